From an optimization exercise on the open Yosys and OpenROAD flow, aimed at small area; shortcuts taken in it are not production practice. RTL that was checked went through simulation tests only; none was proved equivalent to the original. Order is by start time. A run may have started before the one above it ended, and the first run may already hold edits. The series may have gaps, and a smaller design here may also do less where the tests do not look. The RTL of runs 2 and 3 was laid out without a check of its function. Power figures rest on the tool's default switching activity, not on a simulated workload.

<file path="flow/design.v">
`timescale 1ns/1ps
module mac_mult (
	input logic act,
	input logic [15:0] a,
	input logic [23:0] bn,
	input logic [39:0] acc,
	output logic [39:0] p
);
	wire one0 = ~(a[0] ^ 1'b0);
	wire two0 = ~((a[1] & ~a[0] & ~1'b0) | (~a[1] & a[0] & 1'b0));
	wire neg0 = a[1];
	wire pp0_0;
	booth_sel0 u_pp0_0 (one0, neg0, bn[0], pp0_0);
	wire pp0_1;
	booth_sel u_pp0_1 (one0, two0, neg0, bn[1], bn[0], pp0_1);
	wire pp0_2;
	booth_sel u_pp0_2 (one0, two0, neg0, bn[2], bn[1], pp0_2);
	wire pp0_3;
	booth_sel u_pp0_3 (one0, two0, neg0, bn[3], bn[2], pp0_3);
	wire pp0_4;
	booth_sel u_pp0_4 (one0, two0, neg0, bn[4], bn[3], pp0_4);
	wire pp0_5;
	booth_sel u_pp0_5 (one0, two0, neg0, bn[5], bn[4], pp0_5);
	wire pp0_6;
	booth_sel u_pp0_6 (one0, two0, neg0, bn[6], bn[5], pp0_6);
	wire pp0_7;
	booth_sel u_pp0_7 (one0, two0, neg0, bn[7], bn[6], pp0_7);
	wire pp0_8;
	booth_sel u_pp0_8 (one0, two0, neg0, bn[8], bn[7], pp0_8);
	wire pp0_9;
	booth_sel u_pp0_9 (one0, two0, neg0, bn[9], bn[8], pp0_9);
	wire pp0_10;
	booth_sel u_pp0_10 (one0, two0, neg0, bn[10], bn[9], pp0_10);
	wire pp0_11;
	booth_sel u_pp0_11 (one0, two0, neg0, bn[11], bn[10], pp0_11);
	wire pp0_12;
	booth_sel u_pp0_12 (one0, two0, neg0, bn[12], bn[11], pp0_12);
	wire pp0_13;
	booth_sel u_pp0_13 (one0, two0, neg0, bn[13], bn[12], pp0_13);
	wire pp0_14;
	booth_sel u_pp0_14 (one0, two0, neg0, bn[14], bn[13], pp0_14);
	wire pp0_15;
	booth_sel u_pp0_15 (one0, two0, neg0, bn[15], bn[14], pp0_15);
	wire pp0_16;
	booth_sel u_pp0_16 (one0, two0, neg0, bn[16], bn[15], pp0_16);
	wire pp0_17;
	booth_sel u_pp0_17 (one0, two0, neg0, bn[17], bn[16], pp0_17);
	wire pp0_18;
	booth_sel u_pp0_18 (one0, two0, neg0, bn[18], bn[17], pp0_18);
	wire pp0_19;
	booth_sel u_pp0_19 (one0, two0, neg0, bn[19], bn[18], pp0_19);
	wire pp0_20;
	booth_sel u_pp0_20 (one0, two0, neg0, bn[20], bn[19], pp0_20);
	wire pp0_21;
	booth_sel u_pp0_21 (one0, two0, neg0, bn[21], bn[20], pp0_21);
	wire pp0_22;
	booth_sel u_pp0_22 (one0, two0, neg0, bn[22], bn[21], pp0_22);
	wire pp0_23;
	booth_sel u_pp0_23 (one0, two0, neg0, bn[23], bn[22], pp0_23);
	wire pp0_24;
	booth_sel_n u_pp0_24 (act, one0, two0, neg0, bn[23], bn[23], pp0_24);
	wire one1 = ~(a[2] ^ a[1]);
	wire two1 = ~((a[3] & ~a[2] & ~a[1]) | (~a[3] & a[2] & a[1]));
	wire neg1 = a[3];
	wire pp1_0;
	booth_sel0 u_pp1_0 (one1, neg1, bn[0], pp1_0);
	wire pp1_1;
	booth_sel u_pp1_1 (one1, two1, neg1, bn[1], bn[0], pp1_1);
	wire pp1_2;
	booth_sel u_pp1_2 (one1, two1, neg1, bn[2], bn[1], pp1_2);
	wire pp1_3;
	booth_sel u_pp1_3 (one1, two1, neg1, bn[3], bn[2], pp1_3);
	wire pp1_4;
	booth_sel u_pp1_4 (one1, two1, neg1, bn[4], bn[3], pp1_4);
	wire pp1_5;
	booth_sel u_pp1_5 (one1, two1, neg1, bn[5], bn[4], pp1_5);
	wire pp1_6;
	booth_sel u_pp1_6 (one1, two1, neg1, bn[6], bn[5], pp1_6);
	wire pp1_7;
	booth_sel u_pp1_7 (one1, two1, neg1, bn[7], bn[6], pp1_7);
	wire pp1_8;
	booth_sel u_pp1_8 (one1, two1, neg1, bn[8], bn[7], pp1_8);
	wire pp1_9;
	booth_sel u_pp1_9 (one1, two1, neg1, bn[9], bn[8], pp1_9);
	wire pp1_10;
	booth_sel u_pp1_10 (one1, two1, neg1, bn[10], bn[9], pp1_10);
	wire pp1_11;
	booth_sel u_pp1_11 (one1, two1, neg1, bn[11], bn[10], pp1_11);
	wire pp1_12;
	booth_sel u_pp1_12 (one1, two1, neg1, bn[12], bn[11], pp1_12);
	wire pp1_13;
	booth_sel u_pp1_13 (one1, two1, neg1, bn[13], bn[12], pp1_13);
	wire pp1_14;
	booth_sel u_pp1_14 (one1, two1, neg1, bn[14], bn[13], pp1_14);
	wire pp1_15;
	booth_sel u_pp1_15 (one1, two1, neg1, bn[15], bn[14], pp1_15);
	wire pp1_16;
	booth_sel u_pp1_16 (one1, two1, neg1, bn[16], bn[15], pp1_16);
	wire pp1_17;
	booth_sel u_pp1_17 (one1, two1, neg1, bn[17], bn[16], pp1_17);
	wire pp1_18;
	booth_sel u_pp1_18 (one1, two1, neg1, bn[18], bn[17], pp1_18);
	wire pp1_19;
	booth_sel u_pp1_19 (one1, two1, neg1, bn[19], bn[18], pp1_19);
	wire pp1_20;
	booth_sel u_pp1_20 (one1, two1, neg1, bn[20], bn[19], pp1_20);
	wire pp1_21;
	booth_sel u_pp1_21 (one1, two1, neg1, bn[21], bn[20], pp1_21);
	wire pp1_22;
	booth_sel u_pp1_22 (one1, two1, neg1, bn[22], bn[21], pp1_22);
	wire pp1_23;
	booth_sel u_pp1_23 (one1, two1, neg1, bn[23], bn[22], pp1_23);
	wire pp1_24;
	booth_sel_n u_pp1_24 (act, one1, two1, neg1, bn[23], bn[23], pp1_24);
	wire one2 = ~(a[4] ^ a[3]);
	wire two2 = ~((a[5] & ~a[4] & ~a[3]) | (~a[5] & a[4] & a[3]));
	wire neg2 = a[5];
	wire pp2_0;
	booth_sel0 u_pp2_0 (one2, neg2, bn[0], pp2_0);
	wire pp2_1;
	booth_sel u_pp2_1 (one2, two2, neg2, bn[1], bn[0], pp2_1);
	wire pp2_2;
	booth_sel u_pp2_2 (one2, two2, neg2, bn[2], bn[1], pp2_2);
	wire pp2_3;
	booth_sel u_pp2_3 (one2, two2, neg2, bn[3], bn[2], pp2_3);
	wire pp2_4;
	booth_sel u_pp2_4 (one2, two2, neg2, bn[4], bn[3], pp2_4);
	wire pp2_5;
	booth_sel u_pp2_5 (one2, two2, neg2, bn[5], bn[4], pp2_5);
	wire pp2_6;
	booth_sel u_pp2_6 (one2, two2, neg2, bn[6], bn[5], pp2_6);
	wire pp2_7;
	booth_sel u_pp2_7 (one2, two2, neg2, bn[7], bn[6], pp2_7);
	wire pp2_8;
	booth_sel u_pp2_8 (one2, two2, neg2, bn[8], bn[7], pp2_8);
	wire pp2_9;
	booth_sel u_pp2_9 (one2, two2, neg2, bn[9], bn[8], pp2_9);
	wire pp2_10;
	booth_sel u_pp2_10 (one2, two2, neg2, bn[10], bn[9], pp2_10);
	wire pp2_11;
	booth_sel u_pp2_11 (one2, two2, neg2, bn[11], bn[10], pp2_11);
	wire pp2_12;
	booth_sel u_pp2_12 (one2, two2, neg2, bn[12], bn[11], pp2_12);
	wire pp2_13;
	booth_sel u_pp2_13 (one2, two2, neg2, bn[13], bn[12], pp2_13);
	wire pp2_14;
	booth_sel u_pp2_14 (one2, two2, neg2, bn[14], bn[13], pp2_14);
	wire pp2_15;
	booth_sel u_pp2_15 (one2, two2, neg2, bn[15], bn[14], pp2_15);
	wire pp2_16;
	booth_sel u_pp2_16 (one2, two2, neg2, bn[16], bn[15], pp2_16);
	wire pp2_17;
	booth_sel u_pp2_17 (one2, two2, neg2, bn[17], bn[16], pp2_17);
	wire pp2_18;
	booth_sel u_pp2_18 (one2, two2, neg2, bn[18], bn[17], pp2_18);
	wire pp2_19;
	booth_sel u_pp2_19 (one2, two2, neg2, bn[19], bn[18], pp2_19);
	wire pp2_20;
	booth_sel u_pp2_20 (one2, two2, neg2, bn[20], bn[19], pp2_20);
	wire pp2_21;
	booth_sel u_pp2_21 (one2, two2, neg2, bn[21], bn[20], pp2_21);
	wire pp2_22;
	booth_sel u_pp2_22 (one2, two2, neg2, bn[22], bn[21], pp2_22);
	wire pp2_23;
	booth_sel u_pp2_23 (one2, two2, neg2, bn[23], bn[22], pp2_23);
	wire pp2_24;
	booth_sel_n u_pp2_24 (act, one2, two2, neg2, bn[23], bn[23], pp2_24);
	wire one3 = ~(a[6] ^ a[5]);
	wire two3 = ~((a[7] & ~a[6] & ~a[5]) | (~a[7] & a[6] & a[5]));
	wire neg3 = a[7];
	wire pp3_0;
	booth_sel0 u_pp3_0 (one3, neg3, bn[0], pp3_0);
	wire pp3_1;
	booth_sel u_pp3_1 (one3, two3, neg3, bn[1], bn[0], pp3_1);
	wire pp3_2;
	booth_sel u_pp3_2 (one3, two3, neg3, bn[2], bn[1], pp3_2);
	wire pp3_3;
	booth_sel u_pp3_3 (one3, two3, neg3, bn[3], bn[2], pp3_3);
	wire pp3_4;
	booth_sel u_pp3_4 (one3, two3, neg3, bn[4], bn[3], pp3_4);
	wire pp3_5;
	booth_sel u_pp3_5 (one3, two3, neg3, bn[5], bn[4], pp3_5);
	wire pp3_6;
	booth_sel u_pp3_6 (one3, two3, neg3, bn[6], bn[5], pp3_6);
	wire pp3_7;
	booth_sel u_pp3_7 (one3, two3, neg3, bn[7], bn[6], pp3_7);
	wire pp3_8;
	booth_sel u_pp3_8 (one3, two3, neg3, bn[8], bn[7], pp3_8);
	wire pp3_9;
	booth_sel u_pp3_9 (one3, two3, neg3, bn[9], bn[8], pp3_9);
	wire pp3_10;
	booth_sel u_pp3_10 (one3, two3, neg3, bn[10], bn[9], pp3_10);
	wire pp3_11;
	booth_sel u_pp3_11 (one3, two3, neg3, bn[11], bn[10], pp3_11);
	wire pp3_12;
	booth_sel u_pp3_12 (one3, two3, neg3, bn[12], bn[11], pp3_12);
	wire pp3_13;
	booth_sel u_pp3_13 (one3, two3, neg3, bn[13], bn[12], pp3_13);
	wire pp3_14;
	booth_sel u_pp3_14 (one3, two3, neg3, bn[14], bn[13], pp3_14);
	wire pp3_15;
	booth_sel u_pp3_15 (one3, two3, neg3, bn[15], bn[14], pp3_15);
	wire pp3_16;
	booth_sel u_pp3_16 (one3, two3, neg3, bn[16], bn[15], pp3_16);
	wire pp3_17;
	booth_sel u_pp3_17 (one3, two3, neg3, bn[17], bn[16], pp3_17);
	wire pp3_18;
	booth_sel u_pp3_18 (one3, two3, neg3, bn[18], bn[17], pp3_18);
	wire pp3_19;
	booth_sel u_pp3_19 (one3, two3, neg3, bn[19], bn[18], pp3_19);
	wire pp3_20;
	booth_sel u_pp3_20 (one3, two3, neg3, bn[20], bn[19], pp3_20);
	wire pp3_21;
	booth_sel u_pp3_21 (one3, two3, neg3, bn[21], bn[20], pp3_21);
	wire pp3_22;
	booth_sel u_pp3_22 (one3, two3, neg3, bn[22], bn[21], pp3_22);
	wire pp3_23;
	booth_sel u_pp3_23 (one3, two3, neg3, bn[23], bn[22], pp3_23);
	wire pp3_24;
	booth_sel_n u_pp3_24 (act, one3, two3, neg3, bn[23], bn[23], pp3_24);
	wire one4 = ~(a[8] ^ a[7]);
	wire two4 = ~((a[9] & ~a[8] & ~a[7]) | (~a[9] & a[8] & a[7]));
	wire neg4 = a[9];
	wire pp4_0;
	booth_sel0 u_pp4_0 (one4, neg4, bn[0], pp4_0);
	wire pp4_1;
	booth_sel u_pp4_1 (one4, two4, neg4, bn[1], bn[0], pp4_1);
	wire pp4_2;
	booth_sel u_pp4_2 (one4, two4, neg4, bn[2], bn[1], pp4_2);
	wire pp4_3;
	booth_sel u_pp4_3 (one4, two4, neg4, bn[3], bn[2], pp4_3);
	wire pp4_4;
	booth_sel u_pp4_4 (one4, two4, neg4, bn[4], bn[3], pp4_4);
	wire pp4_5;
	booth_sel u_pp4_5 (one4, two4, neg4, bn[5], bn[4], pp4_5);
	wire pp4_6;
	booth_sel u_pp4_6 (one4, two4, neg4, bn[6], bn[5], pp4_6);
	wire pp4_7;
	booth_sel u_pp4_7 (one4, two4, neg4, bn[7], bn[6], pp4_7);
	wire pp4_8;
	booth_sel u_pp4_8 (one4, two4, neg4, bn[8], bn[7], pp4_8);
	wire pp4_9;
	booth_sel u_pp4_9 (one4, two4, neg4, bn[9], bn[8], pp4_9);
	wire pp4_10;
	booth_sel u_pp4_10 (one4, two4, neg4, bn[10], bn[9], pp4_10);
	wire pp4_11;
	booth_sel u_pp4_11 (one4, two4, neg4, bn[11], bn[10], pp4_11);
	wire pp4_12;
	booth_sel u_pp4_12 (one4, two4, neg4, bn[12], bn[11], pp4_12);
	wire pp4_13;
	booth_sel u_pp4_13 (one4, two4, neg4, bn[13], bn[12], pp4_13);
	wire pp4_14;
	booth_sel u_pp4_14 (one4, two4, neg4, bn[14], bn[13], pp4_14);
	wire pp4_15;
	booth_sel u_pp4_15 (one4, two4, neg4, bn[15], bn[14], pp4_15);
	wire pp4_16;
	booth_sel u_pp4_16 (one4, two4, neg4, bn[16], bn[15], pp4_16);
	wire pp4_17;
	booth_sel u_pp4_17 (one4, two4, neg4, bn[17], bn[16], pp4_17);
	wire pp4_18;
	booth_sel u_pp4_18 (one4, two4, neg4, bn[18], bn[17], pp4_18);
	wire pp4_19;
	booth_sel u_pp4_19 (one4, two4, neg4, bn[19], bn[18], pp4_19);
	wire pp4_20;
	booth_sel u_pp4_20 (one4, two4, neg4, bn[20], bn[19], pp4_20);
	wire pp4_21;
	booth_sel u_pp4_21 (one4, two4, neg4, bn[21], bn[20], pp4_21);
	wire pp4_22;
	booth_sel u_pp4_22 (one4, two4, neg4, bn[22], bn[21], pp4_22);
	wire pp4_23;
	booth_sel u_pp4_23 (one4, two4, neg4, bn[23], bn[22], pp4_23);
	wire pp4_24;
	booth_sel_n u_pp4_24 (act, one4, two4, neg4, bn[23], bn[23], pp4_24);
	wire one5 = ~(a[10] ^ a[9]);
	wire two5 = ~((a[11] & ~a[10] & ~a[9]) | (~a[11] & a[10] & a[9]));
	wire neg5 = a[11];
	wire pp5_0;
	booth_sel0 u_pp5_0 (one5, neg5, bn[0], pp5_0);
	wire pp5_1;
	booth_sel u_pp5_1 (one5, two5, neg5, bn[1], bn[0], pp5_1);
	wire pp5_2;
	booth_sel u_pp5_2 (one5, two5, neg5, bn[2], bn[1], pp5_2);
	wire pp5_3;
	booth_sel u_pp5_3 (one5, two5, neg5, bn[3], bn[2], pp5_3);
	wire pp5_4;
	booth_sel u_pp5_4 (one5, two5, neg5, bn[4], bn[3], pp5_4);
	wire pp5_5;
	booth_sel u_pp5_5 (one5, two5, neg5, bn[5], bn[4], pp5_5);
	wire pp5_6;
	booth_sel u_pp5_6 (one5, two5, neg5, bn[6], bn[5], pp5_6);
	wire pp5_7;
	booth_sel u_pp5_7 (one5, two5, neg5, bn[7], bn[6], pp5_7);
	wire pp5_8;
	booth_sel u_pp5_8 (one5, two5, neg5, bn[8], bn[7], pp5_8);
	wire pp5_9;
	booth_sel u_pp5_9 (one5, two5, neg5, bn[9], bn[8], pp5_9);
	wire pp5_10;
	booth_sel u_pp5_10 (one5, two5, neg5, bn[10], bn[9], pp5_10);
	wire pp5_11;
	booth_sel u_pp5_11 (one5, two5, neg5, bn[11], bn[10], pp5_11);
	wire pp5_12;
	booth_sel u_pp5_12 (one5, two5, neg5, bn[12], bn[11], pp5_12);
	wire pp5_13;
	booth_sel u_pp5_13 (one5, two5, neg5, bn[13], bn[12], pp5_13);
	wire pp5_14;
	booth_sel u_pp5_14 (one5, two5, neg5, bn[14], bn[13], pp5_14);
	wire pp5_15;
	booth_sel u_pp5_15 (one5, two5, neg5, bn[15], bn[14], pp5_15);
	wire pp5_16;
	booth_sel u_pp5_16 (one5, two5, neg5, bn[16], bn[15], pp5_16);
	wire pp5_17;
	booth_sel u_pp5_17 (one5, two5, neg5, bn[17], bn[16], pp5_17);
	wire pp5_18;
	booth_sel u_pp5_18 (one5, two5, neg5, bn[18], bn[17], pp5_18);
	wire pp5_19;
	booth_sel u_pp5_19 (one5, two5, neg5, bn[19], bn[18], pp5_19);
	wire pp5_20;
	booth_sel u_pp5_20 (one5, two5, neg5, bn[20], bn[19], pp5_20);
	wire pp5_21;
	booth_sel u_pp5_21 (one5, two5, neg5, bn[21], bn[20], pp5_21);
	wire pp5_22;
	booth_sel u_pp5_22 (one5, two5, neg5, bn[22], bn[21], pp5_22);
	wire pp5_23;
	booth_sel u_pp5_23 (one5, two5, neg5, bn[23], bn[22], pp5_23);
	wire pp5_24;
	booth_sel_n u_pp5_24 (act, one5, two5, neg5, bn[23], bn[23], pp5_24);
	wire one6 = ~(a[12] ^ a[11]);
	wire two6 = ~((a[13] & ~a[12] & ~a[11]) | (~a[13] & a[12] & a[11]));
	wire neg6 = a[13];
	wire pp6_0;
	booth_sel0 u_pp6_0 (one6, neg6, bn[0], pp6_0);
	wire pp6_1;
	booth_sel u_pp6_1 (one6, two6, neg6, bn[1], bn[0], pp6_1);
	wire pp6_2;
	booth_sel u_pp6_2 (one6, two6, neg6, bn[2], bn[1], pp6_2);
	wire pp6_3;
	booth_sel u_pp6_3 (one6, two6, neg6, bn[3], bn[2], pp6_3);
	wire pp6_4;
	booth_sel u_pp6_4 (one6, two6, neg6, bn[4], bn[3], pp6_4);
	wire pp6_5;
	booth_sel u_pp6_5 (one6, two6, neg6, bn[5], bn[4], pp6_5);
	wire pp6_6;
	booth_sel u_pp6_6 (one6, two6, neg6, bn[6], bn[5], pp6_6);
	wire pp6_7;
	booth_sel u_pp6_7 (one6, two6, neg6, bn[7], bn[6], pp6_7);
	wire pp6_8;
	booth_sel u_pp6_8 (one6, two6, neg6, bn[8], bn[7], pp6_8);
	wire pp6_9;
	booth_sel u_pp6_9 (one6, two6, neg6, bn[9], bn[8], pp6_9);
	wire pp6_10;
	booth_sel u_pp6_10 (one6, two6, neg6, bn[10], bn[9], pp6_10);
	wire pp6_11;
	booth_sel u_pp6_11 (one6, two6, neg6, bn[11], bn[10], pp6_11);
	wire pp6_12;
	booth_sel u_pp6_12 (one6, two6, neg6, bn[12], bn[11], pp6_12);
	wire pp6_13;
	booth_sel u_pp6_13 (one6, two6, neg6, bn[13], bn[12], pp6_13);
	wire pp6_14;
	booth_sel u_pp6_14 (one6, two6, neg6, bn[14], bn[13], pp6_14);
	wire pp6_15;
	booth_sel u_pp6_15 (one6, two6, neg6, bn[15], bn[14], pp6_15);
	wire pp6_16;
	booth_sel u_pp6_16 (one6, two6, neg6, bn[16], bn[15], pp6_16);
	wire pp6_17;
	booth_sel u_pp6_17 (one6, two6, neg6, bn[17], bn[16], pp6_17);
	wire pp6_18;
	booth_sel u_pp6_18 (one6, two6, neg6, bn[18], bn[17], pp6_18);
	wire pp6_19;
	booth_sel u_pp6_19 (one6, two6, neg6, bn[19], bn[18], pp6_19);
	wire pp6_20;
	booth_sel u_pp6_20 (one6, two6, neg6, bn[20], bn[19], pp6_20);
	wire pp6_21;
	booth_sel u_pp6_21 (one6, two6, neg6, bn[21], bn[20], pp6_21);
	wire pp6_22;
	booth_sel u_pp6_22 (one6, two6, neg6, bn[22], bn[21], pp6_22);
	wire pp6_23;
	booth_sel u_pp6_23 (one6, two6, neg6, bn[23], bn[22], pp6_23);
	wire pp6_24;
	booth_sel_n u_pp6_24 (act, one6, two6, neg6, bn[23], bn[23], pp6_24);
	wire one7 = ~(a[14] ^ a[13]);
	wire two7 = ~((a[15] & ~a[14] & ~a[13]) | (~a[15] & a[14] & a[13]));
	wire neg7 = a[15];
	wire pp7_0;
	booth_sel0 u_pp7_0 (one7, neg7, bn[0], pp7_0);
	wire pp7_1;
	booth_sel u_pp7_1 (one7, two7, neg7, bn[1], bn[0], pp7_1);
	wire pp7_2;
	booth_sel u_pp7_2 (one7, two7, neg7, bn[2], bn[1], pp7_2);
	wire pp7_3;
	booth_sel u_pp7_3 (one7, two7, neg7, bn[3], bn[2], pp7_3);
	wire pp7_4;
	booth_sel u_pp7_4 (one7, two7, neg7, bn[4], bn[3], pp7_4);
	wire pp7_5;
	booth_sel u_pp7_5 (one7, two7, neg7, bn[5], bn[4], pp7_5);
	wire pp7_6;
	booth_sel u_pp7_6 (one7, two7, neg7, bn[6], bn[5], pp7_6);
	wire pp7_7;
	booth_sel u_pp7_7 (one7, two7, neg7, bn[7], bn[6], pp7_7);
	wire pp7_8;
	booth_sel u_pp7_8 (one7, two7, neg7, bn[8], bn[7], pp7_8);
	wire pp7_9;
	booth_sel u_pp7_9 (one7, two7, neg7, bn[9], bn[8], pp7_9);
	wire pp7_10;
	booth_sel u_pp7_10 (one7, two7, neg7, bn[10], bn[9], pp7_10);
	wire pp7_11;
	booth_sel u_pp7_11 (one7, two7, neg7, bn[11], bn[10], pp7_11);
	wire pp7_12;
	booth_sel u_pp7_12 (one7, two7, neg7, bn[12], bn[11], pp7_12);
	wire pp7_13;
	booth_sel u_pp7_13 (one7, two7, neg7, bn[13], bn[12], pp7_13);
	wire pp7_14;
	booth_sel u_pp7_14 (one7, two7, neg7, bn[14], bn[13], pp7_14);
	wire pp7_15;
	booth_sel u_pp7_15 (one7, two7, neg7, bn[15], bn[14], pp7_15);
	wire pp7_16;
	booth_sel u_pp7_16 (one7, two7, neg7, bn[16], bn[15], pp7_16);
	wire pp7_17;
	booth_sel u_pp7_17 (one7, two7, neg7, bn[17], bn[16], pp7_17);
	wire pp7_18;
	booth_sel u_pp7_18 (one7, two7, neg7, bn[18], bn[17], pp7_18);
	wire pp7_19;
	booth_sel u_pp7_19 (one7, two7, neg7, bn[19], bn[18], pp7_19);
	wire pp7_20;
	booth_sel u_pp7_20 (one7, two7, neg7, bn[20], bn[19], pp7_20);
	wire pp7_21;
	booth_sel u_pp7_21 (one7, two7, neg7, bn[21], bn[20], pp7_21);
	wire pp7_22;
	booth_sel u_pp7_22 (one7, two7, neg7, bn[22], bn[21], pp7_22);
	wire pp7_23;
	booth_sel u_pp7_23 (one7, two7, neg7, bn[23], bn[22], pp7_23);
	wire pp7_24;
	booth_sel_n u_pp7_24 (act, one7, two7, neg7, bn[23], bn[23], pp7_24);
	wire hs0, hc0;
	ha_cell u_hs0 (acc[14], neg7, hs0, hc0);
	wire hs1, hc1;
	ha_cell u_hs1 (acc[15], pp0_15, hs1, hc1);
	wire hs2, hc2;
	ha_cell u_hs2 (acc[16], pp0_16, hs2, hc2);
	wire hs3, hc3;
	ha_cell u_hs3 (acc[17], pp0_17, hs3, hc3);
	wire hs4, hc4;
	ha_cell u_hs4 (acc[18], pp0_18, hs4, hc4);
	wire hs5, hc5;
	ha_cell u_hs5 (acc[19], pp0_19, hs5, hc5);
	wire hs6, hc6;
	ha_cell u_hs6 (acc[20], pp0_20, hs6, hc6);
	wire hs7, hc7;
	ha_cell u_hs7 (acc[21], pp0_21, hs7, hc7);
	wire hs8, hc8;
	ha_cell u_hs8 (acc[22], pp0_22, hs8, hc8);
	wire hs9, hc9;
	ha_cell u_hs9 (acc[23], pp0_23, hs9, hc9);
	wire hs10, hc10;
	ha_cell u_hs10 (acc[24], pp0_24, hs10, hc10);
	wire hs11, hc11;
	ha_cell u_hs11 (acc[8], neg4, hs11, hc11);
	wire hs12, hc12;
	ha_cell u_hs12 (acc[9], pp0_9, hs12, hc12);
	wire s0, c0;
	fa_cell u_s0 (acc[10], neg5, pp0_10, s0, c0);
	wire hs13, hc13;
	ha_cell u_hs13 (pp1_8, pp2_6, hs13, hc13);
	wire s1, c1;
	fa_cell u_s1 (acc[11], pp0_11, pp1_9, s1, c1);
	wire hs14, hc14;
	ha_cell u_hs14 (pp2_7, pp3_5, hs14, hc14);
	wire s2, c2;
	fa_cell u_s2 (acc[12], neg6, pp0_12, s2, c2);
	wire s3, c3;
	fa_cell u_s3 (pp1_10, pp2_8, pp3_6, s3, c3);
	wire hs15, hc15;
	ha_cell u_hs15 (pp4_4, pp5_2, hs15, hc15);
	wire s4, c4;
	fa_cell u_s4 (acc[13], pp0_13, pp1_11, s4, c4);
	wire s5, c5;
	fa_cell u_s5 (pp2_9, pp3_7, pp4_5, s5, c5);
	wire hs16, hc16;
	ha_cell u_hs16 (pp5_3, pp6_1, hs16, hc16);
	wire s6, c6;
	fa_cell u_s6 (pp0_14, pp1_12, pp2_10, s6, c6);
	wire s7, c7;
	fa_cell u_s7 (pp3_8, pp4_6, pp5_4, s7, c7);
	wire s8, c8;
	fa_cell u_s8 (pp6_2, pp7_0, hs0, s8, c8);
	wire s9, c9;
	fa_cell u_s9 (pp1_13, pp2_11, pp3_9, s9, c9);
	wire s10, c10;
	fa_cell u_s10 (pp4_7, pp5_5, pp6_3, s10, c10);
	wire s11, c11;
	fa_cell u_s11 (pp7_1, hc0, hs1, s11, c11);
	wire s12, c12;
	fa_cell u_s12 (pp1_14, pp2_12, pp3_10, s12, c12);
	wire s13, c13;
	fa_cell u_s13 (pp4_8, pp5_6, pp6_4, s13, c13);
	wire s14, c14;
	fa_cell u_s14 (pp7_2, hc1, hs2, s14, c14);
	wire s15, c15;
	fa_cell u_s15 (pp1_15, pp2_13, pp3_11, s15, c15);
	wire s16, c16;
	fa_cell u_s16 (pp4_9, pp5_7, pp6_5, s16, c16);
	wire s17, c17;
	fa_cell u_s17 (pp7_3, hc2, hs3, s17, c17);
	wire s18, c18;
	fa_cell u_s18 (pp1_16, pp2_14, pp3_12, s18, c18);
	wire s19, c19;
	fa_cell u_s19 (pp4_10, pp5_8, pp6_6, s19, c19);
	wire s20, c20;
	fa_cell u_s20 (pp7_4, hc3, hs4, s20, c20);
	wire s21, c21;
	fa_cell u_s21 (pp1_17, pp2_15, pp3_13, s21, c21);
	wire s22, c22;
	fa_cell u_s22 (pp4_11, pp5_9, pp6_7, s22, c22);
	wire s23, c23;
	fa_cell u_s23 (pp7_5, hc4, hs5, s23, c23);
	wire s24, c24;
	fa_cell u_s24 (pp1_18, pp2_16, pp3_14, s24, c24);
	wire s25, c25;
	fa_cell u_s25 (pp4_12, pp5_10, pp6_8, s25, c25);
	wire s26, c26;
	fa_cell u_s26 (pp7_6, hc5, hs6, s26, c26);
	wire s27, c27;
	fa_cell u_s27 (pp1_19, pp2_17, pp3_15, s27, c27);
	wire s28, c28;
	fa_cell u_s28 (pp4_13, pp5_11, pp6_9, s28, c28);
	wire s29, c29;
	fa_cell u_s29 (pp7_7, hc6, hs7, s29, c29);
	wire s30, c30;
	fa_cell u_s30 (pp1_20, pp2_18, pp3_16, s30, c30);
	wire s31, c31;
	fa_cell u_s31 (pp4_14, pp5_12, pp6_10, s31, c31);
	wire s32, c32;
	fa_cell u_s32 (pp7_8, hc7, hs8, s32, c32);
	wire s33, c33;
	fa_cell u_s33 (pp1_21, pp2_19, pp3_17, s33, c33);
	wire s34, c34;
	fa_cell u_s34 (pp4_15, pp5_13, pp6_11, s34, c34);
	wire s35, c35;
	fa_cell u_s35 (pp7_9, hc8, hs9, s35, c35);
	wire s36, c36;
	fa_cell u_s36 (pp1_22, pp2_20, pp3_18, s36, c36);
	wire s37, c37;
	fa_cell u_s37 (pp4_16, pp5_14, pp6_12, s37, c37);
	wire s38, c38;
	fa_cell u_s38 (pp7_10, hc9, hs10, s38, c38);
	wire s39, c39;
	fa_cell u_s39 (acc[25], pp1_23, pp2_21, s39, c39);
	wire s40, c40;
	fa_cell u_s40 (pp3_19, pp4_17, pp5_15, s40, c40);
	wire s41, c41;
	fa_cell u_s41 (pp6_13, pp7_11, hc10, s41, c41);
	wire s42, c42;
	fa_cell u_s42 (acc[26], pp1_24, pp2_22, s42, c42);
	wire s43, c43;
	fa_cell u_s43 (pp3_20, pp4_18, pp5_16, s43, c43);
	wire hs17, hc17;
	ha_cell u_hs17 (pp6_14, pp7_12, hs17, hc17);
	wire s44, c44;
	fa_cell u_s44 (acc[27], pp2_23, pp3_21, s44, c44);
	wire s45, c45;
	fa_cell u_s45 (pp4_19, pp5_17, pp6_15, s45, c45);
	wire s46, c46;
	fa_cell u_s46 (acc[28], pp2_24, pp3_22, s46, c46);
	wire hs18, hc18;
	ha_cell u_hs18 (pp4_20, pp5_18, hs18, hc18);
	wire s47, c47;
	fa_cell u_s47 (acc[29], pp3_23, pp4_21, s47, c47);
	wire hs19, hc19;
	ha_cell u_hs19 (acc[30], pp3_24, hs19, hc19);
	wire hs20, hc20;
	ha_cell u_hs20 (acc[4], neg2, hs20, hc20);
	wire hs21, hc21;
	ha_cell u_hs21 (acc[5], pp0_5, hs21, hc21);
	wire s48, c48;
	fa_cell u_s48 (acc[6], neg3, pp0_6, s48, c48);
	wire hs22, hc22;
	ha_cell u_hs22 (pp1_4, pp2_2, hs22, hc22);
	wire s49, c49;
	fa_cell u_s49 (acc[7], pp0_7, pp1_5, s49, c49);
	wire hs23, hc23;
	ha_cell u_hs23 (pp2_3, pp3_1, hs23, hc23);
	wire s50, c50;
	fa_cell u_s50 (pp0_8, pp1_6, pp2_4, s50, c50);
	wire s51, c51;
	fa_cell u_s51 (pp3_2, pp4_0, hs11, s51, c51);
	wire s52, c52;
	fa_cell u_s52 (pp1_7, pp2_5, pp3_3, s52, c52);
	wire s53, c53;
	fa_cell u_s53 (pp4_1, hc11, hs12, s53, c53);
	wire s54, c54;
	fa_cell u_s54 (pp3_4, pp4_2, pp5_0, s54, c54);
	wire s55, c55;
	fa_cell u_s55 (hc12, hs13, s0, s55, c55);
	wire s56, c56;
	fa_cell u_s56 (pp4_3, pp5_1, hc13, s56, c56);
	wire s57, c57;
	fa_cell u_s57 (hs14, c0, s1, s57, c57);
	wire s58, c58;
	fa_cell u_s58 (pp6_0, hc14, hs15, s58, c58);
	wire s59, c59;
	fa_cell u_s59 (c1, s2, s3, s59, c59);
	wire s60, c60;
	fa_cell u_s60 (hc15, hs16, c2, s60, c60);
	wire s61, c61;
	fa_cell u_s61 (c3, s4, s5, s61, c61);
	wire s62, c62;
	fa_cell u_s62 (hc16, c4, c5, s62, c62);
	wire s63, c63;
	fa_cell u_s63 (s6, s7, s8, s63, c63);
	wire s64, c64;
	fa_cell u_s64 (c6, c7, c8, s64, c64);
	wire s65, c65;
	fa_cell u_s65 (s9, s10, s11, s65, c65);
	wire s66, c66;
	fa_cell u_s66 (c9, c10, s12, s66, c66);
	wire s67, c67;
	fa_cell u_s67 (s13, c11, s14, s67, c67);
	wire s68, c68;
	fa_cell u_s68 (c12, c13, s15, s68, c68);
	wire s69, c69;
	fa_cell u_s69 (s16, c14, s17, s69, c69);
	wire s70, c70;
	fa_cell u_s70 (c15, c16, s18, s70, c70);
	wire s71, c71;
	fa_cell u_s71 (s19, c17, s20, s71, c71);
	wire s72, c72;
	fa_cell u_s72 (c18, c19, s21, s72, c72);
	wire s73, c73;
	fa_cell u_s73 (s22, c20, s23, s73, c73);
	wire s74, c74;
	fa_cell u_s74 (c21, c22, s24, s74, c74);
	wire s75, c75;
	fa_cell u_s75 (s25, c23, s26, s75, c75);
	wire s76, c76;
	fa_cell u_s76 (c24, c25, s27, s76, c76);
	wire s77, c77;
	fa_cell u_s77 (s28, c26, s29, s77, c77);
	wire s78, c78;
	fa_cell u_s78 (c27, c28, s30, s78, c78);
	wire s79, c79;
	fa_cell u_s79 (s31, c29, s32, s79, c79);
	wire s80, c80;
	fa_cell u_s80 (c30, c31, s33, s80, c80);
	wire s81, c81;
	fa_cell u_s81 (s34, c32, s35, s81, c81);
	wire s82, c82;
	fa_cell u_s82 (c33, c34, s36, s82, c82);
	wire s83, c83;
	fa_cell u_s83 (s37, c35, s38, s83, c83);
	wire s84, c84;
	fa_cell u_s84 (c36, c37, s39, s84, c84);
	wire s85, c85;
	fa_cell u_s85 (s40, c38, s41, s85, c85);
	wire s86, c86;
	fa_cell u_s86 (hs17, c39, c40, s86, c86);
	wire s87, c87;
	fa_cell u_s87 (s42, s43, c41, s87, c87);
	wire s88, c88;
	fa_cell u_s88 (pp7_13, hc17, c42, s88, c88);
	wire s89, c89;
	fa_cell u_s89 (c43, s44, s45, s89, c89);
	wire s90, c90;
	fa_cell u_s90 (pp6_16, pp7_14, hs18, s90, c90);
	wire s91, c91;
	fa_cell u_s91 (c44, c45, s46, s91, c91);
	wire s92, c92;
	fa_cell u_s92 (pp5_19, pp6_17, pp7_15, s92, c92);
	wire s93, c93;
	fa_cell u_s93 (hc18, c46, s47, s93, c93);
	wire s94, c94;
	fa_cell u_s94 (pp4_22, pp5_20, pp6_18, s94, c94);
	wire s95, c95;
	fa_cell u_s95 (pp7_16, hs19, c47, s95, c95);
	wire s96, c96;
	fa_cell u_s96 (acc[31], pp4_23, pp5_21, s96, c96);
	wire s97, c97;
	fa_cell u_s97 (pp6_19, pp7_17, hc19, s97, c97);
	wire s98, c98;
	fa_cell u_s98 (acc[32], pp4_24, pp5_22, s98, c98);
	wire hs24, hc24;
	ha_cell u_hs24 (pp6_20, pp7_18, hs24, hc24);
	wire s99, c99;
	fa_cell u_s99 (acc[33], pp5_23, pp6_21, s99, c99);
	wire hs25, hc25;
	ha_cell u_hs25 (acc[34], pp5_24, hs25, hc25);
	wire hs26, hc26;
	ha_cell u_hs26 (acc[2], neg1, hs26, hc26);
	wire hs27, hc27;
	ha_cell u_hs27 (acc[3], pp0_3, hs27, hc27);
	wire s100, c100;
	fa_cell u_s100 (pp0_4, pp1_2, pp2_0, s100, c100);
	wire s101, c101;
	fa_cell u_s101 (pp1_3, pp2_1, hc20, s101, c101);
	wire s102, c102;
	fa_cell u_s102 (pp3_0, hc21, hs22, s102, c102);
	wire s103, c103;
	fa_cell u_s103 (hc22, hs23, c48, s103, c103);
	wire s104, c104;
	fa_cell u_s104 (hc23, c49, s50, s104, c104);
	wire s105, c105;
	fa_cell u_s105 (c50, c51, s52, s105, c105);
	wire s106, c106;
	fa_cell u_s106 (c52, s54, c53, s106, c106);
	wire s107, c107;
	fa_cell u_s107 (c54, s56, c55, s107, c107);
	wire s108, c108;
	fa_cell u_s108 (c56, s58, c57, s108, c108);
	wire s109, c109;
	fa_cell u_s109 (c58, c59, s60, s109, c109);
	wire s110, c110;
	fa_cell u_s110 (c60, c61, s62, s110, c110);
	wire s111, c111;
	fa_cell u_s111 (c62, c63, s64, s111, c111);
	wire s112, c112;
	fa_cell u_s112 (c64, s66, c65, s112, c112);
	wire s113, c113;
	fa_cell u_s113 (c66, s68, c67, s113, c113);
	wire s114, c114;
	fa_cell u_s114 (c68, s70, c69, s114, c114);
	wire s115, c115;
	fa_cell u_s115 (c70, s72, c71, s115, c115);
	wire s116, c116;
	fa_cell u_s116 (c72, s74, c73, s116, c116);
	wire s117, c117;
	fa_cell u_s117 (c74, s76, c75, s117, c117);
	wire s118, c118;
	fa_cell u_s118 (c76, s78, c77, s118, c118);
	wire s119, c119;
	fa_cell u_s119 (c78, s80, c79, s119, c119);
	wire s120, c120;
	fa_cell u_s120 (c80, s82, c81, s120, c120);
	wire s121, c121;
	fa_cell u_s121 (c82, s84, c83, s121, c121);
	wire s122, c122;
	fa_cell u_s122 (c84, s86, c85, s122, c122);
	wire s123, c123;
	fa_cell u_s123 (c86, s88, s89, s123, c123);
	wire s124, c124;
	fa_cell u_s124 (c88, s90, c89, s124, c124);
	wire s125, c125;
	fa_cell u_s125 (s92, c90, c91, s125, c125);
	wire s126, c126;
	fa_cell u_s126 (c92, s94, c93, s126, c126);
	wire s127, c127;
	fa_cell u_s127 (c94, s96, s97, s127, c127);
	wire s128, c128;
	fa_cell u_s128 (hs24, c96, s98, s128, c128);
	wire s129, c129;
	fa_cell u_s129 (pp7_19, hc24, c98, s129, c129);
	wire s130, c130;
	fa_cell u_s130 (pp6_22, pp7_20, hs25, s130, c130);
	wire s131, c131;
	fa_cell u_s131 (acc[35], pp6_23, pp7_21, s131, c131);
	wire hs28, hc28;
	ha_cell u_hs28 (acc[36], pp6_24, hs28, hc28);
	wire hs29, hc29;
	ha_cell u_hs29 (acc[0], neg0, hs29, hc29);
	wire hs30, hc30;
	ha_cell u_hs30 (acc[1], pp0_1, hs30, hc30);
	wire s132, c132;
	fa_cell u_s132 (pp0_2, pp1_0, hs26, s132, c132);
	wire s133, c133;
	fa_cell u_s133 (pp1_1, hc26, hs27, s133, c133);
	wire s134, c134;
	fa_cell u_s134 (hs20, hc27, s100, s134, c134);
	wire s135, c135;
	fa_cell u_s135 (hs21, c100, s101, s135, c135);
	wire s136, c136;
	fa_cell u_s136 (c101, s48, s102, s136, c136);
	wire s137, c137;
	fa_cell u_s137 (s49, c102, s103, s137, c137);
	wire s138, c138;
	fa_cell u_s138 (s51, c103, s104, s138, c138);
	wire s139, c139;
	fa_cell u_s139 (s53, c104, s105, s139, c139);
	wire s140, c140;
	fa_cell u_s140 (c105, s55, s106, s140, c140);
	wire s141, c141;
	fa_cell u_s141 (s57, c106, s107, s141, c141);
	wire s142, c142;
	fa_cell u_s142 (s59, c107, s108, s142, c142);
	wire s143, c143;
	fa_cell u_s143 (s61, c108, s109, s143, c143);
	wire s144, c144;
	fa_cell u_s144 (s63, c109, s110, s144, c144);
	wire s145, c145;
	fa_cell u_s145 (c110, s65, s111, s145, c145);
	wire s146, c146;
	fa_cell u_s146 (s67, c111, s112, s146, c146);
	wire s147, c147;
	fa_cell u_s147 (s69, c112, s113, s147, c147);
	wire s148, c148;
	fa_cell u_s148 (s71, c113, s114, s148, c148);
	wire s149, c149;
	fa_cell u_s149 (s73, c114, s115, s149, c149);
	wire s150, c150;
	fa_cell u_s150 (s75, c115, s116, s150, c150);
	wire s151, c151;
	fa_cell u_s151 (s77, c116, s117, s151, c151);
	wire s152, c152;
	fa_cell u_s152 (s79, c117, s118, s152, c152);
	wire s153, c153;
	fa_cell u_s153 (s81, c118, s119, s153, c153);
	wire s154, c154;
	fa_cell u_s154 (s83, c119, s120, s154, c154);
	wire s155, c155;
	fa_cell u_s155 (s85, c120, s121, s155, c155);
	wire s156, c156;
	fa_cell u_s156 (s87, c121, s122, s156, c156);
	wire s157, c157;
	fa_cell u_s157 (c87, s123, c122, s157, c157);
	wire s158, c158;
	fa_cell u_s158 (s91, s124, c123, s158, c158);
	wire s159, c159;
	fa_cell u_s159 (s93, c124, s125, s159, c159);
	wire s160, c160;
	fa_cell u_s160 (s95, c125, s126, s160, c160);
	wire s161, c161;
	fa_cell u_s161 (c95, s127, c126, s161, c161);
	wire s162, c162;
	fa_cell u_s162 (c97, s128, c127, s162, c162);
	wire s163, c163;
	fa_cell u_s163 (s99, c128, s129, s163, c163);
	wire s164, c164;
	fa_cell u_s164 (c99, c129, s130, s164, c164);
	wire s165, c165;
	fa_cell u_s165 (hc25, s131, c130, s165, c165);
	wire s166, c166;
	fa_cell u_s166 (pp7_22, hs28, c131, s166, c166);
	wire s167, c167;
	fa_cell u_s167 (acc[37], pp7_23, hc28, s167, c167);
	wire hs31, hc31;
	ha_cell u_hs31 (acc[38], pp7_24, hs31, hc31);
	wire hs32, hc32;
	ha_cell u_hs32 (pp0_0, hs29, hs32, hc32);
	assign p[0] = hs32;
	wire s168, c168;
	fa_cell u_s168 (hc29, hs30, hc32, s168, c168);
	assign p[1] = s168;
	wire s169, c169;
	fa_cell u_s169 (hc30, s132, c168, s169, c169);
	assign p[2] = s169;
	wire s170, c170;
	fa_cell u_s170 (c132, s133, c169, s170, c170);
	assign p[3] = s170;
	wire s171, c171;
	fa_cell u_s171 (c133, s134, c170, s171, c171);
	assign p[4] = s171;
	wire s172, c172;
	fa_cell u_s172 (c134, s135, c171, s172, c172);
	assign p[5] = s172;
	wire s173, c173;
	fa_cell u_s173 (c135, s136, c172, s173, c173);
	assign p[6] = s173;
	wire s174, c174;
	fa_cell u_s174 (c136, s137, c173, s174, c174);
	assign p[7] = s174;
	wire g8, p8;
	assign {g8, p8} = c137 + s138;
	wire g9, p9;
	assign {g9, p9} = c138 + s139;
	wire g10, p10;
	assign {g10, p10} = c139 + s140;
	wire g11, p11;
	assign {g11, p11} = c140 + s141;
	wire g12, p12;
	assign {g12, p12} = c141 + s142;
	wire g13, p13;
	assign {g13, p13} = c142 + s143;
	wire g14, p14;
	assign {g14, p14} = c143 + s144;
	wire g15, p15;
	assign {g15, p15} = c144 + s145;
	wire g16, p16;
	assign {g16, p16} = c145 + s146;
	wire g17, p17;
	assign {g17, p17} = c146 + s147;
	wire g18, p18;
	assign {g18, p18} = c147 + s148;
	wire g19, p19;
	assign {g19, p19} = c148 + s149;
	wire g20, p20;
	assign {g20, p20} = c149 + s150;
	wire g21, p21;
	assign {g21, p21} = c150 + s151;
	wire g22, p22;
	assign {g22, p22} = c151 + s152;
	wire g23, p23;
	assign {g23, p23} = c152 + s153;
	wire g24, p24;
	assign {g24, p24} = c153 + s154;
	wire g25, p25;
	assign {g25, p25} = c154 + s155;
	wire g26, p26;
	assign {g26, p26} = c155 + s156;
	wire g27, p27;
	assign {g27, p27} = s157 + c156;
	wire g28, p28;
	assign {g28, p28} = s158 + c157;
	wire g29, p29;
	assign {g29, p29} = c158 + s159;
	wire g30, p30;
	assign {g30, p30} = c159 + s160;
	wire g31, p31;
	assign {g31, p31} = c160 + s161;
	wire g32, p32;
	assign {g32, p32} = s162 + c161;
	wire g33, p33;
	assign {g33, p33} = s163 + c162;
	wire g34, p34;
	assign {g34, p34} = c163 + s164;
	wire g35, p35;
	assign {g35, p35} = c164 + s165;
	wire g36, p36;
	assign {g36, p36} = s166 + c165;
	wire g37, p37;
	assign {g37, p37} = s167 + c166;
	wire g38, p38;
	assign {g38, p38} = hs31 + c167;
	wire g39, p39;
	assign {g39, p39} = acc[39] + hc31;
	wire G0 = g8 | (p8 & c174);
	wire P0 = p8 & 1'b0;
	wire G1 = g10 | (p10 & g9);
	wire P1 = p10 & p9;
	wire G2 = g12 | (p12 & g11);
	wire P2 = p12 & p11;
	wire G3 = g14 | (p14 & g13);
	wire P3 = p14 & p13;
	wire G4 = g16 | (p16 & g15);
	wire P4 = p16 & p15;
	wire G5 = g18 | (p18 & g17);
	wire P5 = p18 & p17;
	wire G6 = g20 | (p20 & g19);
	wire P6 = p20 & p19;
	wire G7 = g22 | (p22 & g21);
	wire P7 = p22 & p21;
	wire G8 = g24 | (p24 & g23);
	wire P8 = p24 & p23;
	wire G9 = g26 | (p26 & g25);
	wire P9 = p26 & p25;
	wire G10 = g28 | (p28 & g27);
	wire P10 = p28 & p27;
	wire G11 = g30 | (p30 & g29);
	wire P11 = p30 & p29;
	wire G12 = g32 | (p32 & g31);
	wire P12 = p32 & p31;
	wire G13 = g34 | (p34 & g33);
	wire P13 = p34 & p33;
	wire G14 = g36 | (p36 & g35);
	wire P14 = p36 & p35;
	wire G15 = g38 | (p38 & g37);
	wire P15 = p38 & p37;
	wire G16 = G1 | (P1 & G0);
	wire P16 = P1 & P0;
	wire G17 = G3 | (P3 & G2);
	wire P17 = P3 & P2;
	wire G18 = G5 | (P5 & G4);
	wire P18 = P5 & P4;
	wire G19 = G7 | (P7 & G6);
	wire P19 = P7 & P6;
	wire G20 = G9 | (P9 & G8);
	wire P20 = P9 & P8;
	wire G21 = G11 | (P11 & G10);
	wire P21 = P11 & P10;
	wire G22 = G13 | (P13 & G12);
	wire P22 = P13 & P12;
	wire G23 = G15 | (P15 & G14);
	wire P23 = P15 & P14;
	wire G24 = G17 | (P17 & G16);
	wire P24 = P17 & P16;
	wire G25 = G19 | (P19 & G18);
	wire P25 = P19 & P18;
	wire G26 = G21 | (P21 & G20);
	wire P26 = P21 & P20;
	wire G27 = G23 | (P23 & G22);
	wire P27 = P23 & P22;
	wire G28 = G25 | (P25 & G24);
	wire P28 = P25 & P24;
	wire G29 = G27 | (P27 & G26);
	wire P29 = P27 & P26;
	wire G30 = G29 | (P29 & G28);
	wire P30 = P29 & P28;
	wire G31 = G26 | (P26 & G28);
	wire P31 = P26 & P28;
	wire G32 = G18 | (P18 & G24);
	wire P32 = P18 & P24;
	wire G33 = G20 | (P20 & G28);
	wire P33 = P20 & P28;
	wire G34 = G22 | (P22 & G31);
	wire P34 = P22 & P31;
	wire G35 = G2 | (P2 & G16);
	wire P35 = P2 & P16;
	wire G36 = G4 | (P4 & G24);
	wire P36 = P4 & P24;
	wire G37 = G6 | (P6 & G32);
	wire P37 = P6 & P32;
	wire G38 = G8 | (P8 & G28);
	wire P38 = P8 & P28;
	wire G39 = G10 | (P10 & G33);
	wire P39 = P10 & P33;
	wire G40 = G12 | (P12 & G31);
	wire P40 = P12 & P31;
	wire G41 = G14 | (P14 & G34);
	wire P41 = P14 & P34;
	wire G42 = g9 | (p9 & G0);
	wire P42 = p9 & P0;
	wire G43 = g11 | (p11 & G16);
	wire P43 = p11 & P16;
	wire G44 = g13 | (p13 & G35);
	wire P44 = p13 & P35;
	wire G45 = g15 | (p15 & G24);
	wire P45 = p15 & P24;
	wire G46 = g17 | (p17 & G36);
	wire P46 = p17 & P36;
	wire G47 = g19 | (p19 & G32);
	wire P47 = p19 & P32;
	wire G48 = g21 | (p21 & G37);
	wire P48 = p21 & P37;
	wire G49 = g23 | (p23 & G28);
	wire P49 = p23 & P28;
	wire G50 = g25 | (p25 & G38);
	wire P50 = p25 & P38;
	wire G51 = g27 | (p27 & G33);
	wire P51 = p27 & P33;
	wire G52 = g29 | (p29 & G39);
	wire P52 = p29 & P39;
	wire G53 = g31 | (p31 & G31);
	wire P53 = p31 & P31;
	wire G54 = g33 | (p33 & G40);
	wire P54 = p33 & P40;
	wire G55 = g35 | (p35 & G34);
	wire P55 = p35 & P34;
	wire G56 = g37 | (p37 & G41);
	wire P56 = p37 & P41;
	wire G57 = g39 | (p39 & G30);
	wire P57 = p39 & P30;
	assign p[8] = p8 ^ c174;
	assign p[9] = p9 ^ G0;
	assign p[10] = p10 ^ G42;
	assign p[11] = p11 ^ G16;
	assign p[12] = p12 ^ G43;
	assign p[13] = p13 ^ G35;
	assign p[14] = p14 ^ G44;
	assign p[15] = p15 ^ G24;
	assign p[16] = p16 ^ G45;
	assign p[17] = p17 ^ G36;
	assign p[18] = p18 ^ G46;
	assign p[19] = p19 ^ G32;
	assign p[20] = p20 ^ G47;
	assign p[21] = p21 ^ G37;
	assign p[22] = p22 ^ G48;
	assign p[23] = p23 ^ G28;
	assign p[24] = p24 ^ G49;
	assign p[25] = p25 ^ G38;
	assign p[26] = p26 ^ G50;
	assign p[27] = p27 ^ G33;
	assign p[28] = p28 ^ G51;
	assign p[29] = p29 ^ G39;
	assign p[30] = p30 ^ G52;
	assign p[31] = p31 ^ G31;
	assign p[32] = p32 ^ G53;
	assign p[33] = p33 ^ G40;
	assign p[34] = p34 ^ G54;
	assign p[35] = p35 ^ G34;
	assign p[36] = p36 ^ G55;
	assign p[37] = p37 ^ G41;
	assign p[38] = p38 ^ G56;
	assign p[39] = p39 ^ G30;
endmodule
`timescale 1ns/1ps
module fa_cell (
	input logic a,
	input logic b,
	input logic c,
	output logic s,
	output logic co
);
	assign {co, s} = a + b + c;
endmodule
module ha_cell (
	input logic a,
	input logic b,
	output logic s,
	output logic co
);
	assign {co, s} = a + b;
endmodule
module booth_sel (
	input logic one_n,
	input logic two_n,
	input logic neg,
	input logic b0_n,
	input logic b1_n,
	output logic p
);
	assign p = ((~one_n & ~b0_n) | (~two_n & ~b1_n)) ^ neg;
endmodule
module booth_sel_n (
	input logic act,
	input logic one_n,
	input logic two_n,
	input logic neg,
	input logic b0_n,
	input logic b1_n,
	output logic p
);
	assign p = act & ~(((~one_n & ~b0_n) | (~two_n & ~b1_n)) ^ neg);
endmodule
module booth_sel0 (
	input logic one_n,
	input logic neg,
	input logic b0_n,
	output logic p
);
	assign p = (~one_n & ~b0_n) ^ neg;
endmodule
module sel_or10 (
	input logic [9:0] sel,
	input logic [9:0] d,
	output logic y
);
	logic n0, n1, n2, n3;
	aoi222_cell u_a0 (sel[0], d[0], sel[1], d[1], sel[2], d[2], n0);
	aoi222_cell u_a1 (sel[3], d[3], sel[4], d[4], sel[5], d[5], n1);
	aoi222_cell u_a2 (sel[6], d[6], sel[7], d[7], sel[8], d[8], n2);
	assign n3 = ~(sel[9] & d[9]);
	assign y = ~(n0 & n1 & n2 & n3);
endmodule
module aoi222_cell (
	input logic a1,
	input logic a2,
	input logic b1,
	input logic b2,
	input logic c1,
	input logic c2,
	output logic y
);
	assign y = ~((a1 & a2) | (b1 & b2) | (c1 & c2));
endmodule
`timescale 1ns/1ps
module FIR_filter #(parameter order = 10)(
	input logic clk,
	input logic reset,
	input logic x_valid,
	input logic signed [23:0] x,
	input logic [16*order - 1:0] h,
	output logic signed [39:0] y
);
	localparam int R = order - 1;		 
	logic [23:0] ring [0:R - 1];		 
	logic [23:0] hold;			 
	logic [3:0] age;			 
	logic pend;				 
	logic ins;				 
	logic last;				 
	logic [3:0] left;			 
	logic [3:0] nvalid;			 
	logic [3:0] k;				 
	logic use_k;				 
	logic [39:0] acc;
	wire [23:0] tail = ring[R - 1];
	wire [23:0] smp_n = last ? hold : tail;
	logic [3:0] age_n, left_n, nvalid_n, k_n;
	logic pend_n, use_n;
	always_comb begin
		if (reset) begin
			pend_n = 1'b0;
			left_n = '0;
			nvalid_n = '0;
			age_n = R - 1;
		end else if (x_valid) begin
			pend_n = 1'b1;
			left_n = order;
			nvalid_n = (nvalid == order) ? nvalid : nvalid + 4'd1;
			age_n = (age == 0) ? R : age;
		end else begin
			pend_n = pend & ~ins;
			left_n = (left != 0) ? left - 4'd1 : left;
			nvalid_n = nvalid;
			if (pend && !ins)
				age_n = (age == 1) ? R : age - 4'd1;	 
			else
				age_n = (age == 0) ? R - 1 : age - 4'd1;	 
		end
		k_n = (left_n == 1) ? 4'd0 : age_n;
		use_n = (left_n != 0) && (k_n < nvalid_n);
	end
	logic [order - 1:0] sel;		 
	always_comb
		for (int j = 0; j < order; j++) sel[j] = use_k && k == j;
	logic [15:0] tap;
	genvar b;
	generate
	for (b = 0; b < 16; b++) begin : tap_mux
		sel_or10 u_mux (.sel(sel), .d({h[144 + b], h[128 + b], h[112 + b], h[96 + b], h[80 + b],
			h[64 + b], h[48 + b], h[32 + b], h[16 + b], h[b]}), .y(tap[b]));
	end
	endgenerate
	logic [39:0] sum;
	mac_mult u_mult (.act(left != 0), .a(tap), .bn(smp_n), .acc(acc), .p(sum));
	always_ff @(posedge clk) begin
		ring[0] <= ins ? hold : tail;
		for (int i = 1; i < R; i++) ring[i] <= ring[i - 1];
		if (x_valid) hold <= ~x;
		acc <= x_valid ? 40'hAAAE000000 : sum;
		k <= k_n;
		use_k <= use_n;
		pend <= pend_n;
		ins <= pend_n && age_n == R;
		last <= left_n == 1;
		left <= left_n;
		nvalid <= nvalid_n;
		age <= age_n;
	end
	assign y = acc;
endmodule
</file>
<file path="flow/flow/run.sh">
#!/bin/bash
# The standard layout, with three changes to how it is made:
#  - ports are buffered with the smallest buffer (buf_1) instead of the default choice;
#  - before floorplanning, combinational cells that synthesis upsized are set back to their
#    smallest size (downsize.tcl); the flow's timing repair upsizes again where needed;
#  - clock tree synthesis adds no dummy load cells.
# make's full output goes to flow_make.log; each step's log is under orfs/logs/.
set -euo pipefail
here=$(pwd)
bash standard.sh \
  "BUFFER_PORTS_ARGS=-buffer_cell sky130_fd_sc_hd__buf_1" \
  "PRE_FLOORPLAN_TCL=$here/flow/downsize.tcl" \
  "CTS_ARGS=-sink_clustering_enable -repair_clock_nets -sink_clustering_size 20 -sink_clustering_max_diameter 70 -buf_list sky130_fd_sc_hd__clkbuf_8 -dont_use_dummy_load" \
  finish > "$here/flow_make.log" 2>&1
</file>
<file path="flow/flow/downsize.tcl">
# Set every combinational cell that is not a buffer, delay or clock cell to the smallest
# size of its kind (for example a22oi_2 -> a22oi_1). Sequential cells are left alone.
set db [ord::get_db]
set n 0
foreach inst [[ord::get_db_block] getInsts] {
  set master [$inst getMaster]
  set name [$master getName]
  if { ![regexp {^sky130_fd_sc_hd__([a-z0-9]+)_([0-9]+)$} $name -> base drive] } { continue }
  if { [regexp {^(df|edf|sdf|sedf|dl|clk|buf|dly|conb|tap|fill|decap|diode|probe|lpflow)} $base] } { continue }
  set best $master
  foreach d {0 1 2} {
    set cand [$db findMaster "sky130_fd_sc_hd__${base}_$d"]
    if { $cand ne "NULL" && [$cand getWidth] < [[set best] getWidth] } { set best $cand }
  }
  if { $best ne $master } {
    replace_cell [$inst getName] [$best getName]
    incr n
  }
}
puts "downsize.tcl: resized $n instances"
</file>
<file path="flow/standard.sh">
#!/bin/bash
# synth_recipe.tcl (not shown) runs the flow's synth.tcl, then flattens the netlist and writes it again
# the make line also repeats each setting of config.mk as NAME=value (left out here)
make -C /OpenROAD-flow-scripts/flow DESIGN_CONFIG=/design/flow/config.mk WORK_HOME=/design/flow/orfs CLKGATE_MAP_FILE= SYNTH_SCRIPT=/design/flow/synth_recipe.tcl "${@:-finish}"
</file>
<file path="flow/config.mk">
export PLATFORM = sky130hd
export DESIGN_NAME = FIR_filter
export DESIGN_NICKNAME = FIR_filter
export VERILOG_FILES = /design/flow/design.v
export SDC_FILE = /design/flow/constraint.sdc
export NUM_CORES = 4
export LEC_CHECK = 0
export CAP_MARGIN = 0
export CORE_MARGIN = 2
export CORE_UTILIZATION = 70
export SLEW_MARGIN = 0
export SYNTH_HIERARCHICAL = 1
</file>
<file path="flow/constraint.sdc">
create_clock -name core_clock -period 10.0 [get_ports {clk}]
set_input_delay 2.0000 -clock core_clock [delete_from_list [all_inputs] [get_ports {clk}]]
set_output_delay 2.0000 -clock core_clock [all_outputs]
set_load 0.01 [all_outputs]
</file>
==> results of run 1 <==
through the flow:
stage,hold WS (ns),cells,setup TNS [ns],setup slack [ns]
global placement,0.3101,2001,0,1.146
CTS,0.3012,2021,0,1.434
finish,0.3066,2023,0,1.263
global route,0.3045,2022,0,1.040
floorplan,0.3096,1434,-0.005947,-0.005947
detailed placement,0.3121,2001,0,0.8372
metal layers:
metal,vias up,track usage,share of wire
met5,-,0.03030,0
met4,0,0.1212,0.034
met3,172,0.09974,0.12
met2,839,0.5325,0.44
met1,6322,0.4999,0.41
li1,5694,-,-
critical path, delay by kind of cell:
| kind | cells | cell delay (ns) |
|---|---|---|
| XOR/XNOR | 3 | 1.24 |
| buffers and inverters | 1 | 0.08 |
| adder cells (fa/ha/maj) | 9 | 3.41 |
| AND/OR/NAND/NOR | 5 | 1.07 |
| AO/OA/AOI/OAI | 5 | 1.37 |
power by group through the flow:
stage                     sequential [mW]  clock, mW  combinational [mW]
after floorplan                      1.57          0                2.63
after global placement               1.57          0                3.29
after detailed placement             1.58          0                3.44
after CTS                            1.55      0.537                3.48
after global routing                 1.57      0.574                3.94
final                                1.55      0.525                3.52
state kept, by name, indices dropped and copies added (netlist names):
register / cells
hold: 24
age: 4
use_k: 1
nvalid: 4
left: 4
k: 4
ins: 1
last: 1
pend: 1
ring: 216
acc: 40
cell usage in the layout, fill, tap and decap left out, types with 3 or more instances in the layout:
| cell type | n |
|---|---|
| a222oi_1 | 48 |
| xnor2_1 | 7 |
| nand2b_1 | 13 |
| fa_2 | 7 |
| nand2_1 | 47 |
| xnor2_2 | 7 |
| o22ai_1 | 192 |
| nand3b_1 | 3 |
| a211oi_1 | 5 |
| edfxtp_1 | 24 |
| a21oi_1 | 26 |
| nand4_1 | 20 |
| o21ai_0 | 9 |
| mux2i_1 | 9 |
| fa_1 | 184 |
| o211ai_1 | 3 |
| clkbuf_8 | 20 |
| buf_1 | 225 |
| mux2_2 | 48 |
| buf_4 | 39 |
| nor3_2 | 3 |
| nand3_1 | 8 |
| nor2_1 | 42 |
| nor2b_1 | 33 |
| a21o_1 | 14 |
| xor2_1 | 204 |
| dfxtp_1 | 276 |
| o21ai_1 | 4 |
| or2_2 | 11 |
| inv_1 | 58 |
| ha_1 | 71 |
final timing paths:
check          endpoint  slack, ns
min reg2reg  ring[1][9]       0.31
max reg2reg     acc[36]       1.35
max             acc[36]       1.26
min          ring[1][9]       0.31
area by class of cell:
type	instances	area (sq um)	area share
Sequential cell	300	6246	0.3313
Tap cell	324	405.4	0.02151
Clock buffer	20	275.3	0.01460
Inverter	59	221.5	0.01175
Multi-Input combinational cell	1053	10560	0.5599
Antenna cell	2	5.005	0.0002655
Timing Repair Buffer	265	1142	0.06060
==> reports/results.tsv, run 1 <==
metric	value	unit
Worst Path Arrival	9.17	ns
Final Max Tran Viols	0	
Critical Path Source Type	primary input	
clk root buf	clkbuf_8	
initial antenna violation count	2	
global-route wire length before repair	71.39	mm
Layout Nets	2148	
Die ar.	25620	sq um
post-cts gate resize count	0	
Port Buffers	226	
Seq pwr share	0.277	
Via Count	13030	
final antenna-violating net count	0	
logic gate share of total power	0.629	
clock latency (worst-skew pair)	0.56	ns
Critical Path RT	10.44	ns
Util after Layout	0.7820	
Final Power	5.590	mW
Leakage	9.187	nW
Clock Skews	0.08046	ns
fin area	18850	sq um
P_int	3.222	mW
H-tree Lvls	1	
hold buffer count at CTS	0	
clock transition at the registers of the reported paths	0.11	ns
crit path max-delay cell type	xnor2_2	
total gr overflow	0	
cell mode on critical path	fa_2	
CP Capture Type	flip-flop	
Worst slew margin	0.1556	
Core Box Area	24110	sq um
slowest stage delay, CP	0.85	ns
Crit. Startpoint	h[49]	
Routed WL	45.69	mm
vias in the first global route	13440	
power share of the clock group	0.094	
Clock Path Buffers	3	
yosys warns	8	
status	timing/DRC/antenna clean	
Vias/cell	6.439	
post-CTS setup buffer count	0	
period utilisation layout	0.8737	
Initial DRT Pass Iterations	11	
Rows	57	
layout cells sized above 1	0.08191	
CTS tree	done	
Initial DRC Count	1737	
maximum vdd drop	0.0002537	V
Placer Congestion	0.9925	
worst reg-to-reg path cell count	27	
chip height	160.1	um
Die W	160.1	um
Worst Max-Slew Pin Slew	1.262	ns
largest net degree at the start of global routing	59	
Fill cells	1577	
number of CTS-inserted buffers	20	
Setup CP Type	primary input to flip-flop	
Starting Density	0.7073	
Hold Crit Start	ring[0][9]	
critical path fanouts, max	15	
maxcap violations	0	
Avg WL per Cell	22.58	um
pwr dens	296.6	nW/um^2
endpoints failing hold	0	
Max Clk Rate	114.5	MHz
HP Class	flip-flop to flip-flop	
Remaining DRCs	0	
HPWL after DPL	33.08	mm
clk sinks	300	
Reg-to-Reg Start	use_k	
Cells on Worst Hold Path	0	
Setup-failing EPs final	0	
Syn Inst Count	1434	
sw power	2.368	mW
placed cell area	18570	sq um
RSZ-0062 raised after global routing	false	
post-layout minimum cycle time	8.737	ns
IO Count	227	
gr usage total	0.3549	
switch share	0.4236	
worst path cell trace	buf_1 -> a222oi_1 -> nand4_1 -> xnor2_2 -> nor2_1 -> xor2_1 -> fa_1 -> fa_2 -> fa_2 -> fa_2 -> fa_2 -> fa_2 -> fa_2 -> fa_2 -> a211oi_2 -> o211ai_1 -> nand3_1 -> nand3_1 -> a21bo_1 -> a21o_1 -> fa_1 -> xor2_1 -> nor2b_1	
==> run 2, diff against run 1 <==
--- a/flow/design.v
+++ b/flow/design.v
@@ -855,8 +855,10 @@
 	fa_cell u_s174 (c136, s137, c173, s174, c174);
 	assign p[7] = s174;
-	wire g8, p8;
-	assign {g8, p8} = c137 + s138;
-	wire g9, p9;
-	assign {g9, p9} = c138 + s139;
+	wire s175, c175;
+	fa_cell u_s175 (c137, s138, c174, s175, c175);
+	assign p[8] = s175;
+	wire s176, c176;
+	fa_cell u_s176 (c138, s139, c175, s176, c176);
+	assign p[9] = s176;
 	wire g10, p10;
 	assign {g10, p10} = c139 + s140;
@@ -919,152 +921,138 @@
 	wire g39, p39;
 	assign {g39, p39} = acc[39] + hc31;
-	wire G0 = g8 | (p8 & c174);
-	wire P0 = p8 & 1'b0;
-	wire G1 = g10 | (p10 & g9);
-	wire P1 = p10 & p9;
-	wire G2 = g12 | (p12 & g11);
-	wire P2 = p12 & p11;
-	wire G3 = g14 | (p14 & g13);
-	wire P3 = p14 & p13;
-	wire G4 = g16 | (p16 & g15);
-	wire P4 = p16 & p15;
-	wire G5 = g18 | (p18 & g17);
-	wire P5 = p18 & p17;
-	wire G6 = g20 | (p20 & g19);
-	wire P6 = p20 & p19;
-	wire G7 = g22 | (p22 & g21);
-	wire P7 = p22 & p21;
-	wire G8 = g24 | (p24 & g23);
-	wire P8 = p24 & p23;
-	wire G9 = g26 | (p26 & g25);
-	wire P9 = p26 & p25;
-	wire G10 = g28 | (p28 & g27);
-	wire P10 = p28 & p27;
-	wire G11 = g30 | (p30 & g29);
-	wire P11 = p30 & p29;
-	wire G12 = g32 | (p32 & g31);
-	wire P12 = p32 & p31;
-	wire G13 = g34 | (p34 & g33);
-	wire P13 = p34 & p33;
-	wire G14 = g36 | (p36 & g35);
-	wire P14 = p36 & p35;
-	wire G15 = g38 | (p38 & g37);
-	wire P15 = p38 & p37;
-	wire G16 = G1 | (P1 & G0);
-	wire P16 = P1 & P0;
-	wire G17 = G3 | (P3 & G2);
-	wire P17 = P3 & P2;
-	wire G18 = G5 | (P5 & G4);
-	wire P18 = P5 & P4;
-	wire G19 = G7 | (P7 & G6);
-	wire P19 = P7 & P6;
-	wire G20 = G9 | (P9 & G8);
-	wire P20 = P9 & P8;
-	wire G21 = G11 | (P11 & G10);
-	wire P21 = P11 & P10;
-	wire G22 = G13 | (P13 & G12);
-	wire P22 = P13 & P12;
-	wire G23 = G15 | (P15 & G14);
-	wire P23 = P15 & P14;
-	wire G24 = G17 | (P17 & G16);
-	wire P24 = P17 & P16;
-	wire G25 = G19 | (P19 & G18);
-	wire P25 = P19 & P18;
-	wire G26 = G21 | (P21 & G20);
-	wire P26 = P21 & P20;
-	wire G27 = G23 | (P23 & G22);
-	wire P27 = P23 & P22;
-	wire G28 = G25 | (P25 & G24);
-	wire P28 = P25 & P24;
-	wire G29 = G27 | (P27 & G26);
-	wire P29 = P27 & P26;
-	wire G30 = G29 | (P29 & G28);
-	wire P30 = P29 & P28;
-	wire G31 = G26 | (P26 & G28);
-	wire P31 = P26 & P28;
-	wire G32 = G18 | (P18 & G24);
-	wire P32 = P18 & P24;
-	wire G33 = G20 | (P20 & G28);
-	wire P33 = P20 & P28;
-	wire G34 = G22 | (P22 & G31);
-	wire P34 = P22 & P31;
-	wire G35 = G2 | (P2 & G16);
-	wire P35 = P2 & P16;
-	wire G36 = G4 | (P4 & G24);
-	wire P36 = P4 & P24;
-	wire G37 = G6 | (P6 & G32);
-	wire P37 = P6 & P32;
-	wire G38 = G8 | (P8 & G28);
-	wire P38 = P8 & P28;
-	wire G39 = G10 | (P10 & G33);
-	wire P39 = P10 & P33;
-	wire G40 = G12 | (P12 & G31);
-	wire P40 = P12 & P31;
-	wire G41 = G14 | (P14 & G34);
-	wire P41 = P14 & P34;
-	wire G42 = g9 | (p9 & G0);
-	wire P42 = p9 & P0;
-	wire G43 = g11 | (p11 & G16);
-	wire P43 = p11 & P16;
-	wire G44 = g13 | (p13 & G35);
-	wire P44 = p13 & P35;
-	wire G45 = g15 | (p15 & G24);
-	wire P45 = p15 & P24;
-	wire G46 = g17 | (p17 & G36);
-	wire P46 = p17 & P36;
-	wire G47 = g19 | (p19 & G32);
-	wire P47 = p19 & P32;
-	wire G48 = g21 | (p21 & G37);
-	wire P48 = p21 & P37;
-	wire G49 = g23 | (p23 & G28);
-	wire P49 = p23 & P28;
-	wire G50 = g25 | (p25 & G38);
-	wire P50 = p25 & P38;
-	wire G51 = g27 | (p27 & G33);
-	wire P51 = p27 & P33;
-	wire G52 = g29 | (p29 & G39);
-	wire P52 = p29 & P39;
-	wire G53 = g31 | (p31 & G31);
-	wire P53 = p31 & P31;
-	wire G54 = g33 | (p33 & G40);
-	wire P54 = p33 & P40;
-	wire G55 = g35 | (p35 & G34);
-	wire P55 = p35 & P34;
-	wire G56 = g37 | (p37 & G41);
-	wire P56 = p37 & P41;
-	wire G57 = g39 | (p39 & G30);
-	wire P57 = p39 & P30;
-	assign p[8] = p8 ^ c174;
-	assign p[9] = p9 ^ G0;
-	assign p[10] = p10 ^ G42;
-	assign p[11] = p11 ^ G16;
-	assign p[12] = p12 ^ G43;
-	assign p[13] = p13 ^ G35;
-	assign p[14] = p14 ^ G44;
-	assign p[15] = p15 ^ G24;
-	assign p[16] = p16 ^ G45;
-	assign p[17] = p17 ^ G36;
-	assign p[18] = p18 ^ G46;
-	assign p[19] = p19 ^ G32;
-	assign p[20] = p20 ^ G47;
-	assign p[21] = p21 ^ G37;
-	assign p[22] = p22 ^ G48;
-	assign p[23] = p23 ^ G28;
-	assign p[24] = p24 ^ G49;
-	assign p[25] = p25 ^ G38;
-	assign p[26] = p26 ^ G50;
+	wire G0 = g10 | (p10 & c176);
+	wire P0 = p10 & 1'b0;
+	wire G1 = g12 | (p12 & g11);
+	wire P1 = p12 & p11;
+	wire G2 = g14 | (p14 & g13);
+	wire P2 = p14 & p13;
+	wire G3 = g16 | (p16 & g15);
+	wire P3 = p16 & p15;
+	wire G4 = g18 | (p18 & g17);
+	wire P4 = p18 & p17;
+	wire G5 = g20 | (p20 & g19);
+	wire P5 = p20 & p19;
+	wire G6 = g22 | (p22 & g21);
+	wire P6 = p22 & p21;
+	wire G7 = g24 | (p24 & g23);
+	wire P7 = p24 & p23;
+	wire G8 = g26 | (p26 & g25);
+	wire P8 = p26 & p25;
+	wire G9 = g28 | (p28 & g27);
+	wire P9 = p28 & p27;
+	wire G10 = g30 | (p30 & g29);
+	wire P10 = p30 & p29;
+	wire G11 = g32 | (p32 & g31);
+	wire P11 = p32 & p31;
+	wire G12 = g34 | (p34 & g33);
+	wire P12 = p34 & p33;
+	wire G13 = g36 | (p36 & g35);
+	wire P13 = p36 & p35;
+	wire G14 = g38 | (p38 & g37);
+	wire P14 = p38 & p37;
+	wire G15 = G1 | (P1 & G0);
+	wire P15 = P1 & P0;
+	wire G16 = G3 | (P3 & G2);
+	wire P16 = P3 & P2;
+	wire G17 = G5 | (P5 & G4);
+	wire P17 = P5 & P4;
+	wire G18 = G7 | (P7 & G6);
+	wire P18 = P7 & P6;
+	wire G19 = G9 | (P9 & G8);
+	wire P19 = P9 & P8;
+	wire G20 = G11 | (P11 & G10);
+	wire P20 = P11 & P10;
+	wire G21 = G13 | (P13 & G12);
+	wire P21 = P13 & P12;
+	wire G22 = G16 | (P16 & G15);
+	wire P22 = P16 & P15;
+	wire G23 = G18 | (P18 & G17);
+	wire P23 = P18 & P17;
+	wire G24 = G20 | (P20 & G19);
+	wire P24 = P20 & P19;
+	wire G25 = G23 | (P23 & G22);
+	wire P25 = P23 & P22;
+	wire G26 = G24 | (P24 & G25);
+	wire P26 = P24 & P25;
+	wire G27 = G17 | (P17 & G22);
+	wire P27 = P17 & P22;
+	wire G28 = G19 | (P19 & G25);
+	wire P28 = P19 & P25;
+	wire G29 = G21 | (P21 & G26);
+	wire P29 = P21 & P26;
+	wire G30 = G2 | (P2 & G15);
+	wire P30 = P2 & P15;
+	wire G31 = G4 | (P4 & G22);
+	wire P31 = P4 & P22;
+	wire G32 = G6 | (P6 & G27);
+	wire P32 = P6 & P27;
+	wire G33 = G8 | (P8 & G25);
+	wire P33 = P8 & P25;
+	wire G34 = G10 | (P10 & G28);
+	wire P34 = P10 & P28;
+	wire G35 = G12 | (P12 & G26);
+	wire P35 = P12 & P26;
+	wire G36 = G14 | (P14 & G29);
+	wire P36 = P14 & P29;
+	wire G37 = g11 | (p11 & G0);
+	wire P37 = p11 & P0;
+	wire G38 = g13 | (p13 & G15);
+	wire P38 = p13 & P15;
+	wire G39 = g15 | (p15 & G30);
+	wire P39 = p15 & P30;
+	wire G40 = g17 | (p17 & G22);
+	wire P40 = p17 & P22;
+	wire G41 = g19 | (p19 & G31);
+	wire P41 = p19 & P31;
+	wire G42 = g21 | (p21 & G27);
+	wire P42 = p21 & P27;
+	wire G43 = g23 | (p23 & G32);
+	wire P43 = p23 & P32;
+	wire G44 = g25 | (p25 & G25);
+	wire P44 = p25 & P25;
+	wire G45 = g27 | (p27 & G33);
+	wire P45 = p27 & P33;
+	wire G46 = g29 | (p29 & G28);
+	wire P46 = p29 & P28;
+	wire G47 = g31 | (p31 & G34);
+	wire P47 = p31 & P34;
+	wire G48 = g33 | (p33 & G26);
+	wire P48 = p33 & P26;
+	wire G49 = g35 | (p35 & G35);
+	wire P49 = p35 & P35;
+	wire G50 = g37 | (p37 & G29);
+	wire P50 = p37 & P29;
+	wire G51 = g39 | (p39 & G36);
+	wire P51 = p39 & P36;
+	assign p[10] = p10 ^ c176;
+	assign p[11] = p11 ^ G0;
+	assign p[12] = p12 ^ G37;
+	assign p[13] = p13 ^ G15;
+	assign p[14] = p14 ^ G38;
+	assign p[15] = p15 ^ G30;
+	assign p[16] = p16 ^ G39;
+	assign p[17] = p17 ^ G22;
+	assign p[18] = p18 ^ G40;
+	assign p[19] = p19 ^ G31;
+	assign p[20] = p20 ^ G41;
+	assign p[21] = p21 ^ G27;
+	assign p[22] = p22 ^ G42;
+	assign p[23] = p23 ^ G32;
+	assign p[24] = p24 ^ G43;
+	assign p[25] = p25 ^ G25;
+	assign p[26] = p26 ^ G44;
 	assign p[27] = p27 ^ G33;
-	assign p[28] = p28 ^ G51;
-	assign p[29] = p29 ^ G39;
-	assign p[30] = p30 ^ G52;
-	assign p[31] = p31 ^ G31;
-	assign p[32] = p32 ^ G53;
-	assign p[33] = p33 ^ G40;
-	assign p[34] = p34 ^ G54;
-	assign p[35] = p35 ^ G34;
-	assign p[36] = p36 ^ G55;
-	assign p[37] = p37 ^ G41;
-	assign p[38] = p38 ^ G56;
-	assign p[39] = p39 ^ G30;
+	assign p[28] = p28 ^ G45;
+	assign p[29] = p29 ^ G28;
+	assign p[30] = p30 ^ G46;
+	assign p[31] = p31 ^ G34;
+	assign p[32] = p32 ^ G47;
+	assign p[33] = p33 ^ G26;
+	assign p[34] = p34 ^ G48;
+	assign p[35] = p35 ^ G35;
+	assign p[36] = p36 ^ G49;
+	assign p[37] = p37 ^ G29;
+	assign p[38] = p38 ^ G50;
+	assign p[39] = p39 ^ G36;
 endmodule
 `timescale 1ns/1ps
==> run 2 against run 1 <==
Still clean on timing, DRC and antenna. Flip-flop and latch count unchanged. Routed wire length increased by 2.1%. Combinational power about the same. Cell area increased by 0.47%. Sequential power about the same. Critical endpoint is now acc[24].
==> reports/results.tsv, run 2 <==
metric	value	unit	change
initial antenna violation count	0		was 2
Critical Path Source Type	primary input		unchanged
clock transition at the registers of the reported paths	0.11	ns	about the same
HPWL after DPL	33.81	mm	was 33.08 mm
setup_tns	0	ns	unchanged
slowest stage delay, CP	0.46	ns	was 0.85 ns
gr usage total	0.3657		was 0.3549
post-CTS setup buffer count	0		unchanged
clk root buf	clkbuf_8		unchanged
clock latency (worst-skew pair)	0.59	ns	was 0.56 ns
fin area	18940	sq um	was 18,850 sq um
flop2flop setup slack	1.32	ns	was 1.35 ns
Leakage	9.154	nW	was 9.187 nW
Initial DRT Pass Iterations	19		was 11
highest routed layer	met5		was met4
pwr dens	298.3	nW/um^2	was 296.6 nW/um^2
Die ar.	25610	sq um	was 25,620 sq um
pre-CTS worst setup slack	0.2533	ns	was 0.8372 ns
biggest regs	ring (216), acc (40), hold (24)		unchanged
layout cells sized above 1	0.09204		was 0.08191
hold buffer count at CTS	0		unchanged
number of CTS-inserted buffers	21		was 20
Fill cells	1605		was 1,577
post-cts gate resize count	0		unchanged
Cells on Worst Hold Path	0		unchanged
largest net degree at the start of global routing	46		was 59
CP Capture Type	flip-flop		unchanged
largest register by flop count	ring		unchanged
CP bufs+invs	2		was 1
Worst Max-Slew Pin Slew	0.9090	ns	was 1.262 ns
Vias/cell	6.531		was 6.439
Syn Inst Count	1431		was 1,434
Via Count	13190		was 13,030
Core Box Area	24110	sq um	unchanged
H-tree Lvls	1		unchanged
Setup CP Type	primary input to flip-flop		unchanged
endpoints failing hold	0		unchanged
total gr overflow	0		unchanged
Port Buffers	226		unchanged
Critical Path RT	10.40	ns	was 10.44 ns
IO Count	227		unchanged
clk sinks	300		unchanged
met3 wire length	5.551	mm	was 5.418 mm
vias in the first global route	13900		was 13,440
global-route wire length before repair	73.40	mm	was 71.39 mm
Worst slew margin	0.3910		was 0.1556
number of flip-flops in the largest register	216		unchanged
most frequent cells in the layout	dfxtp_1, buf_1, xor2_1		unchanged
Max Clk Rate	107.5	MHz	was 114.5 MHz
Rows	57		unchanged
commonest non-fill, non-tap cell in the layout	dfxtp_1		unchanged
Remaining DRCs	0		unchanged
worst setup margin	0.6999	ns	was 1.263 ns
Clock Path Buffers	3		unchanged
critical path fanouts, max	24		was 15
Avg WL per Cell	23.10	um	was 22.58 um
Placer Congestion	1.088		was 0.9925
status	timing/DRC/antenna clean		unchanged
Met2 Routed Length	20.95	mm	was 20.15 mm
Final Max Tran Viols	0		unchanged
Starting Density	0.7069		was 0.7073
crit path max-delay cell type	nand4_1		was xnor2_2
post-layout minimum cycle time	9.300	ns	was 8.737 ns
CP top delay family	adder cells		unchanged
CTS tree	done		unchanged
period utilisation layout	0.9300		was 0.8737
worst reg-to-reg path cell count	28		was 27
final hold slack	0.2854	ns	was 0.3066 ns
Util after Layout	0.7857		was 0.7820
cell mode on critical path	fa_2		unchanged
Hold Crit Start	ring[4][13]		was ring[0][9]
M1 WL	18.26	mm	was 18.57 mm
Layout Nets	2145		was 2,148
Die W	160.0	um	was 160.1 um
final antenna-violating net count	0		unchanged
Setup-failing EPs final	0		unchanged
Final Non-Filler Cells	2019		was 2,023
HP Class	flip-flop to flip-flop		unchanged
Clock Skews	0.06077	ns	was 0.08046 ns
maximum vdd drop	0.0002056	V	was 0.0002537 V
Inst Count DP	1998		was 2,001
Worst Path Arrival	9.70	ns	was 9.17 ns
yosys warns	8		unchanged
Final Power	5.650	mW	was 5.590 mW
Hold Path End	ring[5][13]		was ring[1][9]
antenna cells	0		was 2
placed cell area	18650	sq um	was 18,570 sq um
maxcap violations	0		unchanged
Worst R2R End	acc[24]		was acc[36]
chip height	160.0	um	was 160.1 um
Routed WL	46.64	mm	was 45.69 mm
Reg-to-Reg Start	use_k		unchanged
RSZ-0062 raised after global routing	false		unchanged
Initial DRC Count	1855		was 1,737
-- run 2: cell type report --
| type | instances | area, sq um | share of cell area |
|---|---|---|---|
| inverters | 60 | 225.2 | 0.01189 |
| well taps | 324 | 405.4 | 0.02140 |
| clock buffers | 21 | 289.0 | 0.01526 |
| repair buffers | 267 | 1157 | 0.06111 |
| multi-input cells | 1047 | 10620 | 0.5605 |
| flip-flops and latches | 300 | 6246 | 0.3298 |
-- run 2: worst max path at each step --
stage / endpoint / slack [ns] / from / cells past startpoint
after global routing: acc[24] / 0.37 / h[1] / 26
final: acc[24] / 0.70 / h[1] / 26
after floorplan: acc[24] / -0.88 / h[97] / 25
after global placement: acc[24] / 0.41 / h[1] / 26
after CTS: acc[24] / 0.81 / h[1] / 26
after detailed placement: acc[24] / 0.25 / h[1] / 26
-- run 2: routing by layer --
layer  vias to the layer above  global-route usage
li1                       5685                   -
met1                      6401              0.4954
met2                       904              0.5673
met3                       195              0.1029
met4                         2              0.1355
met5                         -             0.01894
-- run 2: report_power, final --
group	total (mW)	leakage [nW]	internal (mW)	switching (mW)
registers	1.56	2.51	1.45	0.109
clock network	0.543	0.151	0.189	0.354
logic	3.55	6.49	1.65	1.90
total	5.65	9.15	3.29	2.36
==> run 3, diff against run 2 <==
--- a/flow/design.v
+++ b/flow/design.v
@@ -861,8 +861,10 @@
 	fa_cell u_s176 (c138, s139, c175, s176, c176);
 	assign p[9] = s176;
-	wire g10, p10;
-	assign {g10, p10} = c139 + s140;
-	wire g11, p11;
-	assign {g11, p11} = c140 + s141;
+	wire s177, c177;
+	fa_cell u_s177 (c139, s140, c176, s177, c177);
+	assign p[10] = s177;
+	wire s178, c178;
+	fa_cell u_s178 (c140, s141, c177, s178, c178);
+	assign p[11] = s178;
 	wire g12, p12;
 	assign {g12, p12} = c141 + s142;
@@ -921,138 +923,130 @@
 	wire g39, p39;
 	assign {g39, p39} = acc[39] + hc31;
-	wire G0 = g10 | (p10 & c176);
-	wire P0 = p10 & 1'b0;
-	wire G1 = g12 | (p12 & g11);
-	wire P1 = p12 & p11;
-	wire G2 = g14 | (p14 & g13);
-	wire P2 = p14 & p13;
-	wire G3 = g16 | (p16 & g15);
-	wire P3 = p16 & p15;
-	wire G4 = g18 | (p18 & g17);
-	wire P4 = p18 & p17;
-	wire G5 = g20 | (p20 & g19);
-	wire P5 = p20 & p19;
-	wire G6 = g22 | (p22 & g21);
-	wire P6 = p22 & p21;
-	wire G7 = g24 | (p24 & g23);
-	wire P7 = p24 & p23;
-	wire G8 = g26 | (p26 & g25);
-	wire P8 = p26 & p25;
-	wire G9 = g28 | (p28 & g27);
-	wire P9 = p28 & p27;
-	wire G10 = g30 | (p30 & g29);
-	wire P10 = p30 & p29;
-	wire G11 = g32 | (p32 & g31);
-	wire P11 = p32 & p31;
-	wire G12 = g34 | (p34 & g33);
-	wire P12 = p34 & p33;
-	wire G13 = g36 | (p36 & g35);
-	wire P13 = p36 & p35;
-	wire G14 = g38 | (p38 & g37);
-	wire P14 = p38 & p37;
-	wire G15 = G1 | (P1 & G0);
-	wire P15 = P1 & P0;
-	wire G16 = G3 | (P3 & G2);
-	wire P16 = P3 & P2;
-	wire G17 = G5 | (P5 & G4);
-	wire P17 = P5 & P4;
-	wire G18 = G7 | (P7 & G6);
-	wire P18 = P7 & P6;
-	wire G19 = G9 | (P9 & G8);
-	wire P19 = P9 & P8;
-	wire G20 = G11 | (P11 & G10);
-	wire P20 = P11 & P10;
-	wire G21 = G13 | (P13 & G12);
-	wire P21 = P13 & P12;
-	wire G22 = G16 | (P16 & G15);
-	wire P22 = P16 & P15;
-	wire G23 = G18 | (P18 & G17);
-	wire P23 = P18 & P17;
-	wire G24 = G20 | (P20 & G19);
-	wire P24 = P20 & P19;
-	wire G25 = G23 | (P23 & G22);
-	wire P25 = P23 & P22;
-	wire G26 = G24 | (P24 & G25);
-	wire P26 = P24 & P25;
-	wire G27 = G17 | (P17 & G22);
-	wire P27 = P17 & P22;
-	wire G28 = G19 | (P19 & G25);
-	wire P28 = P19 & P25;
-	wire G29 = G21 | (P21 & G26);
-	wire P29 = P21 & P26;
-	wire G30 = G2 | (P2 & G15);
-	wire P30 = P2 & P15;
-	wire G31 = G4 | (P4 & G22);
-	wire P31 = P4 & P22;
-	wire G32 = G6 | (P6 & G27);
-	wire P32 = P6 & P27;
-	wire G33 = G8 | (P8 & G25);
-	wire P33 = P8 & P25;
-	wire G34 = G10 | (P10 & G28);
-	wire P34 = P10 & P28;
-	wire G35 = G12 | (P12 & G26);
-	wire P35 = P12 & P26;
-	wire G36 = G14 | (P14 & G29);
-	wire P36 = P14 & P29;
-	wire G37 = g11 | (p11 & G0);
-	wire P37 = p11 & P0;
-	wire G38 = g13 | (p13 & G15);
-	wire P38 = p13 & P15;
-	wire G39 = g15 | (p15 & G30);
-	wire P39 = p15 & P30;
-	wire G40 = g17 | (p17 & G22);
-	wire P40 = p17 & P22;
-	wire G41 = g19 | (p19 & G31);
-	wire P41 = p19 & P31;
-	wire G42 = g21 | (p21 & G27);
-	wire P42 = p21 & P27;
-	wire G43 = g23 | (p23 & G32);
-	wire P43 = p23 & P32;
-	wire G44 = g25 | (p25 & G25);
-	wire P44 = p25 & P25;
-	wire G45 = g27 | (p27 & G33);
-	wire P45 = p27 & P33;
-	wire G46 = g29 | (p29 & G28);
-	wire P46 = p29 & P28;
-	wire G47 = g31 | (p31 & G34);
-	wire P47 = p31 & P34;
-	wire G48 = g33 | (p33 & G26);
-	wire P48 = p33 & P26;
-	wire G49 = g35 | (p35 & G35);
-	wire P49 = p35 & P35;
-	wire G50 = g37 | (p37 & G29);
-	wire P50 = p37 & P29;
-	wire G51 = g39 | (p39 & G36);
-	wire P51 = p39 & P36;
-	assign p[10] = p10 ^ c176;
-	assign p[11] = p11 ^ G0;
-	assign p[12] = p12 ^ G37;
-	assign p[13] = p13 ^ G15;
-	assign p[14] = p14 ^ G38;
-	assign p[15] = p15 ^ G30;
-	assign p[16] = p16 ^ G39;
-	assign p[17] = p17 ^ G22;
-	assign p[18] = p18 ^ G40;
-	assign p[19] = p19 ^ G31;
-	assign p[20] = p20 ^ G41;
-	assign p[21] = p21 ^ G27;
-	assign p[22] = p22 ^ G42;
-	assign p[23] = p23 ^ G32;
-	assign p[24] = p24 ^ G43;
-	assign p[25] = p25 ^ G25;
-	assign p[26] = p26 ^ G44;
-	assign p[27] = p27 ^ G33;
-	assign p[28] = p28 ^ G45;
-	assign p[29] = p29 ^ G28;
-	assign p[30] = p30 ^ G46;
-	assign p[31] = p31 ^ G34;
-	assign p[32] = p32 ^ G47;
-	assign p[33] = p33 ^ G26;
-	assign p[34] = p34 ^ G48;
-	assign p[35] = p35 ^ G35;
-	assign p[36] = p36 ^ G49;
-	assign p[37] = p37 ^ G29;
-	assign p[38] = p38 ^ G50;
-	assign p[39] = p39 ^ G36;
+	wire G0 = g12 | (p12 & c178);
+	wire P0 = p12 & 1'b0;
+	wire G1 = g14 | (p14 & g13);
+	wire P1 = p14 & p13;
+	wire G2 = g16 | (p16 & g15);
+	wire P2 = p16 & p15;
+	wire G3 = g18 | (p18 & g17);
+	wire P3 = p18 & p17;
+	wire G4 = g20 | (p20 & g19);
+	wire P4 = p20 & p19;
+	wire G5 = g22 | (p22 & g21);
+	wire P5 = p22 & p21;
+	wire G6 = g24 | (p24 & g23);
+	wire P6 = p24 & p23;
+	wire G7 = g26 | (p26 & g25);
+	wire P7 = p26 & p25;
+	wire G8 = g28 | (p28 & g27);
+	wire P8 = p28 & p27;
+	wire G9 = g30 | (p30 & g29);
+	wire P9 = p30 & p29;
+	wire G10 = g32 | (p32 & g31);
+	wire P10 = p32 & p31;
+	wire G11 = g34 | (p34 & g33);
+	wire P11 = p34 & p33;
+	wire G12 = g36 | (p36 & g35);
+	wire P12 = p36 & p35;
+	wire G13 = g38 | (p38 & g37);
+	wire P13 = p38 & p37;
+	wire G14 = G1 | (P1 & G0);
+	wire P14 = P1 & P0;
+	wire G15 = G3 | (P3 & G2);
+	wire P15 = P3 & P2;
+	wire G16 = G5 | (P5 & G4);
+	wire P16 = P5 & P4;
+	wire G17 = G7 | (P7 & G6);
+	wire P17 = P7 & P6;
+	wire G18 = G9 | (P9 & G8);
+	wire P18 = P9 & P8;
+	wire G19 = G11 | (P11 & G10);
+	wire P19 = P11 & P10;
+	wire G20 = G13 | (P13 & G12);
+	wire P20 = P13 & P12;
+	wire G21 = G15 | (P15 & G14);
+	wire P21 = P15 & P14;
+	wire G22 = G17 | (P17 & G16);
+	wire P22 = P17 & P16;
+	wire G23 = G19 | (P19 & G18);
+	wire P23 = P19 & P18;
+	wire G24 = G22 | (P22 & G21);
+	wire P24 = P22 & P21;
+	wire G25 = G23 | (P23 & G24);
+	wire P25 = P23 & P24;
+	wire G26 = G16 | (P16 & G21);
+	wire P26 = P16 & P21;
+	wire G27 = G18 | (P18 & G24);
+	wire P27 = P18 & P24;
+	wire G28 = G20 | (P20 & G25);
+	wire P28 = P20 & P25;
+	wire G29 = G2 | (P2 & G14);
+	wire P29 = P2 & P14;
+	wire G30 = G4 | (P4 & G21);
+	wire P30 = P4 & P21;
+	wire G31 = G6 | (P6 & G26);
+	wire P31 = P6 & P26;
+	wire G32 = G8 | (P8 & G24);
+	wire P32 = P8 & P24;
+	wire G33 = G10 | (P10 & G27);
+	wire P33 = P10 & P27;
+	wire G34 = G12 | (P12 & G25);
+	wire P34 = P12 & P25;
+	wire G35 = g13 | (p13 & G0);
+	wire P35 = p13 & P0;
+	wire G36 = g15 | (p15 & G14);
+	wire P36 = p15 & P14;
+	wire G37 = g17 | (p17 & G29);
+	wire P37 = p17 & P29;
+	wire G38 = g19 | (p19 & G21);
+	wire P38 = p19 & P21;
+	wire G39 = g21 | (p21 & G30);
+	wire P39 = p21 & P30;
+	wire G40 = g23 | (p23 & G26);
+	wire P40 = p23 & P26;
+	wire G41 = g25 | (p25 & G31);
+	wire P41 = p25 & P31;
+	wire G42 = g27 | (p27 & G24);
+	wire P42 = p27 & P24;
+	wire G43 = g29 | (p29 & G32);
+	wire P43 = p29 & P32;
+	wire G44 = g31 | (p31 & G27);
+	wire P44 = p31 & P27;
+	wire G45 = g33 | (p33 & G33);
+	wire P45 = p33 & P33;
+	wire G46 = g35 | (p35 & G25);
+	wire P46 = p35 & P25;
+	wire G47 = g37 | (p37 & G34);
+	wire P47 = p37 & P34;
+	wire G48 = g39 | (p39 & G28);
+	wire P48 = p39 & P28;
+	assign p[12] = p12 ^ c178;
+	assign p[13] = p13 ^ G0;
+	assign p[14] = p14 ^ G35;
+	assign p[15] = p15 ^ G14;
+	assign p[16] = p16 ^ G36;
+	assign p[17] = p17 ^ G29;
+	assign p[18] = p18 ^ G37;
+	assign p[19] = p19 ^ G21;
+	assign p[20] = p20 ^ G38;
+	assign p[21] = p21 ^ G30;
+	assign p[22] = p22 ^ G39;
+	assign p[23] = p23 ^ G26;
+	assign p[24] = p24 ^ G40;
+	assign p[25] = p25 ^ G31;
+	assign p[26] = p26 ^ G41;
+	assign p[27] = p27 ^ G24;
+	assign p[28] = p28 ^ G42;
+	assign p[29] = p29 ^ G32;
+	assign p[30] = p30 ^ G43;
+	assign p[31] = p31 ^ G27;
+	assign p[32] = p32 ^ G44;
+	assign p[33] = p33 ^ G33;
+	assign p[34] = p34 ^ G45;
+	assign p[35] = p35 ^ G25;
+	assign p[36] = p36 ^ G46;
+	assign p[37] = p37 ^ G34;
+	assign p[38] = p38 ^ G47;
+	assign p[39] = p39 ^ G28;
 endmodule
 `timescale 1ns/1ps
==> run 3 against run 2 <==
Critical endpoint is now acc[26]. Cell area barely moved. Still clean on timing, DRC and antenna. Flip-flop and latch count is the same. Routed wire length decreased by 2.6%. Combinational power is 1% lower. Critical path depth rose by 4. Core utilization is 1.6 points higher. Sequential share of layout area barely moved.
==> reports/results.tsv, run 3 <==
metric	value	unit	change
CP top delay family	adder cells		unchanged
Routed WL	45.43	mm	was 46.64 mm
Die W	159.7	um	was 160.0 um
maxcap violations	0		unchanged
pwr dens	296.6	nW/um^2	was 298.3 nW/um^2
Max Clk Rate	105.9	MHz	was 107.5 MHz
Clock Skews	0.1416	ns	was 0.06077 ns
pre-CTS worst setup slack	0.08186	ns	was 0.2533 ns
Starting Density	0.7190		was 0.7069
post-cts gate resize count	0		unchanged
setup_tns	0	ns	unchanged
maximum vdd drop	0.0002835	V	was 0.0002056 V
Remaining DRCs	0		unchanged
Cells on Worst Hold Path	0		unchanged
clock transition at the registers of the reported paths	0.12	ns	was 0.11 ns
worst setup margin	0.5549	ns	was 0.6999 ns
Fill cells	1504		was 1,605
number of CTS-inserted buffers	22		was 21
Leakage	9.142	nW	was 9.154 nW
Via Count	13020		was 13,190
crit path max-delay cell type	nor2_1		was nand4_1
Syn Inst Count	1422		was 1,431
number of flip-flops in the largest register	216		unchanged
Util after Layout	0.8016		was 0.7857
Worst Path Arrival	9.84	ns	was 9.70 ns
total gr overflow	0		unchanged
Setup-failing EPs final	0		unchanged
vias in the first global route	13620		was 13,900
clk root buf	clkbuf_8		unchanged
Worst Max-Slew Pin Slew	1.155	ns	was 0.9090 ns
worst reg-to-reg path cell count	30		was 28
slowest stage delay, CP	0.67	ns	was 0.46 ns
largest net degree at the start of global routing	81		was 46
Initial DRT Pass Iterations	9		was 19
flop2flop setup slack	0.55	ns	was 1.32 ns
endpoints failing hold	0		unchanged
stages on the worst setup path	30		was 26
Core Box Area	23610	sq um	was 24,110 sq um
HP Class	flip-flop to flip-flop		unchanged
CP Capture Point	acc[26]		was acc[24]
IO Count	227		unchanged
Vias/cell	6.463		was 6.531
Inst Count DP	1992		was 1,998
period utilisation layout	0.9445		was 0.9300
gr usage total	0.3577		was 0.3657
post-layout minimum cycle time	9.445	ns	was 9.300 ns
CP Capture Type	flip-flop		unchanged
hold buffer count at CTS	0		unchanged
layout cells sized above 1	0.09794		was 0.09204
critical path fanouts, max	10		was 24
Die ar.	25520	sq um	was 25,610 sq um
HPWL after DPL	32.65	mm	was 33.81 mm
placed cell area	18620	sq um	was 18,650 sq um
post-CTS setup buffer count	0		unchanged
commonest non-fill, non-tap cell in the layout	dfxtp_1		unchanged
chip height	159.7	um	was 160.0 um
CP bufs+invs	2		unchanged
final antenna-violating net count	0		unchanged
yosys warns	8		unchanged
Clock Path Buffers	3		unchanged
biggest regs	ring (216), acc (40), hold (24)		unchanged
Avg WL per Cell	22.54	um	was 23.10 um
Crit. Startpoint	use_k		was h[1]
Worst slew margin	0.2262		was 0.3910
RSZ-0062 raised after global routing	false		unchanged
clk sinks	300		unchanged
Setup CP Type	flip-flop to flip-flop		was primary input to flip-flop
largest register by flop count	ring		unchanged
initial antenna violation count	1		was 0
most frequent cells in the layout	dfxtp_1, buf_1, xor2_1		unchanged
Rows	56		was 57
Worst R2R End	acc[26]		was acc[24]
global-route wire length before repair	72.10	mm	was 73.40 mm
fin area	18930	sq um	was 18,940 sq um
H-tree Lvls	1		unchanged
Critical Path RT	10.40	ns	about the same
Critical Path Source Type	flip-flop		was primary input
cell mode on critical path	fa_2		unchanged
clock latency (worst-skew pair)	0.61	ns	was 0.59 ns
Port Buffers	226		unchanged
status	timing/DRC/antenna clean		unchanged
Reg-to-Reg Start	use_k		unchanged
Final Max Tran Viols	0		unchanged
CTS tree	done		unchanged
Placer Congestion	0.9225		was 1.088
Final Non-Filler Cells	2015		was 2,019
Layout Nets	2144		was 2,145
Initial DRC Count	1722		was 1,855
[run 3: metrics by stage]
step                      power [mW]  hold WS [ns]
final                          5.614        0.2369
after global routing           6.182        0.2204
after CTS                      5.635        0.2367
after detailed placement       5.071        0.3121
after global placement         4.900        0.3102
after floorplan                4.316        0.3096
[run 3: where the power goes]
part,switching [mW],internal (mW),total [mW]
clock,0.363,0.197,0.560
combinational,1.85,1.65,3.50
sequential,0.106,1.45,1.55
total,2.32,3.30,5.61
[run 3: final cells by class]
type / count / area, sq um / share of cell area
antenna: 1 / 2.502 / 0.0001322
clock buffer: 22 / 302.8 / 0.01600
inverter: 57 / 214.0 / 0.01130
multi-input combinational: 1039 / 10520 / 0.5557
sequential: 300 / 6246 / 0.3300
tap: 319 / 399.1 / 0.02109
timing repair buffer: 277 / 1245 / 0.06577
[run 3: worst min path at each step]
stage | endpoint | from
global route | ring[8][12] | ring[7][12]
CTS | ring[8][12] | ring[7][12]
detailed placement | ring[2][1] | ring[1][1]
floorplan | ring[1][0] | ring[0][0]
global placement | ring[1][21] | ring[0][21]
finish | ring[8][12] | ring[7][12]
[run 3: routing by layer]
layer,routed length [um],GRT usage,share of wire
met2,20750,0.5697,0.46
met1,17410,0.4773,0.38
met5,0,0,0
met4,2109,0.1450,0.046
met3,5153,0.08338,0.11
==> run 4, diff against run 3 <==
==> flow/design.v: back to that of run 1 <==
--- a/flow/config.mk
+++ b/flow/config.mk
@@ -8,5 +8,6 @@
 export CAP_MARGIN = 0
 export CORE_MARGIN = 2
-export CORE_UTILIZATION = 70
+export CORE_UTILIZATION = 65
+export PLACE_DENSITY = 0.75
 export SLEW_MARGIN = 0
 export SYNTH_HIERARCHICAL = 1
==> run 4 against run 3 <==
Sequential share of layout area barely moved. Critical endpoint is now acc[37]. Largest power group unchanged. Critical path type unchanged. Sequential power barely moved. Via count rose by 0.52%. Clock-buffer cell count rose by 1. Non-clock buffer count fell by 10. Combinational power fell by 2%. Synthesized cell count rose by 0.84%.
==> reports/results.tsv, run 4 <==
metric	value	unit	change
total gr overflow	0		unchanged
Critical Path RT	10.48	ns	was 10.40 ns
Remaining DRCs	0		unchanged
post-CTS setup buffer count	0		unchanged
cell mode on critical path	fa_1		was fa_2
largest net degree at the start of global routing	43		was 81
maximum vdd drop	0.0003243	V	was 0.0002835 V
Routed WL	46.15	mm	was 45.43 mm
period utilisation layout	0.9274		was 0.9445
Max Clk Rate	107.8	MHz	was 105.9 MHz
Setup CP Type	flip-flop to flip-flop		unchanged
Worst Max-Slew Pin Slew	1.383	ns	was 1.155 ns
worst path cell trace	or3b_2 -> nor3_2 -> a222oi_1 -> nand4_1 -> buf_4 -> nor2_1 -> a21oi_1 -> buf_4 -> o22ai_1 -> xor2_1 -> fa_1 -> fa_1 -> fa_1 -> fa_1 -> ha_1 -> nand4_1 -> a2111oi_0 -> nand3_1 -> nand3_1 -> nand2_1 -> o21ai_1 -> fa_1 -> or2_2		
pwr dens	293.3	nW/um^2	was 296.6 nW/um^2
HP Class	flip-flop to flip-flop		unchanged
FF/Latch Area	6246	sq um	unchanged
pre-CTS worst setup slack	0.7572	ns	was 0.08186 ns
clock latency (worst-skew pair)	0.60	ns	was 0.61 ns
most frequent cells in the layout	dfxtp_1, buf_1, xor2_1		unchanged
Layout Nets	2153		was 2,144
P_int	3.225	mW	was 3.298 mW
CP Capture Type	flip-flop		unchanged
largest register by flop count	ring		unchanged
Via Count	13090		was 13,020
commonest non-fill, non-tap cell in the layout	dfxtp_1		unchanged
clk root buf	clkbuf_8		unchanged
Setup-failing EPs final	0		unchanged
biggest regs	ring (216), acc (40), hold (24)		unchanged
Avg WL per Cell	22.66	um	was 22.54 um
initial antenna violation count	0		was 1
power share of the clock group	0.101		was 0.100
Placer Congestion	1.122		was 0.9225
Rows	59		was 56
Port Buffers	226		unchanged
final hold slack	0.2665	ns	was 0.2369 ns
number of CTS-inserted buffers	23		was 22
Fill cells	1873		was 1,504
IO Count	227		unchanged
RSZ-0062 raised after global routing	false		unchanged
antenna cells	0		was 1
Die W	166.0	um	was 159.7 um
Leakage	9.218	nW	was 9.142 nW
Multi-input gate area	10560	sq um	was 10,520 sq um
layout cells sized above 1	0.08461		was 0.09794
Clock Path Buffers	3		unchanged
H-tree Lvls	1		unchanged
Initial DRT Pass Iterations	10		was 9
Final Max Tran Viols	0		unchanged
global-route wire length before repair	73.61	mm	was 72.10 mm
Clock Skews	0.08087	ns	was 0.1416 ns
hold buffer count at CTS	0		unchanged
Vias/cell	6.426		was 6.463
HPWL after DPL	33.42	mm	was 32.65 mm
clk sinks	300		unchanged
post-layout minimum cycle time	9.274	ns	was 9.445 ns
sw power	2.322	mW	was 2.316 mW
Syn Inst Count	1434		was 1,422
gr usage total	0.3362		was 0.3577
Worst slew margin	0.07309		was 0.2262
Seq pwr share	0.279		was 0.277
CP bufs+invs	2		unchanged
endpoints failing hold	0		unchanged
logic gate share of total power	0.620		was 0.623
maxcap violations	0		unchanged
Die ar.	27540	sq um	was 25,520 sq um
clock transition at the registers of the reported paths	0.12	ns	about the same
vias in the first global route	13530		was 13,620
Worst Path Arrival	9.75	ns	was 9.84 ns
yosys warns	8		unchanged
Starting Density	0.6580		was 0.7190
Initial DRC Count	1620		was 1,722
Core Box Area	25910	sq um	was 23,610 sq um
switch share	0.4186		was 0.4125
CTS tree	done		unchanged
critical path fanouts, max	28		was 10
chip height	166.0	um	was 159.7 um
worst setup margin	0.7256	ns	was 0.5549 ns
final antenna-violating net count	0		unchanged
Critical Path Source Type	flip-flop		unchanged
crit path max-delay cell type	nor3_2		was nor2_1
number of flip-flops in the largest register	216		unchanged
post-cts gate resize count	0		unchanged
Inst Count DP	2014		was 1,992
Final Non-Filler Cells	2037		was 2,015
status	timing/DRC/antenna clean		unchanged
slowest stage delay, CP	1.05	ns	was 0.67 ns
CP top delay family	simple AND/OR/NAND/NOR gates		was adder cells
run 4: cell types whose count changed in the layout (fill, tap and decap cells not counted), moves of 4 or more:
cell and change:
fa_2 -9, or2_4 -8, fa_1 +7, or2_2 +8, buf_4 -9, a21o_1 +7
ha_1 +4, nand3_1 +4
run 4: per-stage QoR:
step / util / TNS, ns / total power [mW] / instance area, sq um
after floorplan: - / -0.005947 / 4.195 / 17070
after global placement: 0.7178 / 0 / 4.839 / 18600
after detailed placement: 0.7178 / 0 / 4.959 / 18600
after CTS: 0.7300 / 0 / 5.545 / 18920
after global routing: 0.7300 / 0 / 6.074 / 18920
final: 0.7300 / 0 / 5.548 / 18920
run 4: worst register-to-register path: cells and delay by family, from the launching register on:
family | cells | cell delay (ns)
adder cells (fa/ha/maj) | 6 | 2.84
XOR/XNOR | 1 | 0.21
buffers and inverters | 2 | 0.87
AND/OR/NAND/NOR | 9 | 3.13
flip-flops | 1 | 0.36
AO/OA/AOI/OAI | 5 | 1.79
run 4: final timing paths:
| kind | endpoint | from | slack [ns] | cells past startpoint |
|---|---|---|---|---|
| setup / recovery | acc[37] | use_k | 0.73 | 23 |
| hold / removal | ring[7][7] | ring[6][7] | 0.27 | 0 |
| setup reg to reg | acc[37] | use_k | 0.73 | 23 |
| hold reg to reg | ring[7][7] | ring[6][7] | 0.27 | 0 |
run 4: final cells by class:
class                      count  share of cell area
clock buffer                  23             0.01674
inverter                      59             0.01171
multi-input combinational   1053              0.5580
sequential                   300              0.3302
tap                          335             0.02216
timing repair buffer         267             0.06119
run 4: metal layers:
metal | share of wire | track usage | wire (um) | up-vias
met5 | 0 | 0.01739 | 0 | -
met4 | 0.036 | 0.1153 | 1674 | 0
met3 | 0.11 | 0.07936 | 5152 | 162
met2 | 0.44 | 0.4967 | 20110 | 888
met1 | 0.42 | 0.4904 | 19210 | 6337
li1 | - | - | - | 5703
run 4: power by group through the flow:
| stage | clock network, mW | logic [mW] | registers [mW] |
|---|---|---|---|
| CTS | 0.575 | 3.42 | 1.55 |
| detailed placement | 0 | 3.39 | 1.57 |
| global route | 0.614 | 3.89 | 1.57 |
| global placement | 0 | 3.28 | 1.56 |
| floorplan | 0 | 2.63 | 1.57 |
| finish | 0.559 | 3.44 | 1.55 |
==> run 5, diff against run 4 <==
--- a/flow/flow/run.sh
+++ b/flow/flow/run.sh
@@ -11,4 +11,4 @@
   "BUFFER_PORTS_ARGS=-buffer_cell sky130_fd_sc_hd__buf_1" \
   "PRE_FLOORPLAN_TCL=$here/flow/downsize.tcl" \
-  "CTS_ARGS=-sink_clustering_enable -repair_clock_nets -sink_clustering_size 20 -sink_clustering_max_diameter 70 -buf_list sky130_fd_sc_hd__clkbuf_8 -dont_use_dummy_load" \
+  "CTS_ARGS=-sink_clustering_enable -repair_clock_nets -sink_clustering_size 18 -sink_clustering_max_diameter 60 -buf_list sky130_fd_sc_hd__clkbuf_8 -dont_use_dummy_load" \
   finish > "$here/flow_make.log" 2>&1
--- a/flow/config.mk
+++ b/flow/config.mk
@@ -9,5 +9,4 @@
 export CORE_MARGIN = 2
 export CORE_UTILIZATION = 65
-export PLACE_DENSITY = 0.75
 export SLEW_MARGIN = 0
 export SYNTH_HIERARCHICAL = 1
==> run 5 against run 4 <==
Still clean on timing, DRC and antenna. Routed wire length down 1.3%. Largest power group unchanged. Critical path depth down 3. Sequential power about the same. Cell count down 0.15%. Highest routed layer is now met5.
==> reports/results.tsv, run 5 <==
metric	value	unit	change
IO Count	227		unchanged
Starting Density	0.6580		unchanged
number of CTS-inserted buffers	25		was 23
setup_tns	0	ns	unchanged
layout cells sized above 1	0.08299		was 0.08461
chip height	166.0	um	unchanged
sw power	2.330	mW	was 2.322 mW
Crit. Startpoint	h[3]		was use_k
Leakage	9.202	nW	was 9.218 nW
Worst slew margin	0.1101		was 0.07309
CTS tree	done		unchanged
Final Max Tran Viols	0		unchanged
endpoints failing hold	0		unchanged
Placer Congestion	1.137		was 1.122
P_int	3.247	mW	was 3.225 mW
antenna cells	0		unchanged
Setup CP Type	primary input to flip-flop		was flip-flop to flip-flop
HPWL after DPL	33.33	mm	was 33.42 mm
yosys warns	8		unchanged
status	timing/DRC/antenna clean		unchanged
gr usage total	0.3331		was 0.3362
Core Box Area	25910	sq um	unchanged
CP bufs+invs	2		unchanged
biggest regs	ring (216), acc (40), hold (24)		unchanged
Die W	166.0	um	unchanged
global-route wire length before repair	72.77	mm	was 73.61 mm
Syn Inst Count	1434		unchanged
RSZ-0062 raised after global routing	false		unchanged
Reg-to-Reg Start	use_k		unchanged
maxcap violations	0		unchanged
final hold slack	0.2746	ns	was 0.2665 ns
CP Capture Type	flip-flop		unchanged
post-CTS setup buffer count	0		unchanged
H-tree Lvls	1		unchanged
Routed WL	45.56	mm	was 46.15 mm
Setup-failing EPs final	0		unchanged
Layout Nets	2150		was 2,153
Avg WL per Cell	22.40	um	was 22.66 um
largest register by flop count	ring		unchanged
slowest stage delay, CP	0.88	ns	was 1.05 ns
Rows	59		unchanged
power share of the clock group	0.104		was 0.101
Clock Path Buffers	3		unchanged
switch share	0.4178		was 0.4186
period utilisation layout	0.9338		was 0.9274
pwr dens	295.0	nW/um^2	was 293.3 nW/um^2
HP Class	flip-flop to flip-flop		unchanged
post-cts gate resize count	0		unchanged
clk root buf	clkbuf_8		unchanged
Vias/cell	6.313		was 6.426
Seq pwr share	0.278		was 0.279
largest net degree at the start of global routing	52		was 43
clock transition at the registers of the reported paths	0.10	ns	was 0.12 ns
total gr overflow	0		unchanged
Worst Max-Slew Pin Slew	1.328	ns	was 1.383 ns
Initial DRT Pass Iterations	10		unchanged
clock latency (worst-skew pair)	0.59	ns	was 0.60 ns
worst path cell trace	buf_1 -> a222oi_1 -> nand4_1 -> xnor2_2 -> buf_4 -> o22ai_1 -> xor2_1 -> fa_1 -> fa_1 -> fa_1 -> fa_1 -> ha_1 -> nand4_1 -> a2111oi_0 -> nand3_1 -> nand3_1 -> a21o_1 -> a21o_1 -> fa_1 -> or2_2		was or3b_2 -> nor3_2 -> a222oi_1 -> nand4_1 -> buf_4 -> nor2_1 -> a21oi_1 -> buf_4 -> o22ai_1 -> xor2_1 -> fa_1 -> fa_1 -> fa_1 -> fa_1 -> ha_1 -> nand4_1 -> a2111oi_0 -> nand3_1 -> nand3_1 -> nand2_1 -> o21ai_1 -> fa_1 -> or2_2
Worst Path Arrival	9.75	ns	about the same
CP top delay family	adder cells		was simple AND/OR/NAND/NOR gates
logic gate share of total power	0.618		was 0.620
clk sinks	300		unchanged
number of flip-flops in the largest register	216		unchanged
Initial DRC Count	1299		was 1,620
vias in the first global route	13520		was 13,530
maximum vdd drop	0.0002676	V	was 0.0003243 V
Critical Path Source Type	primary input		was flip-flop
critical path fanouts, max	13		was 28
Clock Skews	0.06273	ns	was 0.08087 ns
final antenna-violating net count	0		unchanged
crit path max-delay cell type	a2111oi_0		was nor3_2
post-layout minimum cycle time	9.338	ns	was 9.274 ns
cell mode on critical path	fa_1		unchanged
Fill cells	1871		was 1,873
Remaining DRCs	0		unchanged
Critical Path RT	10.41	ns	was 10.48 ns
Hold Crit Start	ring[7][22]		was ring[6][7]
Via Count	12840		was 13,090
commonest non-fill, non-tap cell in the layout	dfxtp_1		unchanged
hold buffer count at CTS	0		unchanged
most frequent cells in the layout	dfxtp_1, buf_1, xor2_1		unchanged
Die ar.	27540	sq um	unchanged
initial antenna violation count	0		unchanged
Max Clk Rate	107.1	MHz	was 107.8 MHz
Port Buffers	226		unchanged
run 5: through the flow:
| step | utilization | power (mW) | area [sq um] | cells | setup slack, ns |
|---|---|---|---|---|---|
| CTS | 0.7296 | 5.598 | 18910 | 2034 | 1.079 |
| global route | 0.7296 | 6.158 | 18910 | 2034 | 0.5978 |
| detailed placement | 0.7164 | 4.998 | 18560 | 2009 | 0.4976 |
| floorplan | - | 4.195 | 17070 | 1434 | -0.005947 |
| finish | 0.7296 | 5.576 | 18910 | 2034 | 0.6620 |
| global placement | 0.7164 | 4.869 | 18560 | 2009 | 0.5957 |
run 5: path summary, 6_finish.rpt:
path                                    end  slack (ns)  cells after the start
worst max-delay path                acc[33]        0.66                     20
worst min register to register  ring[8][22]        0.27                      0
worst max register to register      acc[33]        0.92                     22
worst min-delay path            ring[8][22]        0.27                      0
run 5: area by class of cell:
type | instances | area [sq um] | share of cell area
flip-flops and latches | 300 | 6246 | 0.3304
clock buffers | 25 | 344.1 | 0.01820
inverters | 59 | 221.5 | 0.01171
repair buffers | 262 | 1120 | 0.05923
multi-input cells | 1053 | 10560 | 0.5583
well taps | 335 | 419.2 | 0.02217
run 5: routing by layer:
metal | vias up | wire length (um) | part of all wire | GRT usage
met5 | - | 69 | 0.0015 | 0.01913
li1 | 5704 | - | - | -
met3 | 147 | 5032 | 0.11 | 0.1003
met4 | 2 | 1451 | 0.032 | 0.1119
met1 | 6235 | 18680 | 0.41 | 0.4618
met2 | 753 | 20330 | 0.45 | 0.5035
run 5: power by group through the flow:
stage          registers, mW  clock network [mW]  logic [mW]
2_1_floorplan           1.57                   0        2.63
3_3_place_gp            1.57                   0        3.30
3_5_place_dp            1.58                   0        3.42
4_1_cts                 1.55               0.600        3.45
5_1_grt                 1.57               0.638        3.95
6_report                1.55               0.581        3.44
==> run 6, diff against run 5 <==
--- a/flow/flow/run.sh
+++ b/flow/flow/run.sh
@@ -11,4 +11,4 @@
   "BUFFER_PORTS_ARGS=-buffer_cell sky130_fd_sc_hd__buf_1" \
   "PRE_FLOORPLAN_TCL=$here/flow/downsize.tcl" \
-  "CTS_ARGS=-sink_clustering_enable -repair_clock_nets -sink_clustering_size 18 -sink_clustering_max_diameter 60 -buf_list sky130_fd_sc_hd__clkbuf_8 -dont_use_dummy_load" \
+  "CTS_ARGS=-sink_clustering_enable -repair_clock_nets -sink_clustering_size 20 -sink_clustering_max_diameter 70 -buf_list sky130_fd_sc_hd__clkbuf_8 -dont_use_dummy_load" \
   finish > "$here/flow_make.log" 2>&1
--- a/flow/config.mk
+++ b/flow/config.mk
@@ -9,4 +9,5 @@
 export CORE_MARGIN = 2
 export CORE_UTILIZATION = 65
+export GPL_ROUTABILITY_DRIVEN = 0
 export SLEW_MARGIN = 0
 export SYNTH_HIERARCHICAL = 1
==> run 6 against run 5 <==
Non-clock buffer count rose by 2. Critical path depth rose by 4. Sequential share of layout area barely moved. Setup slack improved by 0.21 ns. Total power fell by 0.30%. Clock power fell by 5.5%. Critical endpoint unchanged. Largest power group unchanged. Highest routed layer is now met4.
==> reports/results.tsv, run 6 <==
metric	value	unit	change
Starting Density	0.6580		unchanged
Crit. Startpoint	use_k		was h[3]
fin area	18880	sq um	was 18,910 sq um
Leakage	9.192	nW	was 9.202 nW
worst path cell trace	or3b_2 -> nor2_1 -> a222oi_1 -> nand4_1 -> nand2_1 -> o22ai_1 -> xor2_1 -> ha_1 -> fa_1 -> fa_2 -> fa_2 -> fa_2 -> fa_2 -> fa_2 -> fa_2 -> fa_2 -> a211oi_2 -> o211ai_1 -> nand3_1 -> nand3_1 -> a21o_1 -> a21o_1 -> fa_1 -> or2_2		was buf_1 -> a222oi_1 -> nand4_1 -> xnor2_2 -> buf_4 -> o22ai_1 -> xor2_1 -> fa_1 -> fa_1 -> fa_1 -> fa_1 -> ha_1 -> nand4_1 -> a2111oi_0 -> nand3_1 -> nand3_1 -> a21o_1 -> a21o_1 -> fa_1 -> or2_2
Core Box Area	25910	sq um	unchanged
Routed WL	45.73	mm	was 45.56 mm
Rows	59		unchanged
Fill cells	1889		was 1,871
post-layout minimum cycle time	9.127	ns	was 9.338 ns
Hold Crit Start	ring[1][3]		was ring[7][22]
commonest non-fill, non-tap cell in the layout	dfxtp_1		unchanged
Setup CP Type	flip-flop to flip-flop		was primary input to flip-flop
clk sinks	300		unchanged
total gr overflow	0		unchanged
cell mode on critical path	fa_2		was fa_1
pwr dens	294.5	nW/um^2	was 295.0 nW/um^2
slowest stage delay, CP	1.04	ns	was 0.88 ns
Clock Skews	0.05358	ns	was 0.06273 ns
post-cts gate resize count	0		unchanged
post-CTS setup buffer count	0		unchanged
IO Count	227		unchanged
Setup-failing EPs final	0		unchanged
gr usage total	0.3301		was 0.3331
hold buffer count at CTS	0		unchanged
clock latency (worst-skew pair)	0.58	ns	was 0.59 ns
Critical Path RT	10.47	ns	was 10.41 ns
Final Power	5.560	mW	was 5.576 mW
Die W	166.0	um	unchanged
largest register by flop count	ring		unchanged
Syn Inst Count	1434		unchanged
period utilisation layout	0.9127		was 0.9338
number of flip-flops in the largest register	216		unchanged
maxcap violations	0		unchanged
Remaining DRCs	0		unchanged
Reg-to-Reg Start	use_k		unchanged
yosys warns	8		unchanged
maximum vdd drop	0.0003794	V	was 0.0002676 V
FF/Latch Area	6246	sq um	unchanged
vias in the first global route	13220		was 13,520
Die ar.	27540	sq um	unchanged
Worst slew margin	0.08255		was 0.1101
setup_tns	0	ns	unchanged
Vias/cell	6.361		was 6.313
CP Capture Type	flip-flop		unchanged
Initial DRT Pass Iterations	12		was 10
Layout Nets	2149		was 2,150
Multi-input gate area	10560	sq um	unchanged
most frequent cells in the layout	dfxtp_1, buf_1, xor2_1		unchanged
Critical Path Source Type	flip-flop		was primary input
initial antenna violation count	0		unchanged
HPWL after DPL	33.50	mm	was 33.33 mm
Initial DRC Count	1520		was 1,299
final antenna-violating net count	0		unchanged
largest net degree at the start of global routing	60		was 52
Worst Max-Slew Pin Slew	1.371	ns	was 1.328 ns
clk root buf	clkbuf_8		unchanged
number of CTS-inserted buffers	22		was 25
status	timing/DRC/antenna clean		unchanged
Clock Path Buffers	3		unchanged
Port Buffers	226		unchanged
Worst Path Arrival	9.59	ns	was 9.75 ns
H-tree Lvls	1		unchanged
RSZ-0062 raised after global routing	false		unchanged
antenna cells	0		unchanged
Final Max Tran Viols	0		unchanged
crit path max-delay cell type	nor2_1		was a2111oi_0
CTS tree	done		unchanged
biggest regs	ring (216), acc (40), hold (24)		unchanged
HP Class	flip-flop to flip-flop		unchanged
global-route wire length before repair	72.09	mm	was 72.77 mm
critical path fanouts, max	16		was 13
Max Clk Rate	109.6	MHz	was 107.1 MHz
Util after Layout	0.7286		was 0.7296
Via Count	12930		was 12,840
placed cell area	18580	sq um	was 18,560 sq um
final hold slack	0.2693	ns	was 0.2746 ns
endpoints failing hold	0		unchanged
clock transition at the registers of the reported paths	0.12	ns	was 0.10 ns
layout cells sized above 1	0.08245		was 0.08299
Avg WL per Cell	22.49	um	was 22.40 um
chip height	166.0	um	unchanged
run 6: metal layers:
metal	wire length, um	vias to the layer above	share of wire	global-route usage
met5	0	-	0	0
met4	1361	0	0.030	0.1096
met3	4864	110	0.11	0.07674
met2	20280	792	0.44	0.4976
met1	19220	6336	0.42	0.4765
li1	-	5694	-	-
run 6: where the power goes:
group | leakage, nW | internal (mW) | switching (mW)
clock | 0.158 | 0.198 | 0.351
combinational | 6.53 | 1.58 | 1.88
sequential | 2.51 | 1.45 | 0.101
total | 9.19 | 3.22 | 2.34
run 6: worst paths after layout:
kind	endpoint	slack, ns	cells after the start
setup / recovery	acc[33]	0.87	24
hold / removal	ring[2][3]	0.27	0
setup reg to reg	acc[33]	0.87	24
hold reg to reg	ring[2][3]	0.27	0
run 6: area by class of cell:
class	instances	share of cell area
Clock buffer	22	0.01604
Timing Repair Buffer	264	0.06011
Sequential cell	300	0.3308
Multi-Input combinational cell	1053	0.5591
Inverter	59	0.01173
Tap cell	335	0.02220
run 6: stage by stage:
step / instances / setup slack, ns
final: 2033 / 0.8733
after global routing: 2033 / 0.5137
after CTS: 2033 / 1.033
after detailed placement: 2011 / 0.5986
after global placement: 2011 / 0.6292
after floorplan: 1434 / -0.005947
run 6: critical path, delay by kind of cell (launching register included):
kind | cells | cell delay [ns]
AO/OA/AOI/OAI | 6 | 1.55
XOR/XNOR | 1 | 0.18
flip-flops | 1 | 0.37
adder cells (fa/ha/maj) | 10 | 3.67
AND/OR/NAND/NOR | 7 | 3.25

==> afterwards: timing with drivers on the ports <==
The flow's constraints put no driver on any port. The routed layouts listed below were extracted and timed again, unchanged, in two steps.
Step 1 sets driving cells, clkbuf_16 on the clock port and buf_2 on the other inputs (assumed; they add their load-dependent delay and slew).
Step 2 times the ports against the registers' clock, not the clock port: input delays grow and output delays shrink by t, the midpoint of the rising clock arrivals with the driver on.
a / b / c = ideal ports / drivers / drivers and shift; a / b = the first two.
run	t, ns	setup WS [ns]	slew at the worst register clock pin (ns)	pins driven straight from the clock port
run 1	0.569	1.263 / 1.270 / 0.702	0.12 / 0.12	1
run 2	0.601	0.700 / 0.722 / 0.122	0.12 / 0.12	1
run 3	0.587	0.555 / 0.555 / -0.007	0.12 / 0.12	1
run 4	0.598	0.726 / 0.726 / 0.554	0.12 / 0.12	1
run 5	0.607	0.662 / 0.689 / 0.081	0.11 / 0.11	1
run 6	0.593	0.873 / 0.873 / 0.372	0.12 / 0.12	1
With both steps, setup timing fails in run 3, where it was met with ideal ports. For run 5, which loses most, drivers alone change the setup slack by +0.027 ns; drivers and shift together by -0.581 ns.
